This design comes from an exercise in tuning for small area on the open sky130 flow, not from production work.
Function was checked by simulation only, so behaviour that the tests miss may differ from the original.
Order is by start time. A run may have started before the one above it ended, and the first run may already hold edits.
The series may have gaps, and a smaller design here may also do less where the tests do not look.
Power figures rest on the tool's default switching activity, not on a simulated workload.

`flow/run.sh`:
```
#!/bin/bash
# synth_recipe.tcl (not shown) runs the flow's synth.tcl, then flattens the netlist and writes it again
# the make line also repeats each setting of config.mk as NAME=value (left out here)
make -C /OpenROAD-flow-scripts/flow DESIGN_CONFIG=/design/flow/config.mk WORK_HOME=/design/flow/orfs CLKGATE_MAP_FILE= SYNTH_SCRIPT=/design/flow/synth_recipe.tcl finish
```
`flow/config.mk`:
```
export PLATFORM = sky130hd
export DESIGN_NAME = connect4_core
export DESIGN_NICKNAME = connect4_core
export VERILOG_FILES = /design/flow/design.v
export SDC_FILE = /design/flow/constraint.sdc
export NUM_CORES = 4
export LEC_CHECK = 0
export CAP_MARGIN = 20
export CORE_MARGIN = 2
export CORE_UTILIZATION = 40
export SLEW_MARGIN = 20
```
`flow/constraint.sdc`:
```
create_clock -name core_clock -period 10.0 [get_ports {Clk}]
set_input_delay 2.0000 -clock core_clock [delete_from_list [all_inputs] [get_ports {Clk}]]
set_output_delay 2.0000 -clock core_clock [all_outputs]
set_load 0.01 [all_outputs]
```
`flow/design.v`:
```
`timescale 1ns / 1ps
module connect_four (
        Clk, Reset,
        Left1, Right1, Drop1, Start1,
		  Left2, Right2, Drop2, Start2,
        board, colors, selected_col, player, game_over, winner,
		start_state, end_state
    );
    input Clk, Reset;
	 input Left1, Right1, Drop1, Start1;
	 input Left2, Right2, Drop2, Start2;
    output [41:0] board, colors;
    output [2:0] selected_col;
	output player, game_over;
	output [1:0] winner;
	output start_state, end_state;
    reg [41:0] board;  
    reg [41:0] colors;  
    reg [2:0] selected_col;  
    reg player;  
	 reg game_over;  
    reg [1:0] winner;  
    reg [20:0] col_depth;  
    reg [2:0] state;
    integer index;
    integer i, j;
    localparam
    INITIAL     = 3'b000,
	 START 	    = 3'b001,
    MOVE1       = 3'b010,
	 MOVE2       = 3'b011,
    CHECK_MOVE  = 3'b100,
    CHECK_C4    = 3'b101,
    END         = 3'b110;
	assign start_state = (state==START);
	assign end_state = (state==END);
    always @(posedge Clk, posedge Reset) begin
        if (Reset) begin
            state <= INITIAL;
        end
        else begin : STATE_MACHINE
            (* parallel_case *)
            case (state)
				INITIAL : 
				begin
				  game_over = 0;
				  player <= 0;
				  selected_col <= 3;  
				  winner <= 0;
				  board <= {42{1'b0}};
				  colors <= {42{1'b0}};
				  col_depth <= {20{1'b0}};
				  state <= START;
				end
				START :
				begin
					if(Start1 | Drop1)
						state <= MOVE1;
				end
				MOVE1 :
				begin
				  if(Drop1)
						state <= CHECK_MOVE;
				  else
				  begin
						if(Left1 & !Right1 & (selected_col > 0))
							 selected_col <= selected_col - 1'b1;
						if(Right1 & !Left1 & (selected_col < 6))
							 selected_col <= selected_col + 1'b1;
				  end
				end
				MOVE2 :
				begin
				  if(Drop2)
						state <= CHECK_MOVE;
				  else
				  begin
						if(Left2 & !Right2 & (selected_col > 0))
							 selected_col <= selected_col - 1'b1;
						if(Right2 & !Left2 & (selected_col < 6))
							 selected_col <= selected_col + 1'b1;
				  end
				end
				CHECK_MOVE :
				begin
				  if(col_depth[selected_col*3 +: 3] != 6)
				  begin
						state <= CHECK_C4;
						col_depth[selected_col*3 +: 3] <= col_depth[selected_col*3 +: 3] + 1'b1;
						board[7*col_depth[selected_col*3 +: 3]+selected_col] <= 1;
						if(player)  
							 colors[7*col_depth[selected_col*3 +: 3]+selected_col] <= 1;
				  end
				  else
				  begin
					if(player)
						state <= MOVE2;
					else
						state <= MOVE1;
					end
				end
				CHECK_C4 :
				begin
				  for(i=0; i<7; i=i+1) begin  
						for(j=0; j<3; j=j+1) begin  
							 if(board[7*(j)+i] & board[7*(j+1)+i] & board[7*(j+2)+i] & board[7*(j+3)+i]) begin
									  if(!((colors[7*(j)+i]^colors[7*(j+1)+i]) |
										(colors[7*(j+1)+i]^colors[7*(j+2)+i]) |
										(colors[7*(j+2)+i]^colors[7*(j+3)+i]))) begin
										game_over = 1;
								  end
							 end
						end
				  end
				  for(i=0; i<6; i=i+1) begin  
						for(j=0; j<4; j=j+1) begin  
							 if(board[7*i+(j)] & board[7*i+(j+1)] & board[7*i+(j+2)] & board[7*i+(j+3)]) begin
								  if(!((colors[7*i+(j)]^colors[7*i+(j+1)]) |
										(colors[7*i+(j+1)]^colors[7*i+(j+2)]) |
										(colors[7*i+(j+2)]^colors[7*i+(j+3)]))) begin
										game_over = 1;
								  end
							 end
						end
				  end
				  for(i=0; i<4; i=i+1) begin  
						for(j=0; j<3; j=j+1) begin  
							 if(board[7*(j)+(i)] & board[7*(j+1)+(i+1)] &
								  board[7*(j+2)+(i+2)] & board[7*(j+3)+(i+3)]) begin
								  if(!((colors[7*(j)+(i)]^colors[7*(j+1)+(i+1)]) |
										(colors[7*(j+1)+(i+1)]^colors[7*(j+2)+(i+2)]) |
										(colors[7*(j+2)+(i+2)]^colors[7*(j+3)+(i+3)]))) begin
										game_over = 1;
								  end
							 end
						end
				  end
				  for(i=0; i<4; i=i+1) begin  
						for(j=3; j<6; j=j+1) begin  
							 if(board[7*(j)+(i)] & board[7*(j-1)+(i+1)] &
								  board[7*(j-2)+(i+2)] & board[7*(j-3)+(i+3)]) begin
								  if(!((colors[7*(j)+(i)]^colors[7*(j-1)+(i+1)]) |
										(colors[7*(j-1)+(i+1)]^colors[7*(j-2)+(i+2)]) |
										(colors[7*(j-2)+(i+2)]^colors[7*(j-3)+(i+3)]))) begin
										game_over = 1;
								  end
							 end
						end
				  end
				  if(game_over) begin
						state <= END;
						winner <= { player, ~player };
				  end
				  else begin
						game_over=1;
						for(i=0; i<7; i=i+1) begin
							 if(col_depth[i*3 +: 3] != 6)
								game_over=0;
						end
						if(game_over) begin
							 state <= END;
							 winner <= 2'b00;
						end
						else begin
							 begin
							if(player)
								state <= MOVE1;
							else
								state <= MOVE2;
							end
							 player <= player ^ 1'b1;
							 selected_col <= 3;
						end
				  end
				 end
				 END :
				 begin
					if(Start1 | Start2)
						state <= INITIAL;
				 end
          endcase
        end
    end
endmodule
module hvsync_generator(clk, reset, vga_h_sync, vga_v_sync, inDisplayArea, CounterX, CounterY);
input clk;
input reset;
output vga_h_sync, vga_v_sync;
output inDisplayArea;
output [9:0] CounterX;
output [9:0] CounterY;
reg [9:0] CounterX;
reg [9:0] CounterY;
reg vga_HS, vga_VS;
reg inDisplayArea;
always @(posedge clk)
begin
   if(reset)
      CounterX <= 0;
   else if(CounterX==10'h320)
	   CounterX <= 0;
   else
	   CounterX <= CounterX +1;
end
always @(posedge clk)
begin
   if(reset)
      CounterY<=0; 
   else if(CounterY==10'h209)     
      CounterY<=0;
   else if(CounterX==10'h320)     
      CounterY <= CounterY + 1;
end
always @(posedge clk)
begin
	vga_HS <= (CounterX>655 && CounterX<752); 	 
	vga_VS <= (CounterY==490 ||CounterY==491); 	 
end 
always @(posedge clk)
   if(reset)
      inDisplayArea<=0;
   else
	   inDisplayArea <= (CounterX<640) && (CounterY<480);
assign vga_h_sync = ~vga_HS;
assign vga_v_sync = ~vga_VS;
endmodule
`timescale 1ns / 1ps
module vga_display (
        Clk, Reset,
        VGA_Hsync, VGA_Vsync,
		VGA_Red0, VGA_Green0, VGA_Blue0,	 
		VGA_Red1, VGA_Green1, VGA_Blue1,	 
		VGA_Red2, VGA_Green2, 				 
		board, colors, selected_col,
		player, game_over, winner,
		start_state, end_state
    );
	input Clk, Reset;
	input [41:0] board;
	input [41:0] colors;
	input [2:0] selected_col;
	input player, game_over, start_state, end_state;
	input [1:0] winner;
	output VGA_Hsync, VGA_Vsync;
	output VGA_Red0, VGA_Green0, VGA_Blue0;
	output VGA_Red1, VGA_Green1, VGA_Blue1;
	output VGA_Red2, VGA_Green2;
	wire inDisplayArea;
	wire [9:0] CounterX;
	wire [9:0] CounterY;
	reg [1:0] color;
	reg VGA_Red0, VGA_Green0, VGA_Blue0;
	reg VGA_Red1, VGA_Green1, VGA_Blue1;
	reg VGA_Red2, VGA_Green2;
	wire [9:0] x_centers [6:0];
	wire [9:0] y_centers [5:0];
	genvar gi;
	generate
		for(gi=0; gi<7; gi=gi+1) begin : XC
			assign x_centers[gi] = 10'd125 + 10'd65*gi;
		end
		for(gi=0; gi<6; gi=gi+1) begin : YC
			assign y_centers[gi] = 10'd442 - 10'd65*gi;
		end
	endgenerate
	hvsync_generator syncgen(
		.clk(Clk), .reset(Reset),
		.vga_h_sync(VGA_Hsync), .vga_v_sync(VGA_Vsync),
		.inDisplayArea(inDisplayArea),
		.CounterX(CounterX), .CounterY(CounterY)
	);
	integer row, col, offset;
	localparam
    WHITE  = 2'b00,
	 RED	  = 2'b01,
    BLACK  = 2'b10,
    YELLOW = 2'b11,
	 LTR_A  = 4'b0000,
	 LTR_B  = 4'b0001,
	 LTR_C  = 4'b0010,
	 LTR_D  = 4'b0011,
	 LTR_E  = 4'b0100,
	 LTR_I  = 4'b0101,
	 LTR_K  = 4'b0110,
	 LTR_L  = 4'b0111,
	 LTR_N  = 4'b1000,
	 LTR_P  = 4'b1001,
	 LTR_R  = 4'b1010,
	 LTR_S  = 4'b1011,
	 LTR_T  = 4'b1100,
	 LTR_W  = 4'b1101;
	function [1:0] color_letter;
	input [3:0] letter;
	input [9:0] x;
	input [9:0] y;
	input [1:0] fill;
	begin
		color_letter = WHITE;
		case(letter)
			LTR_A :
			begin
				if(((CounterX>=x && CounterX<=x+5)||(CounterX>=x+18 && CounterX<=x+23)) && CounterY>=y+24 && CounterY<=y+29)
					color_letter = fill;
				if(CounterX>=x+9 && CounterX<=x+14 && ((CounterY>=y && CounterY<=y+11)||(CounterY>=y+21 && CounterY<=y+23)))
					color_letter = fill;
				if(((CounterX>=x+3 && CounterX<=x+8)||(CounterX>=x+15 && CounterX<=x+20)) && CounterY>=y+15 && CounterY<=y+23)
					color_letter = fill;
				if(((CounterX>=x+6 && CounterX<=x+8)||(CounterX>=x+15 && CounterX<=x+17)) && CounterY>=y+6 && CounterY<=y+23)
					color_letter = fill;
			end
			LTR_B :
			begin
				if(CounterX >= x && CounterX <= x+5 && CounterY>=y && CounterY<=y+29)
					color_letter = fill;
				if(CounterX >= x && CounterX <= x+20 && ((CounterY>=y && CounterY<=y+2)||(CounterY>=y+12 && CounterY<=y+14)||(CounterY>=y+27 && CounterY<=y+29)))
					color_letter = fill;
				if(CounterX >= x+18 && CounterX <= x+23 && ((CounterY>=y+3 && CounterY<=y+11)||(CounterY>=y+15 && CounterY<=y+26)))
					color_letter = fill;				
			end
			LTR_C :
			begin
				if(CounterX >= x && CounterX <= x+5 && CounterY>=y+6 && CounterY<=y+23)
					color_letter = fill;
				if(CounterX >= x+6 && CounterX <= x+17 && ((CounterY>=y && CounterY<=y+2)||(CounterY>=y+27 && CounterY<=y+29)))
					color_letter = fill;
				if(((CounterX >= x+3 && CounterX <= x+8)||(CounterX >= x+15 && CounterX <= x+20)) && ((CounterY>=y+3 && CounterY<=y+5)||(CounterY>=y+24 && CounterY<=y+26)))
					color_letter = fill;
				if(CounterX >= x+18 && CounterX <= x+20 && ((CounterY>=y+3 && CounterY<=y+8)||(CounterY>=y+21 && CounterY<=y+26)))
					color_letter = fill;
			end
			LTR_D :
			begin
				if(CounterX >= x && CounterX <= x+5 && CounterY>=y && CounterY<=y+29)
					color_letter = fill;
				if(CounterX >= x && CounterX <= x+17 && ((CounterY>=y && CounterY<=y+2)||(CounterY>=y+27 && CounterY<=y+29)))
					color_letter = fill;
				if(CounterX >= x+15 && CounterX <= x+20 && ((CounterY>=y+3 && CounterY<=y+5)||(CounterY>=y+24 && CounterY<=y+26)))
					color_letter = fill;
				if(CounterX >= x+18 && CounterX <= x+23 && CounterY>=y+6 && CounterY<=y+23)
					color_letter = fill;
			end
			LTR_E :
			begin
				if(CounterX >= x && CounterX <= x+5 && CounterY>=y && CounterY<=y+29)
					color_letter = fill;
				if(CounterX >= x && CounterX <= x+20 && ((CounterY>=y && CounterY<=y+2)||(CounterY>=y+27 && CounterY<=y+29)))
					color_letter = fill;
				if(CounterX >= x && CounterX <= x+17 && CounterY>=y+12 && CounterY<=y+14)
					color_letter = fill;
			end
			LTR_I :
			begin
				if(CounterX >= x && CounterX <= x+5 && CounterY>=y && CounterY<=y+29)
					color_letter = fill;
			end
			LTR_K :
			begin
				if(CounterX >= x && CounterX <= x+5 && CounterY>=y && CounterY<=y+29)
					color_letter = fill;
				if(CounterX >= x+6 && CounterX <= x+8 && CounterY>=y+9 && CounterY<=y+17)
					color_letter = fill;
				if(CounterX >= x+9 && CounterX <= x+11 && ((CounterY>=y+6 && CounterY<=y+11)||(CounterY>=y+15 && CounterY<=y+20)))
					color_letter = fill;
				if(CounterX >= x+12 && CounterX <= x+14 && ((CounterY>=y+3 && CounterY<=y+8)||(CounterY>=y+18 && CounterY<=y+23)))
					color_letter = fill;
				if(CounterX >= x+15 && CounterX <= x+17 && ((CounterY>=y && CounterY<=y+5)||(CounterY>=y+21 && CounterY<=y+26)))
					color_letter = fill;
				if(CounterX >= x+18 && CounterX <= x+20 && ((CounterY>=y && CounterY<=y+2)||(CounterY>=y+24 && CounterY<=y+29)))
					color_letter = fill;
				if(CounterX >= x+21 && CounterX <= x+23 && CounterY>=y+27 && CounterY<=y+29)
					color_letter = fill;
			end
			LTR_L :
			begin
				if(CounterX>=x && CounterX<=x+5 && CounterY>=y && CounterY<=y+29)
					color_letter = fill;
				if(CounterX>=x && CounterX<=x+19 && CounterY>=y+27 && CounterY<=y+29)
					color_letter = fill;
			end
			LTR_N :
			begin
				if(((CounterX >= x && CounterX <= x+5)||(CounterX >= x+18 && CounterX <= x+23)) && CounterY>=y && CounterY<=y+29)
					color_letter = fill;
				if(CounterX >= x+6 && CounterX <= x+8 && CounterY>=y+3 && CounterY<=y+11)
					color_letter = fill;
				if(CounterX >= x+9 && CounterX <= x+11 && CounterY>=y+6 && CounterY<=y+17)
					color_letter = fill;
				if(CounterX >= x+12 && CounterX <= x+14 && CounterY>=y+12 && CounterY<=y+23)
					color_letter = fill;
				if(CounterX >= x+15 && CounterX <= x+17 && CounterY>=y+18 && CounterY<=y+26)
					color_letter = fill;
			end
			LTR_P :
			begin
				if(CounterX >= x && CounterX <= x+5 && CounterY>=y && CounterY<=y+29)
					color_letter = fill;
				if(CounterX >= x && CounterX <= x+20 && ((CounterY>=y && CounterY<=y+2)||(CounterY>=y+15 && CounterY<=y+17)))
					color_letter = fill;
				if(CounterX >= x+18 && CounterX <= x+23 && (CounterY>=y+3 && CounterY<=y+14))
					color_letter = fill;
			end
			LTR_R :
			begin
				if(CounterX >= x && CounterX <= x+5 && CounterY>=y && CounterY<=y+29)
					color_letter = fill;
				if(CounterX >= x && CounterX <= x+20 && ((CounterY>=y && CounterY<=y+2)||(CounterY>=y+15 && CounterY<=y+17)))
					color_letter = fill;
				if(CounterX >= x+18 && CounterX <= x+23 && ((CounterY>=y+3 && CounterY<=y+14) || (CounterY>=y+18 && CounterY<=y+26)))
					color_letter = fill;
				if(CounterX >= x+21 && CounterX <= x+26 && CounterY>=y+27 && CounterY<=y+29)
					color_letter = fill;
			end
			LTR_S :
			begin
				if(CounterX >= x+3 && CounterX <= x+17 && ((CounterY>=y && CounterY<=y+2)||(CounterY>=y+27 && CounterY<=y+29)))
					color_letter = fill;
				if(CounterX >= x && CounterX <= x+5 && ((CounterY>=y+3 && CounterY<=y+11) || (CounterY>=y+21 && CounterY<=y+26)))
					color_letter = fill;
				if(CounterX >= x+15 && CounterX <= x+20 && ((CounterY>=y+3 && CounterY<=y+8) || (CounterY>=y+18 && CounterY<=y+26)))
					color_letter = fill;
				if(CounterX >= x+3 && CounterX <= x+11 && CounterY>=y+12 && CounterY<=y+14)
					color_letter = fill;
				if(CounterX >= x+9 && CounterX <= x+17 && CounterY>=y+15 && CounterY<=y+17)
					color_letter = fill;
			end
			LTR_T :
			begin
				if(CounterX>=x && CounterX<=x+23 && CounterY>=y && CounterY<=y+2)
					color_letter = fill;
				if(CounterX>=x+9 && CounterX<=x+14 && CounterY>=y && CounterY<=y+29)
					color_letter = fill;
			end
			LTR_W :
			begin
				if(CounterY>=y && CounterY<=y+8 && ((CounterX>=x && CounterX<=x+5)||(CounterX>=x+36 && CounterX<=x+41)))
					color_letter = fill;
				if(CounterY>=y+9 && CounterY<=y+14 && ((CounterX>=x+3 && CounterX<=x+8)||(CounterX>=x+33 && CounterX<=x+38)))
					color_letter = fill;
				if(CounterY>=y+15 && CounterY<=y+20 && ((CounterX>=x+6 && CounterX<=x+11)||(CounterX>=x+30 && CounterX<=x+35)))
					color_letter = fill;
				if(CounterY>=y+18 && CounterY<=y+29 && ((CounterX>=x+9 && CounterX<=x+14)||(CounterX>=x+27 && CounterX<=x+32)))
					color_letter = fill;
				if(CounterX>=x+18 && CounterX<=x+23 && CounterY>=y && CounterY<=y+14)
					color_letter = fill;
				if(CounterY>=y+9 && CounterY<=y+20 && ((CounterX>=x+15 && CounterX<=x+17)||(CounterX>=x+24 && CounterX<=x+26)))
					color_letter = fill;
			end
		endcase
	end
	endfunction
	always @(posedge Clk)
	begin : GAME_DISPLAY
		if(!Reset)
		begin
			color=WHITE;
			if(CounterX >= 88 && CounterX <= 551 && CounterY >= 80 && CounterY <= 479) begin
				color=YELLOW;
			end
			for(row=0; row<6; row=row+1) begin
				for(col=0; col<7; col=col+1) begin
					if(CounterX >= (x_centers[col]-27) && CounterX <= (x_centers[col]+27) && CounterY >= (y_centers[row]-27) && CounterY <= (y_centers[row]+27)) begin
						if(board[7*(row)+col] == 1'b1)  
							color=(colors[7*(row)+col] == 1'b1)?BLACK:RED;
						else  
							color=WHITE;
					end
				end
			end
			if(CounterY >=13 && CounterY <= 67) begin
				if(start_state) begin
					if(CounterX >= 184 && CounterX <= 207)
						color=color_letter(LTR_P,184, 25, BLACK);
					if(CounterX >= 211 && CounterX <= 237)
						color=color_letter(LTR_R,211, 25, BLACK);
					if(CounterX >= 241 && CounterX <= 261)
						color=color_letter(LTR_E,241, 25, BLACK);
					if(CounterX >= 266 && CounterX <= 286)
						color=color_letter(LTR_S,266, 25, BLACK);
					if(CounterX >= 293 && CounterX <= 313)
						color=color_letter(LTR_S,293, 25, BLACK);
					if(CounterX >= 327 && CounterX <= 347)
						color=color_letter(LTR_S,327, 25, BLACK);
					if(CounterX >= 351 && CounterX <= 374)
						color=color_letter(LTR_T,351, 25, BLACK);
					if(CounterX >= 375 && CounterX <= 398)
						color=color_letter(LTR_A,375, 25, BLACK);
					if(CounterX >= 402 && CounterX <= 428)
						color=color_letter(LTR_R,402, 25, BLACK);
					if(CounterX >= 429 && CounterX <= 452)
						color=color_letter(LTR_T,429, 25, BLACK);
				end
				else if(end_state) begin
					case(winner)
					 2'b00:
					 begin
						if(CounterX >= 262 && CounterX <= 285)
							color=color_letter(LTR_D,262, 25, YELLOW);
						if(CounterX >= 290 && CounterX <= 316)
							color=color_letter(LTR_R,290, 25, YELLOW);
						if(CounterX >= 320 && CounterX <= 343)
							color=color_letter(LTR_A,320, 25, YELLOW);
						if(CounterX >= 344 && CounterX <= 385)
							color=color_letter(LTR_W,344, 25, YELLOW);
					 end
					 2'b01:  
					 begin
						if(CounterX >= 229 && CounterX <= 255)
							color=color_letter(LTR_R,229, 25, RED);
						if(CounterX >= 259 && CounterX <= 279)
							color=color_letter(LTR_E,259, 25, RED);
						if(CounterX >= 285 && CounterX <= 306)
							color=color_letter(LTR_D,285, 25, RED);
						if(CounterX >= 332 && CounterX <= 373)
							color=color_letter(LTR_W,332, 25, RED);
						if(CounterX >= 377 && CounterX <= 382)
							color=color_letter(LTR_I,377, 25, RED);
						if(CounterX >= 389 && CounterX <= 412)
							color=color_letter(LTR_N,389, 25, RED);
						if(CounterX >= 418 && CounterX <= 438)
							color=color_letter(LTR_S,418, 25, RED);
					 end
					 2'b10:  
					 begin
						if(CounterX >= 185 && CounterX <= 208)
							color=color_letter(LTR_B,185, 25, BLACK);
						if(CounterX >= 213 && CounterX <= 232)
							color=color_letter(LTR_L,213, 25, BLACK);
						if(CounterX >= 235 && CounterX <= 259)
							color=color_letter(LTR_A,235, 25, BLACK);
						if(CounterX >= 263 && CounterX <= 283)
							color=color_letter(LTR_C,263, 25, BLACK);
						if(CounterX >= 288 && CounterX <= 311)
							color=color_letter(LTR_K,288, 25, BLACK);
						if(CounterX >= 332 && CounterX <= 373)
							color=color_letter(LTR_W,332, 25, BLACK);
						if(CounterX >= 377 && CounterX <= 382)
							color=color_letter(LTR_I,377, 25, BLACK);
						if(CounterX >= 389 && CounterX <= 412)
							color=color_letter(LTR_N,389, 25, BLACK);
						if(CounterX >= 418 && CounterX <= 438)
							color=color_letter(LTR_S,418, 25, BLACK);
					 end
					 endcase
				end
				else begin
					if(CounterX >= (x_centers[selected_col]-27) && CounterX <= (x_centers[selected_col]+27)) begin
						color = (player==1'b1)?BLACK:RED;  
					end
				end
			end
			case(color)
				RED:
				begin
					VGA_Red0 <= 1'b0;
					VGA_Red1 <= inDisplayArea;
					VGA_Red2 <= inDisplayArea;
					VGA_Green0 <= 1'b0;
					VGA_Green1 <= 1'b0;
					VGA_Green2 <= 1'b0;
					VGA_Blue0 <= 1'b0;
					VGA_Blue1 <= 1'b0;
				end
				BLACK:
				begin
					VGA_Red0 <= 1'b0;
					VGA_Red1 <= 1'b0;
					VGA_Red2 <= 1'b0;
					VGA_Green0 <= 1'b0;
					VGA_Green1 <= 1'b0;
					VGA_Green2 <= 1'b0;
					VGA_Blue0 <= 1'b0;
					VGA_Blue1 <= 1'b0;
				end
				WHITE:
				begin
					VGA_Red0 <= inDisplayArea;
					VGA_Red1 <= inDisplayArea;
					VGA_Red2 <= inDisplayArea;
					VGA_Green0 <= inDisplayArea;
					VGA_Green1 <= inDisplayArea;
					VGA_Green2 <= inDisplayArea;
					VGA_Blue0 <= inDisplayArea;
					VGA_Blue1 <= inDisplayArea;
				end
				YELLOW:
				begin
					VGA_Red0 <= 1'b0;
					VGA_Red1 <= inDisplayArea;
					VGA_Red2 <= inDisplayArea;
					VGA_Green0 <= 1'b0;
					VGA_Green1 <= inDisplayArea;
					VGA_Green2 <= inDisplayArea;
					VGA_Blue0 <= 1'b0;
					VGA_Blue1 <= 1'b0;
				end
			endcase
		end
	end
endmodule
`timescale 1ns / 1ps
module connect4_core (
        Clk, Reset,
        Left1, Right1, Drop1, Start1,
        Left2, Right2, Drop2, Start2,
        VGA_Red0, VGA_Green0, VGA_Blue0,
        VGA_Red1, VGA_Green1, VGA_Blue1,
        VGA_Red2, VGA_Green2,
        VGA_Hsync, VGA_Vsync,
        Ld6, Ld5, Ld4, Ld3, Ld2, Ld1, Ld0,
        board, colors, selected_col, player, game_over, winner,
        start_state, end_state
    );
    input Clk, Reset;
    input Left1, Right1, Drop1, Start1;
    input Left2, Right2, Drop2, Start2;
    output VGA_Red0, VGA_Green0, VGA_Blue0;
    output VGA_Red1, VGA_Green1, VGA_Blue1;
    output VGA_Red2, VGA_Green2;
    output VGA_Hsync, VGA_Vsync;
    output Ld6, Ld5, Ld4, Ld3, Ld2, Ld1, Ld0;
    output [41:0] board, colors;
    output [2:0] selected_col;
    output player, game_over;
    output [1:0] winner;
    output start_state, end_state;
    connect_four connect_four_mod(
        .Clk(Clk), .Reset(Reset),
        .Left1(Left1), .Right1(Right1), .Drop1(Drop1), .Start1(Start1),
        .Left2(Left2), .Right2(Right2), .Drop2(Drop2), .Start2(Start2),
        .board(board), .colors(colors), .selected_col(selected_col),
        .player(player), .game_over(game_over), .winner(winner),
        .start_state(start_state), .end_state(end_state)
    );
    vga_display vga_display_mod(
        .Clk(Clk), .Reset(Reset),
        .VGA_Hsync(VGA_Hsync), .VGA_Vsync(VGA_Vsync),
        .VGA_Red0(VGA_Red0), .VGA_Green0(VGA_Green0), .VGA_Blue0(VGA_Blue0),
        .VGA_Red1(VGA_Red1), .VGA_Green1(VGA_Green1), .VGA_Blue1(VGA_Blue1),
        .VGA_Red2(VGA_Red2), .VGA_Green2(VGA_Green2),
        .board(board), .colors(colors), .selected_col(selected_col),
        .player(player), .game_over(game_over), .winner(winner),
        .start_state(start_state), .end_state(end_state)
    );
    assign Ld6 = (selected_col == 0);
    assign Ld5 = (selected_col == 1);
    assign Ld4 = (selected_col == 2);
    assign Ld3 = (selected_col == 3);
    assign Ld2 = (selected_col == 4);
    assign Ld1 = (selected_col == 5);
    assign Ld0 = (selected_col == 6);
endmodule
```
==> results by group, run 1 <==
Finish
  – Synth-to-layout area growth: 11.2%
  – Reg area: between 0.003 and 0.004 mm2
  – Ant. Diodes: 0
  – Multi-input gate area: around 0.011 mm2
  – Fillers: 4096
  – Most common cell after layout, fill and taps aside: nor2_1
  – Post-Layout Inst Area: 0.0181 mm2
  – Layout Cells excl Fill: 2617
  – Layout cell share with drive strength beyond 1: around 7.0%
  – Layout Nets: ~2100
  – Most frequent cells in the layout: 199 x nor2_1, 172 x nand2_1, 128 x a21oi_1

Worst setup path
  – CP max FO: 16
  – Reg2reg setup slack: 4.18 ns
  – Crit. End Element: flop
  – Max incr delay on CP: 0.75 ns
  – Worst Setup EP: connect_four_mod.colors[1]
  – Class of the most critical setup path: reg -> reg
  – CP Launch Type: flop
  – Buffers and inverters on the worst path: 1
  – Critical-path cell list: mux4_2, o21ai_0, fa_1, inv_1, ha_1, ha_1, nor2b_1, o21ai_0, or3_1, a21oi_1, a21o_1, nor2b_1, ha_1, a31oi_1, nand3_1, nor2_1, o21a_1
  – CP most frequent cell: ha_1
  – FF-to-FF Start: connect_four_mod.selected_col[0]
  – Worst path required time: 10.35 ns
  – Setup crit start: connect_four_mod.selected_col[0]
  – Critical path's top delay family: compound AO/OA/AOI/OAI gates
  – Cell depth of the worst flop-to-flop path: 17
  – CP max stage cell: edfxtp_1
  – Reg-to-Reg End: connect_four_mod.colors[1]
  – Crit. path cell count: 17
  – WP data arrival: 6.17 ns

Logic synthesis
  – Synth Area in Adders: 4.17%
  – Post-Synth Simple-Gate Area: 28.6%
  – Mux cell area share after synthesis: 0.990%
  – Top post-synthesis cells by area: edfxtp_1 21%, nor2_1 4.6%, o21a_1 4.4%
  – Cell taking the most area after synthesis: edfxtp_1
  – Sequential cell area fraction in the yosys report: roughly 24%
  – Compound-cell area share of the yosys netlist: a little under a third
  – Largest family of logic cells by synthesized area: compound AO/OA/AOI/OAI gates
  – Commonest register cell after synthesis: edfxtp_1
  – Mapped Area: 0.0163 mm2
  – Yosys warning count: 3
  – Yosys cell types: 117
  – Share of the synthesized area in the top cell type: 21.2%
  – #FFs+latches synth: between 100 and 150
  – Syn_nets: 2171
  – Synth Instances: around 2100
  – EDFF count, synth: 115
  – FFs w/ async S/R, synth: around 2.1%
  – Xor/xnor share of the synthesized area: 3.22%
  – Syn Area/Cell: slightly below 8 um2

Place
  – Placed Area: 0.0175 mm2
  – Global placement routability congestion: between 1 and 1.5
  – Placed cells: 2585
  – Pre-CTS setup slack: approximately 4.2 ns
  – HPWL Detailed: around 60000 um
  – I/O Buffers: 119

Timing
  – Final TNS setup: 0 ns
  – Final setup fails: 0
  – Crit path time final: 5.82 ns
  – Clk_skew: 0.0177 ns
  – Pins over their slew limit: 0
  – Final worst slack: 4.18 ns
  – Worst Tran Pin Value: 1.19 ns
  – Final hold slack: 0.594 ns
  – Final Hold Fails: 0
  – F_max: between 150 and 200 MHz
  – Period utilization: 58.2%
  – Unrepaired setup endpoints after global routing: no
  – Slew HR: about a fifth

Floorplanning
  – Starting Density: 40.8%
  – Site row count: 73
  – Die Footprint: between 0.04 and 0.05 mm2
  – Die H: 206 um
  – Die width: 206 um
  – Core Region: between 0.04 and 0.05 mm2
  – IO Pins: 120

Detailed routing
  – DR vias: 18792
  – DR WL/cell: 31.7 um
  – WL final: between 80000 and 90000 um
  – Post-route ant nets: 0
  – Initial DRC Count: 2482
  – Drt pass-1 iters: 6
  – Vias per std cell: 7.18
  – DRC viols: 0

Clocking
  – Clock buffer depth: 2
  – Worst skew pair latency: 0.48 ns
  – Clock sink total: 141
  – CTS tree: yes
  – CTS Buf Count: 17
  – Cts-stage hold buffer count: 0
  – Clock slew at reported path FFs: around 0.070 ns
  – Post-cts sizing count: 0
  – Post-CTS setup repair buffer count: 0
  – CTS HTree Levels: 4
  – Root Driver: clkbuf_16

Global route
  – Total grt overflow: 0
  – Initial antenna violation count: 1
  – Global-route wire length before repair: 121000 um
  – Largest net degree at the start of global routing: 83
  – Vias in the first global route: 17587
  – Total GRT Usage: 39.3%

Pwr
  – Power per cell area: approximately 230 mW/mm2
  – Max IR drop VDD: 0.000240 V
  – Leak Pwr: 5.87 nW

Worst hold path
  – Hold path cells: 1
  – Hold path startpoint: vga_display_mod.syncgen.inDisplayArea
  – Hold Crit Class: reg -> reg

Run
  – Max-cap viol count: 0

Status
  – Status: no timing/DRC/antenna violations
power breakdown:
group | switching [mW] | internal, mW
Sequential | 0.389 | 0.812
Combinational | 1.40 | 0.757
Clock | 0.277 | 0.453
Total | 2.06 | 2.02
Yosys cell counts (all sizes together) (24+ instances only):
master / instances
edfxtp: 115
ha: 48
inv: 53
a31oi: 35
and3: 28
nor2b: 37
nand4: 86
a21oi: 132
o21ai: 113
nand3: 63
nor2: 203
buf: 102
or4: 24
a22oi: 27
o21a: 95
xnor2: 51
clkbuf: 102
nor4: 31
nand2b: 53
nand2: 173
nor3: 68
stage by stage:
stage / utilization, % / power, mW
after global routing: 45.3 / 4.33
after global placement: 43.6 / 3.28
after floorplan: - / 2.49
final: 45.3 / 4.09
after CTS: 45.3 / 4.06
after detailed placement: 43.6 / 3.31
metal layers:
layer	part of all wire, %	global-route usage [%]	vias to the layer above
li1	-	-	8043
met1	38	49.6	9050
met2	44	60.1	1362
met3	11	9.30	335
met4	7.1	24.9	2
met5	0.020	0	-
final cells by class:
class	count	area share, %
clock buffers	22	2.73
well taps	525	3.62
multi-input cells	1709	61.5
clock inverters	10	0.946
repair buffers	155	8.06
inverters	55	1.14
flip-flops and latches	141	22.0
worst min-delay path by stage:
stage | end
after global placement | vga_display_mod.VGA_Green1
after floorplan | vga_display_mod.VGA_Green1
after CTS | vga_display_mod.VGA_Red1
final | vga_display_mod.VGA_Red1
after global routing | vga_display_mod.VGA_Red1
after detailed placement | vga_display_mod.VGA_Red1
kinds of logic after synthesis:
family / count (synthesis)
and+or+nand+nor: 880
AOI/OAI and AO/OA: 705
buffers and inverters: 259
DFF: 141
xor gates and xnor gates: 60
adders and majority gates: 52
muxes: 12
==> run 2, diff against run 1 <==
==> flow/design.v (replaced) <==
`timescale 1ns / 1ps
module connect_four (
        Clk, Reset,
        Left1, Right1, Drop1, Start1,
        Left2, Right2, Drop2, Start2,
        board, colors, selected_col, player, game_over, winner,
        start_state, end_state
    );
    input Clk, Reset;
    input Left1, Right1, Drop1, Start1;
    input Left2, Right2, Drop2, Start2;
    output [41:0] board, colors;
    output [2:0] selected_col;
    output player, game_over;
    output [1:0] winner;
    output start_state, end_state;
    reg [41:0] colors;
    reg [2:0] selected_col;
    reg player;
    reg win;                 
    reg [20:0] col_depth;    
    reg [2:0] state;
    localparam
        INITIAL    = 3'b000,
        START      = 3'b001,
        MOVE       = 3'b010,    
        CHECK_MOVE = 3'b011,
        CHECK_C4   = 3'b110,
        END        = 3'b100;
    wire s_init  = (state == INITIAL);
    wire s_move  = (state == MOVE);
    wire s_cm    = (state == CHECK_MOVE);
    wire s_c4    = (state == CHECK_C4);
    assign start_state = (state == START);
    assign end_state   = (state == END);
    assign game_over   = end_state | s_init;
    assign winner      = {win & player, win & ~player};
    genvar gr, gc;
    generate
        for (gc = 0; gc < 7; gc = gc + 1) begin : COLS
            wire [2:0] d = col_depth[3*gc +: 3];
            for (gr = 0; gr < 6; gr = gr + 1) begin : ROWS
                assign board[7*gr+gc] = (d > gr);
            end
        end
    endgenerate
    wire [6:0] full = board[41:35];
    wire sel_full = full[selected_col];
    wire L = player ? Left2  : Left1;
    wire R = player ? Right2 : Right1;
    wire D = player ? Drop2  : Drop1;
    wire [41:0] p = player ? colors : (board & ~colors);
    reg four;
    integer i, j;
    always @* begin
        four = 1'b0;
        for (i = 0; i < 7; i = i + 1)
            for (j = 0; j < 3; j = j + 1)
                if (p[7*j+i] & p[7*(j+1)+i] & p[7*(j+2)+i] & p[7*(j+3)+i]) four = 1'b1;
        for (i = 0; i < 6; i = i + 1)
            for (j = 0; j < 4; j = j + 1)
                if (p[7*i+j] & p[7*i+j+1] & p[7*i+j+2] & p[7*i+j+3]) four = 1'b1;
        for (i = 0; i < 4; i = i + 1)
            for (j = 0; j < 3; j = j + 1)
                if (p[7*j+i] & p[7*(j+1)+i+1] & p[7*(j+2)+i+2] & p[7*(j+3)+i+3]) four = 1'b1;
        for (i = 0; i < 4; i = i + 1)
            for (j = 3; j < 6; j = j + 1)
                if (p[7*j+i] & p[7*(j-1)+i+1] & p[7*(j-2)+i+2] & p[7*(j-3)+i+3]) four = 1'b1;
    end
    wire draw = &full;
    always @(posedge Clk, posedge Reset) begin
        if (Reset)
            state <= INITIAL;
        else case (state)
            INITIAL:    state <= START;
            START:      if (Start1 | Drop1) state <= MOVE;
            MOVE:       if (D) state <= CHECK_MOVE;
            CHECK_MOVE: state <= sel_full ? MOVE : CHECK_C4;
            CHECK_C4:   state <= (four | draw) ? END : MOVE;
            END:        if (Start1 | Start2) state <= INITIAL;
            default:    state <= state;
        endcase
    end
    always @(posedge Clk) begin
        if (s_init) begin
            player <= 1'b0;
            win <= 1'b0;
        end else if (s_c4) begin
            if (four) win <= 1'b1;
            else if (!draw) player <= ~player;
        end
    end
    always @(posedge Clk) begin
        if (s_init || (s_c4 && !four && !draw))
            selected_col <= 3'd3;
        else if (s_move && !D) begin
            if (L & !R & (selected_col != 3'd0))
                selected_col <= selected_col - 1'b1;
            if (R & !L & (selected_col != 3'd6))
                selected_col <= selected_col + 1'b1;
        end
    end
    generate
        for (gc = 0; gc < 7; gc = gc + 1) begin : UPD
            wire place = s_cm & (selected_col == gc);
            wire [2:0] d = col_depth[3*gc +: 3];
            always @(posedge Clk) begin
                if (s_init)
                    col_depth[3*gc +: 3] <= 3'd0;
                else if (place & !full[gc])
                    col_depth[3*gc +: 3] <= d + 1'b1;
            end
            for (gr = 0; gr < 6; gr = gr + 1) begin : CUPD
                always @(posedge Clk) begin
                    if (s_init)
                        colors[7*gr+gc] <= 1'b0;
                    else if (place & player & (d == gr))
                        colors[7*gr+gc] <= 1'b1;
                end
            end
        end
    endgenerate
endmodule
`timescale 1ns / 1ps
module hvsync_generator(clk, reset, vga_h_sync, vga_v_sync, inDisplayArea, CounterX, CounterY);
    input clk;
    input reset;
    output vga_h_sync, vga_v_sync;
    output inDisplayArea;
    output [9:0] CounterX;
    output [9:0] CounterY;
    reg [9:0] CounterX;
    reg [9:0] CounterY;
    reg vga_HS, vga_VS;
    reg inDisplayArea;
    wire x_end = CounterX[9] & CounterX[8] & CounterX[5];    
    wire y_end = CounterY[9] & CounterY[3] & CounterY[0];    
    always @(posedge clk) begin
        if (reset | x_end)
            CounterX <= 10'd0;
        else
            CounterX <= CounterX + 1'b1;
    end
    always @(posedge clk) begin
        if (reset | y_end)
            CounterY <= 10'd0;
        else if (x_end)
            CounterY <= CounterY + 1'b1;
    end
    always @(posedge clk) begin
        vga_HS <= (CounterX > 10'd655) && (CounterX < 10'd752);
        vga_VS <= (CounterY == 10'd490) || (CounterY == 10'd491);
    end
    always @(posedge clk)
        if (reset)
            inDisplayArea <= 1'b0;
        else
            inDisplayArea <= (CounterX < 10'd640) && (CounterY < 10'd480);
    assign vga_h_sync = ~vga_HS;
    assign vga_v_sync = ~vga_VS;
endmodule
`timescale 1ns / 1ps
module vga_display (
        Clk, Reset,
        VGA_Hsync, VGA_Vsync,
        VGA_Red0, VGA_Green0, VGA_Blue0,
        VGA_Red1, VGA_Green1, VGA_Blue1,
        VGA_Red2, VGA_Green2,
        board, colors, selected_col,
        player, game_over, winner,
        start_state, end_state
    );
    input Clk, Reset;
    input [41:0] board;
    input [41:0] colors;
    input [2:0] selected_col;
    input player, game_over, start_state, end_state;
    input [1:0] winner;
    output VGA_Hsync, VGA_Vsync;
    output VGA_Red0, VGA_Green0, VGA_Blue0;
    output VGA_Red1, VGA_Green1, VGA_Blue1;
    output VGA_Red2, VGA_Green2;
    wire inDisplayArea;
    wire [9:0] X, Y;
    hvsync_generator syncgen(
        .clk(Clk), .reset(Reset),
        .vga_h_sync(VGA_Hsync), .vga_v_sync(VGA_Vsync),
        .inDisplayArea(inDisplayArea),
        .CounterX(X), .CounterY(Y)
    );
    reg xin, yin;
    reg [2:0] xc, yr;
    always @* begin
        xin = 1'b1; xc = 3'd0;
        if      (X>=10'd98  && X<=10'd152) xc = 3'd0;
        else if (X>=10'd163 && X<=10'd217) xc = 3'd1;
        else if (X>=10'd228 && X<=10'd282) xc = 3'd2;
        else if (X>=10'd293 && X<=10'd347) xc = 3'd3;
        else if (X>=10'd358 && X<=10'd412) xc = 3'd4;
        else if (X>=10'd423 && X<=10'd477) xc = 3'd5;
        else if (X>=10'd488 && X<=10'd542) xc = 3'd6;
        else xin = 1'b0;
        yin = 1'b1; yr = 3'd0;
        if      (Y>=10'd415 && Y<=10'd469) yr = 3'd0;
        else if (Y>=10'd350 && Y<=10'd404) yr = 3'd1;
        else if (Y>=10'd285 && Y<=10'd339) yr = 3'd2;
        else if (Y>=10'd220 && Y<=10'd274) yr = 3'd3;
        else if (Y>=10'd155 && Y<=10'd209) yr = 3'd4;
        else if (Y>=10'd90  && Y<=10'd144) yr = 3'd5;
        else yin = 1'b0;
    end
    wire [5:0] cidx = 7*yr + xc;
    wire occ = board[cidx];
    wire blk = colors[cidx];
    reg [3:0] gy;
    reg gin;
    always @* begin
        gin = 1'b1; gy = 4'd0;
        case (Y)
            25, 26, 27: gy = 4'd0;
            28, 29, 30: gy = 4'd1;
            31, 32, 33: gy = 4'd2;
            34, 35, 36: gy = 4'd3;
            37, 38, 39: gy = 4'd4;
            40, 41, 42: gy = 4'd5;
            43, 44, 45: gy = 4'd6;
            46, 47, 48: gy = 4'd7;
            49, 50, 51: gy = 4'd8;
            52, 53, 54: gy = 4'd9;
            default: gin = 1'b0;
        endcase
    end
    reg g_start;
    always @* begin
        g_start = 1'b0;
        case (gy)
            4'd0: g_start = (X>=10'd184 && X<=10'd204) || (X>=10'd211 && X<=10'd231) || (X>=10'd241 && X<=10'd261) || (X>=10'd269 && X<=10'd283) || (X>=10'd296 && X<=10'd310) || (X>=10'd330 && X<=10'd344) || (X>=10'd351 && X<=10'd374) || (X>=10'd384 && X<=10'd389) || (X>=10'd402 && X<=10'd422) || (X>=10'd429 && X<=10'd452);
            4'd1: g_start = (X>=10'd184 && X<=10'd189) || (X>=10'd202 && X<=10'd207) || (X>=10'd211 && X<=10'd216) || (X>=10'd229 && X<=10'd234) || (X>=10'd241 && X<=10'd246) || (X>=10'd266 && X<=10'd271) || (X>=10'd281 && X<=10'd286) || (X>=10'd293 && X<=10'd298) || (X>=10'd308 && X<=10'd313) || (X>=10'd327 && X<=10'd332) || (X>=10'd342 && X<=10'd347) || (X>=10'd360 && X<=10'd365) || (X>=10'd384 && X<=10'd389) || (X>=10'd402 && X<=10'd407) || (X>=10'd420 && X<=10'd425) || (X>=10'd438 && X<=10'd443);
            4'd2: g_start = (X>=10'd184 && X<=10'd189) || (X>=10'd202 && X<=10'd207) || (X>=10'd211 && X<=10'd216) || (X>=10'd229 && X<=10'd234) || (X>=10'd241 && X<=10'd246) || (X>=10'd266 && X<=10'd271) || (X>=10'd281 && X<=10'd286) || (X>=10'd293 && X<=10'd298) || (X>=10'd308 && X<=10'd313) || (X>=10'd327 && X<=10'd332) || (X>=10'd342 && X<=10'd347) || (X>=10'd360 && X<=10'd365) || (X>=10'd381 && X<=10'd392) || (X>=10'd402 && X<=10'd407) || (X>=10'd420 && X<=10'd425) || (X>=10'd438 && X<=10'd443);
            4'd3: g_start = (X>=10'd184 && X<=10'd189) || (X>=10'd202 && X<=10'd207) || (X>=10'd211 && X<=10'd216) || (X>=10'd229 && X<=10'd234) || (X>=10'd241 && X<=10'd246) || (X>=10'd266 && X<=10'd271) || (X>=10'd293 && X<=10'd298) || (X>=10'd327 && X<=10'd332) || (X>=10'd360 && X<=10'd365) || (X>=10'd381 && X<=10'd392) || (X>=10'd402 && X<=10'd407) || (X>=10'd420 && X<=10'd425) || (X>=10'd438 && X<=10'd443);
            4'd4: g_start = (X>=10'd184 && X<=10'd189) || (X>=10'd202 && X<=10'd207) || (X>=10'd211 && X<=10'd216) || (X>=10'd229 && X<=10'd234) || (X>=10'd241 && X<=10'd258) || (X>=10'd269 && X<=10'd277) || (X>=10'd296 && X<=10'd304) || (X>=10'd330 && X<=10'd338) || (X>=10'd360 && X<=10'd365) || (X>=10'd381 && X<=10'd383) || (X>=10'd390 && X<=10'd392) || (X>=10'd402 && X<=10'd407) || (X>=10'd420 && X<=10'd425) || (X>=10'd438 && X<=10'd443);
            4'd5: g_start = (X>=10'd184 && X<=10'd204) || (X>=10'd211 && X<=10'd231) || (X>=10'd241 && X<=10'd246) || (X>=10'd275 && X<=10'd283) || (X>=10'd302 && X<=10'd310) || (X>=10'd336 && X<=10'd344) || (X>=10'd360 && X<=10'd365) || (X>=10'd378 && X<=10'd383) || (X>=10'd390 && X<=10'd395) || (X>=10'd402 && X<=10'd422) || (X>=10'd438 && X<=10'd443);
            4'd6: g_start = (X>=10'd184 && X<=10'd189) || (X>=10'd211 && X<=10'd216) || (X>=10'd229 && X<=10'd234) || (X>=10'd241 && X<=10'd246) || (X>=10'd281 && X<=10'd286) || (X>=10'd308 && X<=10'd313) || (X>=10'd342 && X<=10'd347) || (X>=10'd360 && X<=10'd365) || (X>=10'd378 && X<=10'd383) || (X>=10'd390 && X<=10'd395) || (X>=10'd402 && X<=10'd407) || (X>=10'd420 && X<=10'd425) || (X>=10'd438 && X<=10'd443);
            4'd7: g_start = (X>=10'd184 && X<=10'd189) || (X>=10'd211 && X<=10'd216) || (X>=10'd229 && X<=10'd234) || (X>=10'd241 && X<=10'd246) || (X>=10'd266 && X<=10'd271) || (X>=10'd281 && X<=10'd286) || (X>=10'd293 && X<=10'd298) || (X>=10'd308 && X<=10'd313) || (X>=10'd327 && X<=10'd332) || (X>=10'd342 && X<=10'd347) || (X>=10'd360 && X<=10'd365) || (X>=10'd378 && X<=10'd395) || (X>=10'd402 && X<=10'd407) || (X>=10'd420 && X<=10'd425) || (X>=10'd438 && X<=10'd443);
            4'd8: g_start = (X>=10'd184 && X<=10'd189) || (X>=10'd211 && X<=10'd216) || (X>=10'd229 && X<=10'd234) || (X>=10'd241 && X<=10'd246) || (X>=10'd266 && X<=10'd271) || (X>=10'd281 && X<=10'd286) || (X>=10'd293 && X<=10'd298) || (X>=10'd308 && X<=10'd313) || (X>=10'd327 && X<=10'd332) || (X>=10'd342 && X<=10'd347) || (X>=10'd360 && X<=10'd365) || (X>=10'd375 && X<=10'd380) || (X>=10'd393 && X<=10'd398) || (X>=10'd402 && X<=10'd407) || (X>=10'd420 && X<=10'd425) || (X>=10'd438 && X<=10'd443);
            4'd9: g_start = (X>=10'd184 && X<=10'd189) || (X>=10'd211 && X<=10'd216) || (X>=10'd232 && X<=10'd237) || (X>=10'd241 && X<=10'd261) || (X>=10'd269 && X<=10'd283) || (X>=10'd296 && X<=10'd310) || (X>=10'd330 && X<=10'd344) || (X>=10'd360 && X<=10'd365) || (X>=10'd375 && X<=10'd380) || (X>=10'd393 && X<=10'd398) || (X>=10'd402 && X<=10'd407) || (X>=10'd423 && X<=10'd428) || (X>=10'd438 && X<=10'd443);
            default: g_start = 1'b0;
        endcase
    end
    reg g_draw;
    always @* begin
        g_draw = 1'b0;
        case (gy)
            4'd0: g_draw = (X>=10'd262 && X<=10'd279) || (X>=10'd290 && X<=10'd310) || (X>=10'd329 && X<=10'd334) || (X>=10'd344 && X<=10'd349) || (X>=10'd362 && X<=10'd367) || (X>=10'd380 && X<=10'd385);
            4'd1: g_draw = (X>=10'd262 && X<=10'd267) || (X>=10'd277 && X<=10'd282) || (X>=10'd290 && X<=10'd295) || (X>=10'd308 && X<=10'd313) || (X>=10'd329 && X<=10'd334) || (X>=10'd344 && X<=10'd349) || (X>=10'd362 && X<=10'd367) || (X>=10'd380 && X<=10'd385);
            4'd2: g_draw = (X>=10'd262 && X<=10'd267) || (X>=10'd280 && X<=10'd285) || (X>=10'd290 && X<=10'd295) || (X>=10'd308 && X<=10'd313) || (X>=10'd326 && X<=10'd337) || (X>=10'd344 && X<=10'd349) || (X>=10'd362 && X<=10'd367) || (X>=10'd380 && X<=10'd385);
            4'd3: g_draw = (X>=10'd262 && X<=10'd267) || (X>=10'd280 && X<=10'd285) || (X>=10'd290 && X<=10'd295) || (X>=10'd308 && X<=10'd313) || (X>=10'd326 && X<=10'd337) || (X>=10'd347 && X<=10'd352) || (X>=10'd359 && X<=10'd370) || (X>=10'd377 && X<=10'd382);
            4'd4: g_draw = (X>=10'd262 && X<=10'd267) || (X>=10'd280 && X<=10'd285) || (X>=10'd290 && X<=10'd295) || (X>=10'd308 && X<=10'd313) || (X>=10'd326 && X<=10'd328) || (X>=10'd335 && X<=10'd337) || (X>=10'd347 && X<=10'd352) || (X>=10'd359 && X<=10'd370) || (X>=10'd377 && X<=10'd382);
            4'd5: g_draw = (X>=10'd262 && X<=10'd267) || (X>=10'd280 && X<=10'd285) || (X>=10'd290 && X<=10'd310) || (X>=10'd323 && X<=10'd328) || (X>=10'd335 && X<=10'd340) || (X>=10'd350 && X<=10'd355) || (X>=10'd359 && X<=10'd361) || (X>=10'd368 && X<=10'd370) || (X>=10'd374 && X<=10'd379);
            4'd6: g_draw = (X>=10'd262 && X<=10'd267) || (X>=10'd280 && X<=10'd285) || (X>=10'd290 && X<=10'd295) || (X>=10'd308 && X<=10'd313) || (X>=10'd323 && X<=10'd328) || (X>=10'd335 && X<=10'd340) || (X>=10'd350 && X<=10'd361) || (X>=10'd368 && X<=10'd379);
            4'd7: g_draw = (X>=10'd262 && X<=10'd267) || (X>=10'd280 && X<=10'd285) || (X>=10'd290 && X<=10'd295) || (X>=10'd308 && X<=10'd313) || (X>=10'd323 && X<=10'd340) || (X>=10'd353 && X<=10'd358) || (X>=10'd371 && X<=10'd376);
            4'd8: g_draw = (X>=10'd262 && X<=10'd267) || (X>=10'd277 && X<=10'd282) || (X>=10'd290 && X<=10'd295) || (X>=10'd308 && X<=10'd313) || (X>=10'd320 && X<=10'd325) || (X>=10'd338 && X<=10'd343) || (X>=10'd353 && X<=10'd358) || (X>=10'd371 && X<=10'd376);
            4'd9: g_draw = (X>=10'd262 && X<=10'd279) || (X>=10'd290 && X<=10'd295) || (X>=10'd311 && X<=10'd316) || (X>=10'd320 && X<=10'd325) || (X>=10'd338 && X<=10'd343) || (X>=10'd353 && X<=10'd358) || (X>=10'd371 && X<=10'd376);
            default: g_draw = 1'b0;
        endcase
    end
    reg g_red;
    always @* begin
        g_red = 1'b0;
        case (gy)
            4'd0: g_red = (X>=10'd229 && X<=10'd249) || (X>=10'd259 && X<=10'd279) || (X>=10'd285 && X<=10'd302) || (X>=10'd332 && X<=10'd337) || (X>=10'd350 && X<=10'd355) || (X>=10'd368 && X<=10'd373) || (X>=10'd377 && X<=10'd382) || (X>=10'd389 && X<=10'd394) || (X>=10'd407 && X<=10'd412) || (X>=10'd421 && X<=10'd435);
            4'd1: g_red = (X>=10'd229 && X<=10'd234) || (X>=10'd247 && X<=10'd252) || (X>=10'd259 && X<=10'd264) || (X>=10'd285 && X<=10'd290) || (X>=10'd300 && X<=10'd305) || (X>=10'd332 && X<=10'd337) || (X>=10'd350 && X<=10'd355) || (X>=10'd368 && X<=10'd373) || (X>=10'd377 && X<=10'd382) || (X>=10'd389 && X<=10'd397) || (X>=10'd407 && X<=10'd412) || (X>=10'd418 && X<=10'd423) || (X>=10'd433 && X<=10'd438);
            4'd2: g_red = (X>=10'd229 && X<=10'd234) || (X>=10'd247 && X<=10'd252) || (X>=10'd259 && X<=10'd264) || (X>=10'd285 && X<=10'd290) || (X>=10'd303 && X<=10'd306) || (X>=10'd332 && X<=10'd337) || (X>=10'd350 && X<=10'd355) || (X>=10'd368 && X<=10'd373) || (X>=10'd377 && X<=10'd382) || (X>=10'd389 && X<=10'd400) || (X>=10'd407 && X<=10'd412) || (X>=10'd418 && X<=10'd423) || (X>=10'd433 && X<=10'd438);
            4'd3: g_red = (X>=10'd229 && X<=10'd234) || (X>=10'd247 && X<=10'd252) || (X>=10'd259 && X<=10'd264) || (X>=10'd285 && X<=10'd290) || (X>=10'd303 && X<=10'd306) || (X>=10'd335 && X<=10'd340) || (X>=10'd347 && X<=10'd358) || (X>=10'd365 && X<=10'd370) || (X>=10'd377 && X<=10'd382) || (X>=10'd389 && X<=10'd400) || (X>=10'd407 && X<=10'd412) || (X>=10'd418 && X<=10'd423);
            4'd4: g_red = (X>=10'd229 && X<=10'd234) || (X>=10'd247 && X<=10'd252) || (X>=10'd259 && X<=10'd276) || (X>=10'd285 && X<=10'd290) || (X>=10'd303 && X<=10'd306) || (X>=10'd335 && X<=10'd340) || (X>=10'd347 && X<=10'd358) || (X>=10'd365 && X<=10'd370) || (X>=10'd377 && X<=10'd382) || (X>=10'd389 && X<=10'd394) || (X>=10'd398 && X<=10'd403) || (X>=10'd407 && X<=10'd412) || (X>=10'd421 && X<=10'd429);
            4'd5: g_red = (X>=10'd229 && X<=10'd249) || (X>=10'd259 && X<=10'd264) || (X>=10'd285 && X<=10'd290) || (X>=10'd303 && X<=10'd306) || (X>=10'd338 && X<=10'd343) || (X>=10'd347 && X<=10'd349) || (X>=10'd356 && X<=10'd358) || (X>=10'd362 && X<=10'd367) || (X>=10'd377 && X<=10'd382) || (X>=10'd389 && X<=10'd394) || (X>=10'd398 && X<=10'd403) || (X>=10'd407 && X<=10'd412) || (X>=10'd427 && X<=10'd435);
            4'd6: g_red = (X>=10'd229 && X<=10'd234) || (X>=10'd247 && X<=10'd252) || (X>=10'd259 && X<=10'd264) || (X>=10'd285 && X<=10'd290) || (X>=10'd303 && X<=10'd306) || (X>=10'd338 && X<=10'd349) || (X>=10'd356 && X<=10'd367) || (X>=10'd377 && X<=10'd382) || (X>=10'd389 && X<=10'd394) || (X>=10'd401 && X<=10'd412) || (X>=10'd433 && X<=10'd438);
            4'd7: g_red = (X>=10'd229 && X<=10'd234) || (X>=10'd247 && X<=10'd252) || (X>=10'd259 && X<=10'd264) || (X>=10'd285 && X<=10'd290) || (X>=10'd303 && X<=10'd306) || (X>=10'd341 && X<=10'd346) || (X>=10'd359 && X<=10'd364) || (X>=10'd377 && X<=10'd382) || (X>=10'd389 && X<=10'd394) || (X>=10'd401 && X<=10'd412) || (X>=10'd418 && X<=10'd423) || (X>=10'd433 && X<=10'd438);
            4'd8: g_red = (X>=10'd229 && X<=10'd234) || (X>=10'd247 && X<=10'd252) || (X>=10'd259 && X<=10'd264) || (X>=10'd285 && X<=10'd290) || (X>=10'd300 && X<=10'd305) || (X>=10'd341 && X<=10'd346) || (X>=10'd359 && X<=10'd364) || (X>=10'd377 && X<=10'd382) || (X>=10'd389 && X<=10'd394) || (X>=10'd404 && X<=10'd412) || (X>=10'd418 && X<=10'd423) || (X>=10'd433 && X<=10'd438);
            4'd9: g_red = (X>=10'd229 && X<=10'd234) || (X>=10'd250 && X<=10'd255) || (X>=10'd259 && X<=10'd279) || (X>=10'd285 && X<=10'd302) || (X>=10'd341 && X<=10'd346) || (X>=10'd359 && X<=10'd364) || (X>=10'd377 && X<=10'd382) || (X>=10'd389 && X<=10'd394) || (X>=10'd407 && X<=10'd412) || (X>=10'd421 && X<=10'd435);
            default: g_red = 1'b0;
        endcase
    end
    reg g_black;
    always @* begin
        g_black = 1'b0;
        case (gy)
            4'd0: g_black = (X>=10'd185 && X<=10'd205) || (X>=10'd213 && X<=10'd218) || (X>=10'd244 && X<=10'd249) || (X>=10'd269 && X<=10'd280) || (X>=10'd288 && X<=10'd293) || (X>=10'd303 && X<=10'd308) || (X>=10'd332 && X<=10'd337) || (X>=10'd350 && X<=10'd355) || (X>=10'd368 && X<=10'd373) || (X>=10'd377 && X<=10'd382) || (X>=10'd389 && X<=10'd394) || (X>=10'd407 && X<=10'd412) || (X>=10'd421 && X<=10'd435);
            4'd1: g_black = (X>=10'd185 && X<=10'd190) || (X>=10'd203 && X<=10'd208) || (X>=10'd213 && X<=10'd218) || (X>=10'd244 && X<=10'd249) || (X>=10'd266 && X<=10'd271) || (X>=10'd278 && X<=10'd283) || (X>=10'd288 && X<=10'd293) || (X>=10'd300 && X<=10'd305) || (X>=10'd332 && X<=10'd337) || (X>=10'd350 && X<=10'd355) || (X>=10'd368 && X<=10'd373) || (X>=10'd377 && X<=10'd382) || (X>=10'd389 && X<=10'd397) || (X>=10'd407 && X<=10'd412) || (X>=10'd418 && X<=10'd423) || (X>=10'd433 && X<=10'd438);
            4'd2: g_black = (X>=10'd185 && X<=10'd190) || (X>=10'd203 && X<=10'd208) || (X>=10'd213 && X<=10'd218) || (X>=10'd241 && X<=10'd252) || (X>=10'd263 && X<=10'd268) || (X>=10'd281 && X<=10'd283) || (X>=10'd288 && X<=10'd293) || (X>=10'd297 && X<=10'd302) || (X>=10'd332 && X<=10'd337) || (X>=10'd350 && X<=10'd355) || (X>=10'd368 && X<=10'd373) || (X>=10'd377 && X<=10'd382) || (X>=10'd389 && X<=10'd400) || (X>=10'd407 && X<=10'd412) || (X>=10'd418 && X<=10'd423) || (X>=10'd433 && X<=10'd438);
            4'd3: g_black = (X>=10'd185 && X<=10'd190) || (X>=10'd203 && X<=10'd208) || (X>=10'd213 && X<=10'd218) || (X>=10'd241 && X<=10'd252) || (X>=10'd263 && X<=10'd268) || (X>=10'd288 && X<=10'd299) || (X>=10'd335 && X<=10'd340) || (X>=10'd347 && X<=10'd358) || (X>=10'd365 && X<=10'd370) || (X>=10'd377 && X<=10'd382) || (X>=10'd389 && X<=10'd400) || (X>=10'd407 && X<=10'd412) || (X>=10'd418 && X<=10'd423);
            4'd4: g_black = (X>=10'd185 && X<=10'd205) || (X>=10'd213 && X<=10'd218) || (X>=10'd241 && X<=10'd243) || (X>=10'd250 && X<=10'd252) || (X>=10'd263 && X<=10'd268) || (X>=10'd288 && X<=10'd296) || (X>=10'd335 && X<=10'd340) || (X>=10'd347 && X<=10'd358) || (X>=10'd365 && X<=10'd370) || (X>=10'd377 && X<=10'd382) || (X>=10'd389 && X<=10'd394) || (X>=10'd398 && X<=10'd403) || (X>=10'd407 && X<=10'd412) || (X>=10'd421 && X<=10'd429);
            4'd5: g_black = (X>=10'd185 && X<=10'd190) || (X>=10'd203 && X<=10'd208) || (X>=10'd213 && X<=10'd218) || (X>=10'd238 && X<=10'd243) || (X>=10'd250 && X<=10'd255) || (X>=10'd263 && X<=10'd268) || (X>=10'd288 && X<=10'd299) || (X>=10'd338 && X<=10'd343) || (X>=10'd347 && X<=10'd349) || (X>=10'd356 && X<=10'd358) || (X>=10'd362 && X<=10'd367) || (X>=10'd377 && X<=10'd382) || (X>=10'd389 && X<=10'd394) || (X>=10'd398 && X<=10'd403) || (X>=10'd407 && X<=10'd412) || (X>=10'd427 && X<=10'd435);
            4'd6: g_black = (X>=10'd185 && X<=10'd190) || (X>=10'd203 && X<=10'd208) || (X>=10'd213 && X<=10'd218) || (X>=10'd238 && X<=10'd243) || (X>=10'd250 && X<=10'd255) || (X>=10'd263 && X<=10'd268) || (X>=10'd288 && X<=10'd293) || (X>=10'd297 && X<=10'd302) || (X>=10'd338 && X<=10'd349) || (X>=10'd356 && X<=10'd367) || (X>=10'd377 && X<=10'd382) || (X>=10'd389 && X<=10'd394) || (X>=10'd401 && X<=10'd412) || (X>=10'd433 && X<=10'd438);
            4'd7: g_black = (X>=10'd185 && X<=10'd190) || (X>=10'd203 && X<=10'd208) || (X>=10'd213 && X<=10'd218) || (X>=10'd238 && X<=10'd255) || (X>=10'd263 && X<=10'd268) || (X>=10'd281 && X<=10'd283) || (X>=10'd288 && X<=10'd293) || (X>=10'd300 && X<=10'd305) || (X>=10'd341 && X<=10'd346) || (X>=10'd359 && X<=10'd364) || (X>=10'd377 && X<=10'd382) || (X>=10'd389 && X<=10'd394) || (X>=10'd401 && X<=10'd412) || (X>=10'd418 && X<=10'd423) || (X>=10'd433 && X<=10'd438);
            4'd8: g_black = (X>=10'd185 && X<=10'd190) || (X>=10'd203 && X<=10'd208) || (X>=10'd213 && X<=10'd218) || (X>=10'd235 && X<=10'd240) || (X>=10'd253 && X<=10'd258) || (X>=10'd266 && X<=10'd271) || (X>=10'd278 && X<=10'd283) || (X>=10'd288 && X<=10'd293) || (X>=10'd303 && X<=10'd308) || (X>=10'd341 && X<=10'd346) || (X>=10'd359 && X<=10'd364) || (X>=10'd377 && X<=10'd382) || (X>=10'd389 && X<=10'd394) || (X>=10'd404 && X<=10'd412) || (X>=10'd418 && X<=10'd423) || (X>=10'd433 && X<=10'd438);
            4'd9: g_black = (X>=10'd185 && X<=10'd205) || (X>=10'd213 && X<=10'd232) || (X>=10'd235 && X<=10'd240) || (X>=10'd253 && X<=10'd258) || (X>=10'd269 && X<=10'd280) || (X>=10'd288 && X<=10'd293) || (X>=10'd306 && X<=10'd311) || (X>=10'd341 && X<=10'd346) || (X>=10'd359 && X<=10'd364) || (X>=10'd377 && X<=10'd382) || (X>=10'd389 && X<=10'd394) || (X>=10'd407 && X<=10'd412) || (X>=10'd421 && X<=10'd435);
            default: g_black = 1'b0;
        endcase
    end
    localparam WHITE = 2'b00, RED = 2'b01, BLACK = 2'b10, YELLOW = 2'b11;
    reg [1:0] color;
    always @* begin
        color = WHITE;
        if (X >= 10'd88 && X <= 10'd551 && Y >= 10'd80)
            color = YELLOW;
        if (xin && yin)
            color = occ ? (blk ? BLACK : RED) : WHITE;
        if (Y >= 10'd13 && Y <= 10'd67) begin
            color = WHITE;
            if (start_state) begin
                if (gin && g_start) color = BLACK;
            end else if (end_state) begin
                case (winner)
                    2'b00: if (gin && g_draw)  color = YELLOW;
                    2'b01: if (gin && g_red)   color = RED;
                    2'b10: if (gin && g_black) color = BLACK;
                    default: ;
                endcase
            end else if (xin && xc == selected_col)
                color = player ? BLACK : RED;
        end
    end
    reg w_r, nb_r, wy_r;
    always @(posedge Clk) begin
        w_r  <= inDisplayArea & (color == WHITE);
        nb_r <= inDisplayArea & (color != BLACK);
        wy_r <= inDisplayArea & (color == WHITE || color == YELLOW);
    end
    assign VGA_Red0 = w_r;
    assign VGA_Green0 = w_r;
    assign VGA_Blue0 = w_r;
    assign VGA_Blue1 = w_r;
    assign VGA_Red1 = nb_r;
    assign VGA_Red2 = nb_r;
    assign VGA_Green1 = wy_r;
    assign VGA_Green2 = wy_r;
endmodule
`timescale 1ns / 1ps
module connect4_core (
        Clk, Reset,
        Left1, Right1, Drop1, Start1,
        Left2, Right2, Drop2, Start2,
        VGA_Red0, VGA_Green0, VGA_Blue0,
        VGA_Red1, VGA_Green1, VGA_Blue1,
        VGA_Red2, VGA_Green2,
        VGA_Hsync, VGA_Vsync,
        Ld6, Ld5, Ld4, Ld3, Ld2, Ld1, Ld0,
        board, colors, selected_col, player, game_over, winner,
        start_state, end_state
    );
    input Clk, Reset;
    input Left1, Right1, Drop1, Start1;
    input Left2, Right2, Drop2, Start2;
    output VGA_Red0, VGA_Green0, VGA_Blue0;
    output VGA_Red1, VGA_Green1, VGA_Blue1;
    output VGA_Red2, VGA_Green2;
    output VGA_Hsync, VGA_Vsync;
    output Ld6, Ld5, Ld4, Ld3, Ld2, Ld1, Ld0;
    output [41:0] board, colors;
    output [2:0] selected_col;
    output player, game_over;
    output [1:0] winner;
    output start_state, end_state;
    connect_four connect_four_mod(
        .Clk(Clk), .Reset(Reset),
        .Left1(Left1), .Right1(Right1), .Drop1(Drop1), .Start1(Start1),
        .Left2(Left2), .Right2(Right2), .Drop2(Drop2), .Start2(Start2),
        .board(board), .colors(colors), .selected_col(selected_col),
        .player(player), .game_over(game_over), .winner(winner),
        .start_state(start_state), .end_state(end_state)
    );
    vga_display vga_display_mod(
        .Clk(Clk), .Reset(Reset),
        .VGA_Hsync(VGA_Hsync), .VGA_Vsync(VGA_Vsync),
        .VGA_Red0(VGA_Red0), .VGA_Green0(VGA_Green0), .VGA_Blue0(VGA_Blue0),
        .VGA_Red1(VGA_Red1), .VGA_Green1(VGA_Green1), .VGA_Blue1(VGA_Blue1),
        .VGA_Red2(VGA_Red2), .VGA_Green2(VGA_Green2),
        .board(board), .colors(colors), .selected_col(selected_col),
        .player(player), .game_over(game_over), .winner(winner),
        .start_state(start_state), .end_state(end_state)
    );
    assign Ld6 = (selected_col == 0);
    assign Ld5 = (selected_col == 1);
    assign Ld4 = (selected_col == 2);
    assign Ld3 = (selected_col == 3);
    assign Ld2 = (selected_col == 4);
    assign Ld1 = (selected_col == 5);
    assign Ld0 = (selected_col == 6);
endmodule
--- a/flow/config.mk
+++ b/flow/config.mk
@@ -5,6 +5,7 @@
 export SDC_FILE = /design/flow/constraint.sdc
 export NUM_CORES = 4
 export LEC_CHECK = 0
+export ABC_AREA = 1
 export CAP_MARGIN = 20
 export CORE_MARGIN = 2
 export CORE_UTILIZATION = 40
==> run 2 against run 1 <==
Compared with the run above:
- final cell count is 2.8% higher
- largest power group unchanged
- clock skew is 0.011 ns lower
- highest routed layer is now met4
- setup slack worse by 1.4 ns
- wire length decreased by 19%
- still clean on timing, DRC and antenna
- critical path type unchanged
- global-route usage grew 0.98 points
- via count down 11%
==> results by group, run 2 <==
Timing
  – Crit path time final: 7.23 ns (+1.41 ns)
  – Final Hold Fails: 0 (unchanged)
  – Slew HR: 21.0% (+0.87 points)
  – Final setup fails: 0 (unchanged)
  – Unrepaired setup endpoints after global routing: no
  – Clk_skew: 0.00686 ns (-0.0109 ns)
  – F_max: 138 MHz (-19%)
  – Final TNS setup: 0 ns (unchanged)
  – Worst Tran Pin Value: 1.17 ns (-0.0145 ns)
  – Pins over their slew limit: 0 (unchanged)
  – Period utilization: 72.3% (+14 points)

Finish
  – Layout cell share with drive strength beyond 1: 3.92% (-3.1 points)
  – Reg area: 0.00206 mm2 (-48%)
  – Post-Layout Inst Area: 0.0141 mm2 (-22%)
  – Most frequent cells in the layout: 542 x nand2_1, 287 x inv_1, 261 x nor2_1
  – Multi-input gate area: 0.00873 mm2 (-22%)
  – Fin util: 46.3% (+0.95 points)
  – Synth-to-layout area growth: 14.3%
  – Layout Nets: 2359 (+10%)
  – Most common cell after layout, fill and taps aside: nand2_1
  – Fillers: 3344 (-18%)
  – Max reg flops: 42

Logic synthesis
  – #FFs+latches synth: 102 (-28%)
  – Sequential cell area fraction in the yosys report: 16.7% (-7.8 points)
  – EDFF count, synth: 0 (-100%)
  – Yosys cell types: 60 (-49%)
  – FFs w/ async S/R, synth: 2.94% (+0.81 points)
  – Syn_nets: 2289 (+5.4%)
  – Mapped Area: 0.0123 mm2 (-24%)
  – Share of the synthesized area in the top cell type: 16.5% (-4.7 points)
  – Cell taking the most area after synthesis: nand2_1
  – Syn Area/Cell: 5.55 um2 (-28%)
  – Top cells by count, synth: 542 x nand2_1, 287 x inv_1, 262 x nor2_1
  – Yosys warning count: 3 (unchanged)
  – Synth Instances: 2219 (+5.2%)
  – Top-count cell post-synth: nand2_1
  – Top post-synthesis cells by area: nand2_1 17%, dfxtp_1 16%, nand3_1 9.2%
  – Commonest register cell after synthesis: dfxtp_1

Floorplanning
  – Starting Density: 40.5% (-0.27 points)
  – Die H: 179 um (-13%)
  – Core Region: 0.0304 mm2 (-24%)
  – Die width: 179 um (-13%)
  – IO Pins: 120 (unchanged)
  – Die Footprint: 0.0322 mm2 (-24%)
  – Site row count: 64 (-12%)

Detailed routing
  – DR WL/cell: 25.1 um (-21%)
  – Initial DRC Count: 2594 (+4.5%)
  – WL final: 67400 um (-19%)
  – DR vias: 16696 (-11%)
  – Drt pass-1 iters: 6 (unchanged)
  – DRC viols: 0 (unchanged)
  – Post-route ant nets: 0 (unchanged)
  – Vias per std cell: 6.20 (-14%)

Clocking
  – CTS HTree Levels: 3 (-1)
  – CTS Buf Count: 9 (-8)
  – Clock buffer depth: 2 (unchanged)
  – Post-cts sizing count: 0 (unchanged)
  – Clock sink total: 102 (-28%)
  – CTS tree: yes
  – Clock slew at reported path FFs: 0.08 ns (about the same)
  – Cts-stage hold buffer count: 0 (unchanged)
  – Worst skew pair latency: 0.39 ns (-0.09 ns)
  – Root Driver: clkbuf_16
  – Post-CTS setup repair buffer count: 0 (unchanged)

Global route
  – Global-route wire length before repair: 97700 um (-19%)
  – Largest net degree at the start of global routing: 85 (+2.4%)
  – GR Util met1: 54.2% (+4.5 points)
  – Vias in the first global route: 15027 (-15%)
  – Routing usage on met3: 18.1% (+8.8 points)
  – Total grt overflow: 0 (unchanged)
  – Initial antenna violation count: 1 (unchanged)
  – Total GRT Usage: 40.2% (+0.98 points)
  – GR peak layer: met1
  – Met2 usage: 53.8% (-6.3 points)

Worst setup path
  – Max incr delay on CP: 0.80 ns (+0.05 ns)
  – CP max FO: 22 (+6)
  – Crit. End Element: flop
  – CP most frequent cell: nand2_1
  – Class of the most critical setup path: reg -> reg
  – CP Launch Type: flop
  – CP max stage cell: ha_1
  – WP data arrival: 7.53 ns (+1.36 ns)
  – Worst path required time: 10.30 ns (-0.05 ns)
  – Reg2reg setup slack: 2.77 ns (-1.41 ns)

Pwr
  – Combinational share of power: 47.9% (-4.8 points)
  – Power per cell area: 125 mW/mm2 (-44%)
  – Max IR drop VDD: 0.000146 V (-39%)
  – P_sw: 0.824 mW (-60%)
  – Sequential fraction of design power: 29.5% (about the same)
  – Internal: 0.939 mW (-54%)
  – Clk pwr share: 22.6% (+4.7 points)
  – Switch share: 46.7% (-3.8 points)
  – Leak Pwr: 6.24 nW (+6.5%)

Status
  – Status: no timing/DRC/antenna violations

Place
  – I/O Buffers: 119 (unchanged)
  – Placed Area: 0.0137 mm2 (-21%)
  – HPWL Detailed: 54200 um (-9.3%)
  – Global placement routability congestion: 1.14 (+9.9%)

Worst hold path
  – Hold Crit Class: reg -> reg

Run
  – Max-cap viol count: 0 (unchanged)
==> run 2: layout make-up <==
cell class	instances	share of cell area, %
clock buffers	9	1.60
well taps	396	3.52
multi-input cells	1734	62.0
inverters	312	8.34
flip-flops and latches	102	14.6
clock inverters	7	0.702
diodes	1	0.0178
repair buffers	130	9.19
==> run 2: power by group through the flow <==
stage,combinational [mW],clock (mW),sequential (mW)
after floorplan,0.454,0,0.509
after global placement,0.796,0,0.525
after detailed placement,0.801,0,0.526
after CTS,0.806,0.410,0.516
after global routing,0.901,0.421,0.526
final,0.844,0.399,0.520
==> run 2: worst max-delay path: cells and delay by family (launching register included) <==
family / cells / cell delay, ns
AO/OA/AOI/OAI: 5 / 1.06
adder cells (fa/ha/maj): 4 / 2.09
AND/OR/NAND/NOR: 12 / 1.31
flip-flops: 1 / 0.32
buffers and inverters: 8 / 2.34
==> run 2: final timing paths <==
| kind | to | from | depth (start not counted) |
|---|---|---|---|
| min in group asynchronous | connect_four_mod.state[0] | Reset | 2 |
| worst max register to register | vga_display_mod.wy_r | vga_display_mod.syncgen.CounterX[1] | 29 |
| max in group asynchronous | connect_four_mod.state[1] | Reset | 2 |
| worst min-delay path | vga_display_mod.nb_r | vga_display_mod.syncgen.inDisplayArea | 2 |
| worst min register to register | vga_display_mod.nb_r | vga_display_mod.syncgen.inDisplayArea | 2 |
| worst max-delay path | vga_display_mod.wy_r | vga_display_mod.syncgen.CounterX[1] | 29 |
==> run 2: stage by stage <==
step / power [mW] / hold slack (ns) / worst slack (ns) / std cells
2_1_floorplan: 0.963 / 0.416 / 5.04 / 2219
3_3_place_gp: 1.32 / 0.439 / 3.49 / 2673
3_5_place_dp: 1.33 / 0.446 / 3.27 / 2673
4_1_cts: 1.73 / 0.457 / 3.23 / 2689
5_1_grt: 1.85 / 0.481 / 2.43 / 2690
6_report: 1.76 / 0.465 / 2.77 / 2691
==> run 2: kinds of logic (layout without fill, tap and decap cells) <==
kind of cell	count (synthesis)	in the layout	synth area share [%]
AO/OA/AOI/OAI	514	514	23.7
XOR/XNOR	8	8	0.569
adder cells (fa/ha/maj)	60	60	6.34
buffers and inverters	383	458	12.5
flip-flops	102	102	16.7
multiplexers	3	3	0.244
other	0	1	0
AND/OR/NAND/NOR	1149	1149	40.0
==> run 2: per-layer routing <==
layer,wire length (um),vias to the layer above
met3,10900,282
met2,25500,1307
met4,3890,0
met1,27100,7606
met5,0,-
li1,-,7501
## Run 3: large edit since run 2, in outline
flow/design.v: 390 -> 3752 lines; modules unchanged: 0
  connect4_core: edited, 51 -> 3748 lines, shown in part
  removed: connect_four, hvsync_generator, vga_display
==> module connect4_core as of run 3, first 78 of 3748 lines <==
module connect4_core(Clk, Reset, Left1, Right1, Drop1, Start1, Left2, Right2, Drop2, Start2, VGA_Red0, VGA_Green0, VGA_Blue0, VGA_Red1, VGA_Green1, VGA_Blue1, VGA_Red2, VGA_Green2, VGA_Hsync, VGA_Vsync, Ld6
, Ld5, Ld4, Ld3, Ld2, Ld1, Ld0, board, colors, selected_col, player, game_over, winner, start_state, end_state);
  input Clk;
  wire Clk;
  input Reset;
  wire Reset;
  input Left1;
  wire Left1;
  input Right1;
  wire Right1;
  input Drop1;
  wire Drop1;
  input Start1;
  wire Start1;
  input Left2;
  wire Left2;
  input Right2;
  wire Right2;
  input Drop2;
  wire Drop2;
  input Start2;
  wire Start2;
  output VGA_Red0;
  wire VGA_Red0;
  output VGA_Green0;
  wire VGA_Green0;
  output VGA_Blue0;
  reg VGA_Blue0;
  output VGA_Red1;
  reg VGA_Red1;
  output VGA_Green1;
  reg VGA_Green1;
  output VGA_Blue1;
  wire VGA_Blue1;
  output VGA_Red2;
  wire VGA_Red2;
  output VGA_Green2;
  wire VGA_Green2;
  output VGA_Hsync;
  wire VGA_Hsync;
  output VGA_Vsync;
  wire VGA_Vsync;
  output Ld6;
  wire Ld6;
  output Ld5;
  wire Ld5;
  output Ld4;
  wire Ld4;
  output Ld3;
  wire Ld3;
  output Ld2;
  wire Ld2;
  output Ld1;
  wire Ld1;
  output Ld0;
  wire Ld0;
  output [41:0] board;
  wire [41:0] board;
  output [41:0] colors;
  wire [41:0] colors;
  output [2:0] selected_col;
  reg [2:0] selected_col;
  output player;
  reg player;
  output game_over;
  wire game_over;
  output [1:0] winner;
  wire [1:0] winner;
  output start_state;
  wire start_state;
  output end_state;
  wire end_state;
  wire [6:0] \connect_four_mod.COLS[0].w ;
  wire [6:0] \connect_four_mod.COLS[1].w ;
  wire [6:0] \connect_four_mod.COLS[2].w ;
  wire [6:0] \connect_four_mod.COLS[3].w ;
  wire [6:0] \connect_four_mod.COLS[4].w ;
  wire [6:0] \connect_four_mod.COLS[5].w ;
==> run 3 against run 2 <==
Compared with the run above:
- wire length fell by 30%
- die area fell by 21%
- flip-flop and latch count fell by 16
- critical endpoint is now winner[0]
- highest routed layer is now met5
==> results by group, run 3 <==
Logic synthesis
  – Yosys cell types: 54 (-10%)
  – #FFs+latches synth: 86 (-16%)
  – Sequential cell area fraction in the yosys report: 18.0% (+1.3 points)
  – Commonest register cell after synthesis: dfxtp_1
  – Top post-synthesis cells by area: nand2_1 19%, dfxtp_1 17%, inv_1 11%
  – Yosys warning count: 1 (-2)
  – Top-count cell post-synth: nand2_1
  – Syn Area/Cell: 5.64 um2 (+1.5%)
  – Top cells by count, synth: 476 x nand2_1, 270 x inv_1, 214 x nor2_1
  – Share of the synthesized area in the top cell type: 18.5% (+2.0 points)
  – Synth Instances: 1711 (-23%)
  – Syn_nets: 1788 (-22%)
  – Mapped Area: 0.00964 mm2 (-22%)
  – Cell taking the most area after synthesis: nand2_1
  – FFs w/ async S/R, synth: 3.49% (+0.55 points)
  – EDFF count, synth: 0 (unchanged)

Place
  – I/O Buffers: 119 (unchanged)
  – Global placement routability congestion: 1.04 (-9.3%)
  – Placed Area: 0.0111 mm2 (-19%)
  – HPWL Detailed: 37700 um (-30%)

Timing
  – Worst Tran Pin Value: 0.998 ns (-0.175 ns)
  – Final setup fails: 0 (unchanged)
  – Slew HR: 33.4% (+12 points)
  – Period utilization: 55.5% (-17 points)
  – Final TNS setup: 0 ns (unchanged)
  – Final hold slack: 0.498 ns (+0.0323 ns)
  – Clk_skew: 0.0239 ns (+0.0170 ns)
  – Unrepaired setup endpoints after global routing: no
  – Crit path time final: 5.55 ns (-1.68 ns)
  – F_max: 180 MHz (+30%)
  – Pins over their slew limit: 0 (unchanged)
  – Final Hold Fails: 0 (unchanged)

Clocking
  – Worst skew pair latency: 0.37 ns (-0.02 ns)
  – CTS HTree Levels: 3 (unchanged)
  – Root Driver: clkbuf_16
  – Cts-stage hold buffer count: 0 (unchanged)
  – Clock slew at reported path FFs: 0.09 ns (about the same)
  – Post-CTS setup repair buffer count: 0 (unchanged)
  – Clock sink total: 86 (-16%)
  – CTS tree: yes
  – CTS Buf Count: 9 (unchanged)
  – Clock buffer depth: 2 (unchanged)
  – Post-cts sizing count: 0 (unchanged)

Finish
  – Fillers: 2557 (-24%)
  – Synth-to-layout area growth: 18.1%
  – Post-Layout Inst Area: 0.0114 mm2 (-19%)
  – Ant. Diodes: 0 (-1)
  – Most frequent cells in the layout: 476 x nand2_1, 270 x inv_1, 213 x nor2_1
  – Layout cell share with drive strength beyond 1: 4.62% (+0.70 points)
  – Most common cell after layout, fill and taps aside: nand2_1
  – Layout Nets: 1890 (-20%)
  – Fin util: 48.4% (+2.1 points)

Floorplanning
  – Die Footprint: 0.0254 mm2 (-21%)
  – Site row count: 56 (-13%)
  – IO Pins: 120 (unchanged)
  – Core Region: 0.0235 mm2 (-23%)
  – Die H: 159 um (-11%)
  – Die width: 159 um (-11%)
  – Starting Density: 41.0% (+0.48 points)

Detailed routing
  – Drt pass-1 iters: 5 (-1)
  – Post-route ant nets: 0 (unchanged)
  – WL final: 47100 um (-30%)
  – Initial DRC Count: 1593 (-39%)
  – Vias per std cell: 5.85 (-5.8%)
  – DR vias: 12492 (-25%)
  – DRC viols: 0 (unchanged)
  – DR WL/cell: 22.0 um (-12%)

Worst setup path
  – Class of the most critical setup path: reg -> out
  – CP max FO: 50 (+130%)
  – WP data arrival: 3.55 ns (-3.98 ns)
  – Critical-path cell list: buf_4, ha_1, or2_2, o21ai_0, o21ai_0, nand2_1, nand2_1, o21ai_0, nand2_1, nand2_1, nor2_1, nand2_1, nor2_1, nand2_1, nand2_1, nor2_1, clkdlybuf4s50_1
  – Crit. End Element: primary output
  – Worst Setup EP: winner[0]
  – Worst path required time: 8.00 ns (-2.30 ns)
  – Reg-to-Reg End: VGA_Green1
  – CP Launch Type: flop
  – Setup crit start: player
  – Reg2reg setup slack: 6.05 ns (+3.28 ns)
  – Max incr delay on CP: 0.56 ns (-0.24 ns)
  – CP most frequent cell: nand2_1
  – CP max stage cell: clkdlybuf4s50_1
  – FF-to-FF Start: vga_display_mod.Y[1]
  – Cell depth of the worst flop-to-flop path: 21 (-28%)

Status
  – Status: no timing/DRC/antenna violations

Pwr
  – Power per cell area: 152 mW/mm2 (+21%)
  – Max IR drop VDD: 0.0000945 V (-35%)
  – Leak Pwr: 5.85 nW (-6.4%)

Global route
  – Total GRT Usage: 36.0% (-4.2 points)
  – Global-route wire length before repair: 70300 um (-28%)
  – Total grt overflow: 0 (unchanged)
  – Largest net degree at the start of global routing: 51 (-40%)
  – Initial antenna violation count: 1 (unchanged)
  – Vias in the first global route: 11291 (-25%)

Run
  – Max-cap viol count: 0 (unchanged)

Worst hold path
  – Hold Crit Class: reg -> reg
run 3: changes by cell type in the layout (fill, tap and decap cells not counted), sizes merged, moves of 10 or more:
cell / delta
o31ai: -10
nor2: -55
o211ai: -16
dfxtp: -16
nand3: -98
nand2: -62
a21oi: -89
o21ai: -83
inv: -23
ha: +11
run 3: area by class of cell:
type / count / area [um2] / area share (%)
sequential: 86 / 1740 / 15.3
clock buffer: 9 / 225 / 1.98
timing repair buffer: 125 / 1240 / 10.9
multi-input combinational: 1311 / 6660 / 58.5
tap: 319 / 399 / 3.51
clock inverter: 7 / 75.1 / 0.659
inverter: 280 / 1050 / 9.23
run 3: cell families after synthesis:
logic type                 after synthesis  synth area share (%)
AOI/OAI and AO/OA                      314                  18.8
xor gates and xnor gates                 4                 0.363
adders and majority gates               67                  8.69
buffers and inverters                  314                  12.9
DFF                                     86                  18.0
and+or+nand+nor                        926                  41.2
run 3: layer usage:
metal	up-vias	share of wire (%)	track usage, %
li1	5791	-	-
met4	2	2.3	8.31
met1	5786	46	54.8
met3	76	12	8.34
met2	837	39	50.7
met5	-	0.015	0
run 3: per-stage QoR:
step	std cells	power, mW	setup WS (ns)
final	2137	1.73	4.45
after global routing	2137	1.82	4.30
after CTS	2137	1.71	4.49
after detailed placement	2121	1.33	4.88
after global placement	2121	1.33	4.94
after floorplan	1711	0.934	4.92
run 3: worst min path at each step:
stage / start / to / slack, ns / cells after the start
2_1_floorplan: vga_display_mod.inDisplayArea / VGA_Blue0 / 0.43 / 2
3_3_place_gp: vga_display_mod.X[0] / vga_display_mod.X[0] / 0.46 / 1
3_5_place_dp: vga_display_mod.X[0] / vga_display_mod.X[0] / 0.47 / 1
4_1_cts: vga_display_mod.X[0] / vga_display_mod.X[0] / 0.49 / 1
5_1_grt: vga_display_mod.X[0] / vga_display_mod.X[0] / 0.54 / 1
6_report: vga_display_mod.X[0] / vga_display_mod.X[0] / 0.50 / 1
run 3: worst max-delay path, delay by kind of cell (launching register included):
| family | cells | cell delay (ns) |
|---|---|---|
| buffers and inverters | 2 | 1.10 |
| and+or+nand+nor | 11 | 1.08 |
| adders and majority gates | 1 | 0.34 |
| DFF | 1 | 0.33 |
| AOI/OAI and AO/OA | 3 | 0.28 |
run 3: power by group:
group          total (mW)  internal (mW)  switching (mW)  leakage (nW)
registers           0.449          0.386          0.0628         0.710
logic               0.908          0.322           0.586          4.99
clock network       0.372          0.178           0.194         0.144
total                1.73          0.885           0.843          5.85
==> run 4, diff against run 3 <==
==> flow/flow/run.sh (new file) <==
#!/bin/bash
# Layout flow: the standard flow (standard.sh, unchanged synthesis script
# and register set) with these changes:
#  - ABC maps the logic for area (amap, flow/abc_area.script) instead of the
#    delay-aware map of ORFS's abc_area.script (the clock period is generous);
#  - yosys leaves half/full adders to ABC (ADDER_MAP_FILE empty);
#  - ports are buffered with buf_1 cells;
#  - the clock tree is built from clkbuf_8 cells, without dummy loads.
# Each tool's output is in orfs/logs/; make's own output is in standard.log.
set -uo pipefail
W=$(pwd)
mkdir -p scripts
for f in "$FLOW_HOME"/scripts/*; do ln -sf "$f" scripts/; done
rm -f scripts/abc_area.script
cp flow/abc_area.script scripts/abc_area.script
export SCRIPTS_DIR="$W/scripts"
export ADDER_MAP_FILE=
export BUFFER_PORTS_ARGS="-buffer_cell sky130_fd_sc_hd__buf_1"
export CTS_ARGS="-sink_clustering_enable -repair_clock_nets -buf_list sky130_fd_sc_hd__clkbuf_8 -dont_use_dummy_load"
bash standard.sh > standard.log 2>&1
==> flow/flow/abc_area.script (new file) <==
strash
dch -f
amap -m
topo
==> flow/standard.sh (new file) <==
#!/bin/bash
# synth_recipe.tcl (not shown) runs the flow's synth.tcl, then flattens the netlist and writes it again
# the make line also repeats each setting of config.mk as NAME=value (left out here)
make -C /OpenROAD-flow-scripts/flow DESIGN_CONFIG=/design/flow/config.mk WORK_HOME=/design/flow/orfs CLKGATE_MAP_FILE= SYNTH_SCRIPT=/design/flow/synth_recipe.tcl "${@:-finish}"
--- a/flow/config.mk
+++ b/flow/config.mk
@@ -8,5 +8,5 @@
 export ABC_AREA = 1
 export CAP_MARGIN = 20
 export CORE_MARGIN = 2
-export CORE_UTILIZATION = 40
+export CORE_UTILIZATION = 55
 export SLEW_MARGIN = 20
removed: flow/run.sh
==> run 4 against run 3 <==
Compared with the run above:
- highest routed layer is now met4
- setup slack got worse by 1.0 ns
- first-iteration DRC count increased by 40%
- clock-buffer cell count unchanged
- sequential share of layout area increased by 4.4 points
- wire length decreased by 20%
- critical endpoint unchanged
- synthesized area decreased by 17%
- flip-flop and latch count unchanged
- utilization increased by 13 points
- synthesized cell count decreased by 22%
- register-to-register slack got worse by 1.8 ns
- still clean on timing, DRC and antenna
==> results by group, run 4 <==
Finish
  – Multi-input gate area: 0.00543 mm2 (-19%)
  – Post-Layout Inst Area: 0.00883 mm2 (-22%)
  – Fillers: 1425 (-44%)
  – Layout Nets: 1477 (-22%)
  – Layout cell share with drive strength beyond 1: 1.57% (-3.1 points)
  – Most frequent cells in the layout: 388 x nor2_1, 207 x clkinv_1, 119 x buf_1
  – Reg area: 0.00174 mm2 (unchanged)
  – Synth-to-layout area growth: 10.1%
  – Most common cell after layout, fill and taps aside: nor2_1

Detailed routing
  – DRT met1 WL: 14200 um (-34%)
  – WL met3: 6800 um (+17%)
  – Met2 WL: 14600 um (-21%)
  – DR top layer: met4
  – DRC viols: 0 (unchanged)
  – WL final: 37600 um (-20%)
  – Vias per std cell: 7.13 (+22%)
  – Drt pass-1 iters: 11 (+6)
  – DR WL/cell: 22.8 um (+3.3%)
  – Initial DRC Count: 2230 (+40%)
  – DR vias: 11764 (-5.8%)
  – Post-route ant nets: 0 (unchanged)

Clocking
  – CTS HTree Levels: 3 (unchanged)
  – Cts-stage hold buffer count: 0 (unchanged)
  – Clock slew at reported path FFs: 0.10 ns (about the same)
  – CTS tree: yes
  – Post-CTS setup repair buffer count: 0 (unchanged)
  – Clock sink total: 86 (unchanged)
  – Clock buffer depth: 2 (unchanged)
  – Root Driver: clkbuf_8
  – Worst skew pair latency: 0.39 ns (+0.02 ns)
  – CTS Buf Count: 9 (unchanged)
  – Post-cts sizing count: 0 (unchanged)

Logic synthesis
  – Top-count cell post-synth: nor2_1
  – Syn_nets: 1348 (-25%)
  – Commonest register cell after synthesis: dfxtp_1
  – Share of the synthesized area in the top cell type: 20.7% (+2.2 points)
  – Sequential cell area fraction in the yosys report: 21.7% (+3.7 points)
  – Top cells by count, synth: 389 x nor2_1, 207 x clkinv_1, 87 x nand2_1
  – EDFF count, synth: 0 (unchanged)
  – Syn Area/Cell: 5.99 um2 (+6.3%)
  – Cell taking the most area after synthesis: dfxtp_1
  – Yosys warning count: 1 (unchanged)
  – Yosys cell types: 54 (unchanged)
  – #FFs+latches synth: 86 (unchanged)
  – Mapped Area: 0.00802 mm2 (-17%)
  – Synth Instances: 1338 (-22%)
  – FFs w/ async S/R, synth: 3.49% (unchanged)
  – Top post-synthesis cells by area: dfxtp_1 21%, nor2_1 18%, clkinv_1 9.7%

Timing
  – Final TNS setup: 0 ns (unchanged)
  – Final setup fails: 0 (unchanged)
  – Final Hold Fails: 0 (unchanged)
  – Period utilization: 65.6% (+10 points)
  – Pins over their slew limit: 0 (unchanged)
  – Unrepaired setup endpoints after global routing: no
  – Crit path time final: 6.56 ns (+1.00 ns)
  – F_max: 153 MHz (-15%)
  – Clk_skew: 0.0222 ns (-0.00164 ns)
  – Worst Tran Pin Value: 1.20 ns (+0.202 ns)
  – Slew HR: 19.1% (-14 points)

Place
  – I/O Buffers: 119 (unchanged)
  – Placed Area: 0.00870 mm2 (-22%)
  – Global placement routability congestion: 1.17 (+12%)
  – HPWL Detailed: 29400 um (-22%)

Worst hold path
  – Hold path startpoint: n3368
  – Worst Hold End: n3368
  – Hold path cells: 2 (+1)
  – Hold Crit Class: reg -> reg

Global route
  – Largest net degree at the start of global routing: 63 (+24%)
  – Total GRT Usage: 46.4% (+10 points)
  – Total grt overflow: 0 (unchanged)
  – Initial antenna violation count: 1 (unchanged)
  – Global-route wire length before repair: 57400 um (-18%)
  – Vias in the first global route: 10294 (-8.8%)

Floorplanning
  – Die width: 125 um (-22%)
  – IO Pins: 120 (unchanged)
  – Die Footprint: 0.0156 mm2 (-39%)
  – Site row count: 44 (-21%)
  – Core Region: 0.0144 mm2 (-39%)
  – Starting Density: 55.8% (+15 points)
  – Die H: 125 um (-22%)

Worst setup path
  – Reg-to-Reg End: VGA_Blue0
  – Cell depth of the worst flop-to-flop path: 23 (+9.5%)
  – FF-to-FF Start: vga_display_mod.X[9]
  – Reg2reg setup slack: 4.27 ns (-1.78 ns)
  – Class of the most critical setup path: reg -> out
  – Worst path required time: 8.00 ns (about the same)
  – CP max FO: 7 (-86%)
  – WP data arrival: 4.56 ns (+1.01 ns)
  – Crit. End Element: primary output
  – CP Launch Type: flop

Run
  – Max-cap viol count: 0 (unchanged)

Status
  – Status: no timing/DRC/antenna violations
-- run 4: cell types whose count changed in the layout (fill, tap and decap cells not counted), moves of 104 or more --
| cell | change |
|---|---|
| clkdlybuf4s50_1 | -119 |
| nand2_1 | -389 |
| nor2_1 | +175 |
| inv_1 | -270 |
| nand3_1 | -104 |
| clkinv_1 | +206 |
| buf_1 | +119 |
-- run 4: cell type report --
| cell class | instances | area share [%] |
|---|---|---|
| Multi-Input combinational cell | 1033 | 61.5 |
| Sequential cell | 86 | 19.7 |
| Antenna cell | 1 | 0.0283 |
| Inverter | 207 | 8.80 |
| Clock buffer | 9 | 1.40 |
| Tap cell | 184 | 2.61 |
| Timing Repair Buffer | 130 | 5.99 |
-- run 4: worst max-delay path by stage --
stage	startpoint	endpoint	depth (start not counted)
floorplan	player	winner[0]	14
global placement	n3308	winner[0]	19
detailed placement	n3370	winner[0]	20
CTS	n3370	winner[0]	20
global route	n3370	winner[0]	20
finish	n3370	winner[0]	20
-- run 4: through the flow --
step                      hold WS, ns  worst slack (ns)  cells  utilization [%]
after floorplan                 0.442              3.48   1338                -
after detailed placement        0.508              4.08   1640             60.6
after global placement          0.501              4.33   1640             60.6
final                           0.523              3.44   1650             61.4
after global routing            0.560              3.06   1649             61.4
after CTS                       0.525              3.64   1649             61.4
-- run 4: kinds of logic (layout without fill, tap and decap cells) --
| family | Yosys count | in the layout | share of synthesized area [%] |
|---|---|---|---|
| DFF | 86 | 86 | 21.7 |
| AOI/OAI and AO/OA | 401 | 401 | 34.4 |
| buffers and inverters | 219 | 346 | 10.8 |
| other | 0 | 1 | 0 |
| and+or+nand+nor | 632 | 632 | 33.1 |
-- run 4: metal layers --
metal | vias to the layer above | track usage (%)
met1 | 5216 | 63.8
met4 | 0 | 21.2
met2 | 1235 | 64.0
li1 | 5067 | -
met3 | 246 | 17.4
met5 | - | 0
-- run 4: worst max-delay path, stage by stage, from the launching register on --
cell      delay (ns)
dfxtp_1         0.38
nor2_1          0.37
clkinv_1        0.21
nor2_1          0.47
clkinv_1        0.23
nor2_1          0.24
clkinv_1        0.14
nor2_1          0.27
clkinv_1        0.13
nor2_1          0.21
nor2_1          0.14
a22oi_1         0.19
nor4_1          0.07
nor2_1          0.11
o21ai_0         0.09
nor3_1          0.21
nand2_1         0.08
a21oi_1         0.18
or3_1           0.25
nor2_1          0.06
buf_1           0.15
Power of run 4 is not shown: the default activity estimate is doubtful for this run.
## Run 5: large edit since run 4, in outline
flow/design.v: 3752 -> 3396 lines; modules unchanged: 0
  connect4_core: edited, 3748 -> 3392 lines, shown in part
==> module connect4_core, changes in run 5, first 106 of 4229 lines <==
@@ -77,8 +77,9 @@
   wire [6:0] \connect_four_mod.COLS[4].w ;
   wire [6:0] \connect_four_mod.COLS[5].w ;
   wire [6:0] \connect_four_mod.COLS[6].w ;
+  wire \connect_four_mod.four ;
   reg [2:0] \connect_four_mod.state ;
-  wire [9:0] n0;
+  wire n0;
   wire n1;
   wire n10;
   wire n100;
@@ -275,7 +276,7 @@
   wire n1172;
   wire n1173;
   wire n1174;
-  wire n1175;
+  wire [9:0] n1175;
   wire n1176;
   wire n1177;
   wire n1178;
@@ -316,14 +317,14 @@
   wire n1209;
   wire n121;
   wire n1210;
-  wire n1211;
+  wire [9:0] n1211;
   wire n1212;
   wire n1213;
   wire n1214;
   wire n1215;
   wire n1216;
   wire n1217;
-  wire n1218;
+  wire [9:0] n1218;
   wire n1219;
   wire n122;
   wire n1220;
@@ -333,17 +334,17 @@
   wire n1224;
   wire n1225;
   wire n1226;
-  wire n1227;
+  wire [9:0] n1227;
   wire n1228;
-  wire [9:0] n1229;
+  wire n1229;
   wire n123;
-  wire [9:0] n1230;
-  wire [2:0] n1231;
-  wire [9:0] n1232;
+  wire n1230;
+  wire n1231;
+  wire n1232;
   wire n1233;
   wire n1234;
   wire n1235;
-  wire [9:0] n1236;
+  wire n1236;
   wire n1237;
   wire n1238;
   wire n1239;
@@ -548,200 +549,24 @@
   wire n1418;
   wire n1419;
   wire n142;
-  wire n1420;
-  wire n1421;
-  wire n1422;
-  wire n1423;
-  wire n1424;
-  wire n1425;
-  wire n1426;
-  wire n1427;
-  wire n1428;
-  wire n1429;
   wire n143;
-  wire n1430;
-  wire n1431;
-  wire n1432;
-  wire n1433;
-  wire n1434;
-  wire n1435;
-  wire n1436;
-  wire n1437;
-  wire n1438;
-  wire n1439;
   wire n144;
-  wire n1440;
-  wire n1441;
-  wire n1442;
-  wire n1443;
-  wire n1444;
-  wire n1445;
-  wire n1446;
-  wire n1447;
-  wire n1448;
-  wire n1449;
   wire n145;
-  wire n1450;
-  wire n1451;
-  wire n1452;
-  wire n1453;
-  wire n1454;
-  wire n1455;
-  wire n1456;
-  wire n1457;
==> run 5 against run 4 <==
Compared with the run above:
- critical path type unchanged
- utilization up 1.6 points
- still clean
- global-route usage is 1.0 points lower
- worst hold slack about the same
==> results by group, run 5 <==
Status
  – Status: no timing/DRC/antenna violations

Detailed routing
  – DR vias: 10309 (-12%)
  – Post-route ant nets: 0 (unchanged)
  – Initial DRC Count: 1706 (-23%)
  – DRC viols: 0 (unchanged)
  – Drt pass-1 iters: 9 (-2)
  – Vias per std cell: 6.93 (-2.8%)
  – WL final: 32700 um (-13%)
  – DR WL/cell: 22.0 um (-3.6%)

Floorplanning
  – Die H: 119 um (-4.9%)
  – Site row count: 41 (-6.8%)
  – Die width: 119 um (-4.9%)
  – Die Footprint: 0.0141 mm2 (-9.5%)
  – Starting Density: 56.8% (+1.0 points)
  – Core Region: 0.0127 mm2 (-11%)
  – IO Pins: 120 (unchanged)

Run
  – Max-cap viol count: 0 (unchanged)

Logic synthesis
  – Syn_nets: 1200 (-11%)
  – Top-count cell post-synth: nor2_1
  – Share of the synthesized area in the top cell type: 21.6% (+0.87 points)
  – EDFF count, synth: 0 (unchanged)
  – Syn Area/Cell: 6.08 um2 (+1.4%)
  – FFs w/ async S/R, synth: 3.70% (+0.22 points)
  – Cell taking the most area after synthesis: dfxtp_1
  – Yosys warning count: 1 (unchanged)
  – Top cells by count, synth: 336 x nor2_1, 206 x clkinv_1, 78 x dfxtp_1
  – Commonest register cell after synthesis: dfxtp_1
  – Mapped Area: 0.00723 mm2 (-9.8%)
  – Sequential cell area fraction in the yosys report: 22.6% (+0.97 points)
  – Yosys cell types: 47 (-13%)
  – Synth Instances: 1190 (-11%)
  – #FFs+latches synth: 81 (-5.8%)
  – Top post-synthesis cells by area: dfxtp_1 22%, nor2_1 17%, clkinv_1 11%

Global route
  – Total grt overflow: 0 (unchanged)
  – Global-route wire length before repair: 50700 um (-12%)
  – Initial antenna violation count: 0 (-1)
  – Largest net degree at the start of global routing: 65 (+3.2%)
  – Total GRT Usage: 45.4% (-1.0 points)
  – Vias in the first global route: 9260 (-10%)

Worst setup path
  – WP data arrival: 4.84 ns (+0.28 ns)
  – Crit. End Element: primary output
  – FF-to-FF Start: vga_display_mod.X[4]
  – Reg-to-Reg End: VGA_Blue0
  – Worst path required time: 8.00 ns (about the same)
  – Class of the most critical setup path: reg -> out
  – Reg2reg setup slack: 3.97 ns (-0.30 ns)
  – Cell depth of the worst flop-to-flop path: 21 (-8.7%)
  – CP Launch Type: flop
  – CP max FO: 6 (-1)

Worst hold path
  – Hold Crit Class: reg -> reg
  – Worst Hold End: VGA_Green1
  – Hold path cells: 2 (unchanged)
  – Hold path startpoint: vga_display_mod.inDisplayArea

Finish
  – Layout Cells excl Fill: 1487 (-9.9%)
  – Fillers: 1255 (-12%)
  – Synth-to-layout area growth: 11.0%
  – Layout Nets: 1327 (-10%)
  – Most common cell after layout, fill and taps aside: nor2_1
  – Layout cell share with drive strength beyond 1: 1.52% (-0.049 points)
  – Ant. Diodes: 0 (-1)
  – Most frequent cells in the layout: 335 x nor2_1, 206 x clkinv_1, 119 x buf_1
  – Fin util: 63.1% (+1.6 points)

Timing
  – Unrepaired setup endpoints after global routing: no
  – Clk_skew: 0.0370 ns (+0.0148 ns)
  – Slew HR: 25.4% (+6.3 points)
  – Final setup fails: 0 (unchanged)
  – F_max: 146 MHz (-4.2%)
  – Pins over their slew limit: 0 (unchanged)
  – Final TNS setup: 0 ns (unchanged)
  – Final Hold Fails: 0 (unchanged)
  – Worst Tran Pin Value: 1.09 ns (-0.109 ns)
  – Crit path time final: 6.84 ns (+0.288 ns)
  – Period utilization: 68.4% (+2.9 points)
  – Final hold slack: 0.522 ns (-0.000416 ns)

Clocking
  – CTS Buf Count: 9 (unchanged)
  – Clock sink total: 81 (-5.8%)
  – Clock slew at reported path FFs: 0.09 ns (about the same)
  – Worst skew pair latency: 0.38 ns (about the same)
  – CTS HTree Levels: 3 (unchanged)
  – Post-CTS setup repair buffer count: 0 (unchanged)
  – Root Driver: clkbuf_8
  – CTS tree: yes
  – Clock buffer depth: 2 (unchanged)
  – Cts-stage hold buffer count: 0 (unchanged)
  – Post-cts sizing count: 0 (unchanged)

Pwr
  – Combinational share of power: 46.2%
  – Sequential fraction of design power: 36.2%
  – Power per cell area: 142 mW/mm2
  – Switch share: 48.8%
  – Internal: about 0.58 mW
  – Clk pwr share: 17.6%
  – P_sw: 0.555 mW
  – Max IR drop VDD: 0.000166 V
  – Leak Pwr: about 2.4 nW

Place
  – HPWL Detailed: 25400 um (-14%)
  – Global placement routability congestion: 1.12 (-3.6%)
  – I/O Buffers: 119 (unchanged)
  – Placed cells: 1478 (-9.9%)
## run 5: power groups by stage
stage               registers, mW  logic (mW)  clock network, mW
global placement            0.413       0.489                  0
detailed placement          0.415       0.508                  0
floorplan                   0.419       0.320                  0
finish                      0.411       0.525              0.200
CTS                         0.408       0.510              0.198
global route                0.415       0.574              0.207
## run 5: per-stage QoR
step	setup WS, ns	cell area (um2)	power (mW)
2_1_floorplan	3.41	7230	0.739
3_3_place_gp	4.03	7870	0.902
3_5_place_dp	3.88	7900	0.924
4_1_cts	3.41	8020	1.12
5_1_grt	2.94	8020	1.20
6_report	3.16	8020	1.14
## run 5: area by class of cell
type / instances / area (um2) / share of cell area (%)
multi-input cells: 891 / 4740 / 59.1
flip-flops and latches: 81 / 1640 / 20.4
inverters: 206 / 773 / 9.64
repair buffers: 128 / 534 / 6.66
well taps: 172 / 215 / 2.68
clock buffers: 9 / 124 / 1.54
## run 5: routing by layer
metal | share of wire, % | track usage (%) | wire (um)
met3 | 14 | 14.4 | 4710
met4 | 8.5 | 30.6 | 2780
met2 | 42 | 70.1 | 13900
met5 | 0 | 0 | 0
met1 | 35 | 53.6 | 11300
## run 5: kinds of logic (layout without fill, tap and decap cells)
group | after synthesis | in the layout | synth area share [%]
DFF | 81 | 81 | 22.6
AOI/OAI and AO/OA | 366 | 366 | 35.1
and+or+nand+nor | 525 | 525 | 30.3
buffers and inverters | 218 | 343 | 11.9
## run 5: worst max-delay path, cell delays in order, from the launching register on
cell      delay, ns
dfxtp_1        0.39
nor2_1         0.24
clkinv_1       0.17
nor2_1         0.19
clkinv_1       0.13
nor2_1         0.21
clkinv_1       0.16
nor2_1         0.23
clkinv_1       0.17
o221ai_1       0.22
clkinv_1       0.23
o21ai_0        0.22
o21ai_0        0.12
a221oi_1       0.32
nor2_1         0.07
nor3_1         0.25
o21ai_0        0.14
nor3_1         0.50
or3_1          0.24
nor2_1         0.09
buf_1          0.18
## run 5: how the worst max path moves through the flow
stage	cells after the start	start	end
global placement	19	n2399	winner[0]
CTS	20	n2380	winner[0]
finish	20	n2380	winner[0]
global route	20	n2380	winner[0]
floorplan	12	player	winner[1]
detailed placement	19	n2399	winner[0]
## Run 6: large edit since run 5, in outline
flow/design.v: 3396 -> 4716 lines; modules unchanged: 0
  connect4_core: edited, 3392 -> 4712 lines, shown in part
==> module connect4_core, changes in run 6, first 52 of 6311 lines <==
@@ -70,484 +70,594 @@
   wire start_state;
   output end_state;
   wire end_state;
-  wire [6:0] \connect_four_mod.COLS[0].w ;
-  wire [6:0] \connect_four_mod.COLS[1].w ;
-  wire [6:0] \connect_four_mod.COLS[2].w ;
-  wire [6:0] \connect_four_mod.COLS[3].w ;
-  wire [6:0] \connect_four_mod.COLS[4].w ;
-  wire [6:0] \connect_four_mod.COLS[5].w ;
-  wire [6:0] \connect_four_mod.COLS[6].w ;
+  wire \connect_four_mod._000_ ;
+  wire \connect_four_mod._001_ ;
+  wire \connect_four_mod._002_ ;
+  wire \connect_four_mod._003_ ;
+  wire \connect_four_mod._004_ ;
+  wire \connect_four_mod._005_ ;
+  wire \connect_four_mod._006_ ;
+  wire \connect_four_mod._007_ ;
+  wire \connect_four_mod._008_ ;
+  wire \connect_four_mod._009_ ;
+  wire \connect_four_mod._010_ ;
+  wire \connect_four_mod._011_ ;
+  wire \connect_four_mod._012_ ;
+  wire \connect_four_mod._013_ ;
+  wire \connect_four_mod._014_ ;
+  wire \connect_four_mod._015_ ;
+  wire \connect_four_mod._016_ ;
+  wire \connect_four_mod._017_ ;
+  wire \connect_four_mod._018_ ;
+  wire \connect_four_mod._019_ ;
+  wire \connect_four_mod._020_ ;
+  wire \connect_four_mod._021_ ;
+  wire \connect_four_mod._022_ ;
+  wire \connect_four_mod._023_ ;
+  wire \connect_four_mod._024_ ;
+  wire \connect_four_mod._025_ ;
+  wire \connect_four_mod._026_ ;
+  wire \connect_four_mod._027_ ;
+  wire \connect_four_mod._028_ ;
+  wire \connect_four_mod._029_ ;
+  wire \connect_four_mod._030_ ;
+  wire \connect_four_mod._031_ ;
+  wire \connect_four_mod._032_ ;
+  wire \connect_four_mod._033_ ;
+  wire \connect_four_mod._034_ ;
+  wire \connect_four_mod._035_ ;
+  wire \connect_four_mod._036_ ;
+  wire \connect_four_mod._037_ ;
+  wire \connect_four_mod._038_ ;
+  wire \connect_four_mod._039_ ;
+  wire \connect_four_mod._040_ ;
==> run 6 against run 5 <==
Compared with the run above:
- register-to-register slack got worse by 0.25 ns
- fmax decreased by 1.2%
- synthesized cell count decreased by 4.4%
- critical path depth decreased by 1
- flip-flop and latch count unchanged
- worst hold slack got worse by 0.071 ns
- total power increased by 61%
- final area decreased by 3.4%
- global-route usage decreased by 2.4 points
- final cell count decreased by 3.4%
- first-iteration DRC count increased by 0.88%
- setup slack got worse by 0.085 ns
- largest cell class unchanged
==> results by group, run 6 <==
Global route
  – Global-route wire length before repair: 45000 um (-11%)
  – Largest net degree at the start of global routing: 62 (-4.6%)
  – Total grt overflow: 0 (unchanged)
  – Total GRT Usage: 43.0% (-2.4 points)
  – Initial antenna violation count: 1 (+1)
  – Vias in the first global route: 8472 (-8.5%)

Worst setup path
  – Critical path's top delay family: simple AND/OR/NAND/NOR gates
  – WP data arrival: 4.93 ns (+0.09 ns)
  – CP max stage cell: nor4b_1
  – CP Launch Type: flop
  – Crit. path cell count: 19 (-5.0%)
  – Class of the most critical setup path: reg -> out
  – CP max FO: 7 (+1)
  – Crit. End Element: primary output
  – Max incr delay on CP: 0.69 ns (+0.19 ns)
  – Critical-path cell list: nor2_1, clkinv_1, nor2_1, clkinv_1, nor2_1, clkinv_1, nor2_1, clkinv_1, nor2_1, clkinv_1, o221ai_1, clkinv_1, o221a_1, o21a_1, nor3_1, nor4b_1, or3_1, nor2_1, buf_1
  – Reg2reg setup slack: 3.72 ns (-0.25 ns)
  – Buffers and inverters on the worst path: 7 (+1)
  – Worst path required time: 8.00 ns (about the same)
  – Cell depth of the worst flop-to-flop path: 28 (+33%)

Timing
  – Crit path time final: 6.93 ns (+0.0848 ns)
  – Final Hold Fails: 0 (unchanged)
  – Period utilization: 69.3% (+0.85 points)
  – F_max: 144 MHz (-1.2%)
  – Clk_skew: 0.0361 ns (-0.000882 ns)
  – Pins over their slew limit: 0 (unchanged)
  – Final setup fails: 0 (unchanged)
  – Slew HR: 20.7% (-4.7 points)
  – Final TNS setup: 0 ns (unchanged)
  – Final worst slack: 3.07 ns (-0.0848 ns)
  – Unrepaired setup endpoints after global routing: no
  – Worst Tran Pin Value: 1.16 ns (+0.0683 ns)

Floorplanning
  – Die H: 117 um (-1.8%)
  – Die width: 117 um (-1.8%)
  – IO Pins: 120 (unchanged)
  – Site row count: 41 (unchanged)
  – Core Region: 0.0125 mm2 (-1.6%)
  – Die Footprint: 0.0136 mm2 (-3.5%)
  – Starting Density: 55.7% (-1.2 points)

Logic synthesis
  – Top-count cell post-synth: nor2_1
  – Yosys cell types: 49 (+4.3%)
  – #FFs+latches synth: 81 (unchanged)
  – Syn Area/Cell: 6.12 um2 (+0.75%)
  – Top cells by count, synth: 319 x nor2_1, 201 x clkinv_1, 84 x o21ai_0
  – Share of the synthesized area in the top cell type: 22.4% (+0.82 points)
  – Compound-cell area share of the yosys netlist: 35.6% (+0.54 points)
  – Cell taking the most area after synthesis: dfxtp_1
  – Sequential cell area fraction in the yosys report: 23.5% (+0.86 points)
  – Mapped Area: 0.00697 mm2 (-3.7%)
  – FFs w/ async S/R, synth: 3.70% (unchanged)
  – Synth Instances: 1138 (-4.4%)
  – Synth Area in Adders: 0% (unchanged)
  – Yosys warning count: 1 (unchanged)
  – Post-Synth Simple-Gate Area: 28.8% (-1.6 points)
  – EDFF count, synth: 0 (unchanged)
  – Largest family of logic cells by synthesized area: compound AO/OA/AOI/OAI gates
  – Syn_nets: 1148 (-4.3%)
  – Commonest register cell after synthesis: dfxtp_1
  – Top post-synthesis cells by area: dfxtp_1 22%, nor2_1 17%, clkinv_1 11%
  – Mux cell area share after synthesis: 0% (unchanged)
  – Xor/xnor share of the synthesized area: 0% (unchanged)

Detailed routing
  – DRC viols: 0 (unchanged)
  – WL final: 29800 um (-8.8%)
  – DR WL/cell: 20.7 um (-5.5%)
  – Post-route ant nets: 0 (unchanged)
  – DR vias: 9625 (-6.6%)
  – Initial DRC Count: 1721 (+0.88%)
  – Vias per std cell: 6.70 (-3.3%)
  – Drt pass-1 iters: 8 (-1)

Clocking
  – Cts-stage hold buffer count: 0 (unchanged)
  – Clock buffer depth: 2 (unchanged)
  – Clock sink total: 81 (unchanged)
  – CTS Buf Count: 9 (unchanged)
  – Worst skew pair latency: 0.38 ns (about the same)
  – Post-cts sizing count: 0 (unchanged)
  – Post-CTS setup repair buffer count: 0 (unchanged)
  – CTS HTree Levels: 3 (unchanged)
  – CTS tree: yes
  – Root Driver: clkbuf_8
  – Clock slew at reported path FFs: 0.07 ns (-0.02 ns)

Place
  – Placed cells: 1427 (-3.5%)
  – HPWL Detailed: 23200 um (-8.7%)
  – Placed Area: 0.00763 mm2 (-3.5%)
  – Pre-CTS setup slack: 3.73 ns (-0.157 ns)
  – Global placement routability congestion: 1.10 (-2.5%)
  – I/O Buffers: 119 (unchanged)

Pwr
  – Internal: 0.789 mW (+36%)
  – Combinational share of power: 61.2% (+15 points)
  – Max IR drop VDD: 0.000204 V (+23%)
  – Sequential fraction of design power: 28.1% (-8.1 points)
  – Leak Pwr: 2.46 nW (+2.2%)
  – P_sw: 1.05 mW (+88%)
  – Switch share: 57.0% (+8.2 points)
  – Power per cell area: 237 mW/mm2 (+67%)
  – Clk pwr share: 10.7% (-6.9 points)

Finish
  – Synth-to-layout area growth: 11.3%
  – Fin util: 62.0% (-1.1 points)
  – Layout Nets: 1276 (-3.8%)
  – Post-Layout Inst Area: 0.00775 mm2 (-3.4%)
  – Ant. Diodes: 0 (unchanged)
  – Layout Cells excl Fill: 1436 (-3.4%)
  – Layout cell share with drive strength beyond 1: 1.82% (+0.30 points)
  – Max reg flops: 42
  – Most frequent cells in the layout: 319 x nor2_1, 201 x clkinv_1, 119 x buf_1
  – Most common cell after layout, fill and taps aside: nor2_1

Worst hold path
  – Hold Crit Class: reg -> reg
  – Hold path cells: 1 (-1)

Status
  – Status: no timing/DRC/antenna violations

Run
  – Max-cap viol count: 0 (unchanged)
-- run 6: through the flow --
| step | total power [mW] | hold WS, ns |
|---|---|---|
| finish | 1.83 | 0.452 |
| floorplan | 1.23 | 0.417 |
| global route | 1.95 | 0.473 |
| CTS | 1.79 | 0.452 |
| detailed placement | 1.60 | 0.442 |
| global placement | 1.58 | 0.432 |
-- run 6: path summary, 6_finish.rpt --
kind	startpoint	to
setup / recovery	connect_four_mod.board_reg[37]	winner[1]
hold / removal	vga_display_mod.X[0]	vga_display_mod.X[0]
setup reg to reg	connect_four_mod.board_reg[37]	VGA_Red1
hold reg to reg	vga_display_mod.X[0]	vga_display_mod.X[0]
max in group asynchronous	Reset	connect_four_mod.state[0]
min in group asynchronous	Reset	connect_four_mod.state[2]
-- run 6: layout make-up --
class                           count  area, um2
Tap cell                          172        215
Timing Repair Buffer              129        522
Fill cell                        1190       4760
Sequential cell                    81       1640
Clock buffer                        9        124
Multi-Input combinational cell    844       4500
Inverter                          201        754
-- run 6: worst reg2reg max path, delay by kind of cell (launching register included) --
kind / cells / cell delay, ns
flops: 1 / 0.38
compound gates: 6 / 1.31
simple gates: 15 / 3.47
buf+inv: 7 / 1.02
-- run 6: power groups by stage --
stage	registers, mW	logic (mW)	clock network [mW]
6_report	0.515	1.12	0.197
3_5_place_dp	0.514	1.08	0
5_1_grt	0.522	1.22	0.207
4_1_cts	0.507	1.09	0.197
3_3_place_gp	0.512	1.07	0
2_1_floorplan	0.499	0.726	0
-- run 6: per-layer routing --
metal	routed length, um	part of all wire [%]	global-route usage (%)
met1	10600	36	51.5
met2	13100	44	69.2
met3	3620	12	9.29
met4	2420	8.1	29.2
met5	9	0.030	0
-- run 6: cells by family after synthesis --
kind of cell           count (synthesis)
AND/OR/NAND/NOR                      484
AO/OA/AOI/OAI                        360
flip-flops                            81
buffers and inverters                213
==> run 7, diff against run 6 <==
--- a/flow/flow/run.sh
+++ b/flow/flow/run.sh
@@ -1,7 +1,7 @@
 #!/bin/bash
 # Layout flow: the standard flow (standard.sh, unchanged synthesis script
 # and register set) with these changes:
-#  - ABC maps the logic for area (amap, flow/abc_area.script) instead of the
+#  - ABC maps the logic for area (&nf -a, flow/abc_area.script) instead of the
 #    delay-aware map of ORFS's abc_area.script (the clock period is generous);
 #  - yosys leaves half/full adders to ABC (ADDER_MAP_FILE empty);
 #  - ports are buffered with buf_1 cells;
==> flow/flow/abc_area.script (replaced) <==
strash
&get -n
&dch -f
&nf -a -R 1000 -F 10 -A 10
&put
topo
==> run 7 against run 6 <==
Compared with the run above:
- critical path type unchanged
- total power shrank 41%
- clock power is 2% higher
- combinational power is 59% lower
- flip-flop and latch count did not move
- clock skew is 0.0068 ns lower
- synthesized cell count shrank 8.7%
- fmax is 5.7% higher
- utilization is 1.3 points higher
- sequential power is 19% lower
==> results by group, run 7 <==
Status
  – Status: no timing/DRC/antenna violations

Timing
  – Final Hold Fails: 0 (unchanged)
  – Period utilization: 65.6% (-3.7 points)
  – Pins over their slew limit: 0 (unchanged)
  – Final TNS setup: 0 ns (unchanged)
  – F_max: 153 MHz (+5.7%)
  – Unrepaired setup endpoints after global routing: no
  – Crit path time final: 6.56 ns (-0.373 ns)
  – Slew HR: 26.7% (+6.0 points)
  – Final hold slack: 0.528 ns (+0.0765 ns)
  – Final setup fails: 0 (unchanged)
  – Clk_skew: 0.0293 ns (-0.00682 ns)
  – Worst Tran Pin Value: 1.10 ns (-0.0602 ns)

Floorplanning
  – Die H: 116 um (-0.50%)
  – Starting Density: 56.9% (+1.3 points)
  – IO Pins: 120 (unchanged)
  – Site row count: 40 (-2.4%)
  – Die width: 116 um (-0.50%)
  – Die Footprint: 0.0134 mm2 (-1.0%)
  – Core Region: 0.0121 mm2 (-3.2%)

Place
  – Global placement routability congestion: 1.13 (+3.1%)
  – Placed cells: 1324 (-7.2%)
  – I/O Buffers: 119 (unchanged)
  – HPWL Detailed: 21300 um (-8.2%)
  – Placed Area: 0.00754 mm2 (-1.1%)

Worst setup path
  – WP data arrival: 4.56 ns (-0.37 ns)
  – Class of the most critical setup path: reg -> out
  – Worst path required time: 8.00 ns (about the same)
  – CP max FO: 9 (+2)
  – Cell depth of the worst flop-to-flop path: 25 (-11%)
  – Crit. End Element: primary output
  – CP Launch Type: flop

Detailed routing
  – DR vias: 9257 (-3.8%)
  – DRC viols: 0 (unchanged)
  – Initial DRC Count: 1756 (+2.0%)
  – Drt pass-1 iters: 9 (+1)
  – WL final: 29200 um (-2.0%)
  – DR WL/cell: 21.9 um (+5.6%)
  – Post-route ant nets: 0 (unchanged)
  – Vias per std cell: 6.94 (+3.6%)

Pwr
  – Power per cell area: 141 mW/mm2 (-40%)
  – Leak Pwr: 2.45 nW (-0.28%)
  – Switch share: 46.7% (-10 points)
  – Max IR drop VDD: 0.000168 V (-18%)
  – Combinational share of power: 42.6% (-19 points)
  – Sequential fraction of design power: 38.8% (+11 points)
  – P_sw: 0.504 mW (-52%)
  – Internal: 0.576 mW (-27%)
  – Clk pwr share: 18.6% (+7.9 points)

Clocking
  – Clock slew at reported path FFs: 0.06 ns (about the same)
  – Clock buffer depth: 2 (unchanged)
  – Clock sink total: 81 (unchanged)
  – CTS HTree Levels: 3 (unchanged)
  – CTS tree: yes
  – CTS Buf Count: 9 (unchanged)
  – Worst skew pair latency: 0.38 ns (about the same)
  – Root Driver: clkbuf_8
  – Cts-stage hold buffer count: 0 (unchanged)
  – Post-cts sizing count: 0 (unchanged)
  – Post-CTS setup repair buffer count: 0 (unchanged)

Finish
  – Post-Layout Inst Area: 0.00767 mm2 (-1.1%)
  – Most frequent cells in the layout: 133 x a21oi_1, 133 x nand2_1, 130 x nor2_1
  – Layout Nets: 1177 (-7.8%)
  – Ant. Diodes: 0 (unchanged)
  – Layout Cells excl Fill: 1333 (-7.2%)
  – Synth-to-layout area growth: 11.2%
  – Layout cell share with drive strength beyond 1: 1.80% (-0.017 points)
  – Max reg flops: 42 (unchanged)

Run
  – Max-cap viol count: 0 (unchanged)

Logic synthesis
  – Yosys warning count: 1 (unchanged)
  – Top post-synthesis cells by area: dfxtp_1 23%, a21oi_1 9.7%, nand2_1 7.2%
  – Syn Area/Cell: 6.64 um2 (+8.4%)
  – EDFF count, synth: 0 (unchanged)
  – Top cells by count, synth: 133 x a21oi_1, 133 x nand2_1, 130 x nor2_1
  – Mapped Area: 0.00689 mm2 (-1.0%)
  – Cell taking the most area after synthesis: dfxtp_1
  – FFs w/ async S/R, synth: 3.70% (unchanged)
  – Syn_nets: 1049 (-8.6%)
  – Yosys cell types: 53 (+8.2%)
  – Commonest register cell after synthesis: dfxtp_1
  – Share of the synthesized area in the top cell type: 22.6% (+0.24 points)
  – Synth Instances: 1039 (-8.7%)
  – Sequential cell area fraction in the yosys report: 23.7% (+0.25 points)
  – #FFs+latches synth: 81 (unchanged)

Global route
  – Global-route wire length before repair: 44300 um (-1.5%)
  – Total grt overflow: 0 (unchanged)
  – Total GRT Usage: 42.6% (-0.44 points)
  – Initial antenna violation count: 0 (-1)
  – Largest net degree at the start of global routing: 56 (-9.7%)
  – Vias in the first global route: 8082 (-4.6%)

Worst hold path
  – Hold Crit Class: reg -> reg
  – Hold path cells: 2 (+1)
## run 7: layer usage
layer  track usage, %  part of all wire (%)  vias to the layer above
met2             65.8                    44                      768
met3             12.7                    12                      181
met1             50.9                    36                     4183
li1                 -                     -                     4125
met5                0                     0                        -
met4             29.0                   7.8                        0
## run 7: kinds of logic after synthesis
kind of cell	count (synthesis)	synth area share [%]
AOI/OAI and AO/OA	369	32.6
muxes	6	0.926
DFF	81	23.7
buffers and inverters	52	3.48
xor gates and xnor gates	42	5.34
and+or+nand+nor	489	33.9
## run 7: final cells by class
class / count / area, um2
clock buffers: 9 / 124
inverters: 40 / 150
multi-input cells: 906 / 5020
well taps: 168 / 210
flip-flops and latches: 81 / 1640
fillers: 1150 / 4450
repair buffers: 129 / 522
## run 7: metrics by stage
| stage | setup slack [ns] | power [mW] | util [%] |
|---|---|---|---|
| 2_1_floorplan | 3.90 | 0.705 | - |
| 3_3_place_gp | 4.11 | 0.864 | 62.3 |
| 3_5_place_dp | 3.95 | 0.869 | 62.3 |
| 4_1_cts | 3.55 | 1.06 | 63.3 |
| 5_1_grt | 3.07 | 1.13 | 63.3 |
| 6_report | 3.44 | 1.08 | 63.3 |
## run 7: final timing paths
check	start	endpoint	slack [ns]
setup / recovery	connect_four_mod.board_reg[37]	winner[0]	3.44
hold / removal	connect_four_mod.stack_reg[0]	connect_four_mod.stack_reg[1]	0.53
setup reg to reg	connect_four_mod.board_reg[37]	VGA_Green1	3.75
hold reg to reg	connect_four_mod.stack_reg[0]	connect_four_mod.stack_reg[1]	0.53
max in group asynchronous	Reset	connect_four_mod.state[2]	8.38
min in group asynchronous	Reset	connect_four_mod.state[1]	1.49
## run 7: power groups by stage
stage / Clock (mW) / Combinational [mW] / Sequential, mW
global route: 0.209 / 0.497 / 0.423
finish: 0.201 / 0.460 / 0.419
floorplan: 0 / 0.279 / 0.426
global placement: 0 / 0.443 / 0.420
CTS: 0.199 / 0.449 / 0.415
detailed placement: 0 / 0.447 / 0.422
## run 7: critical path, stage by stage (launching register included)
cell and delay (ns):
dfxtp_1 0.40, or2_0 0.33, nor2_1 0.22, clkinv_1 0.17
nor2_1 0.29, clkinv_1 0.19, nor2_1 0.16, clkinv_1 0.14
nor2_1 0.25, nor2b_1 0.13, a21oi_1 0.41, a21oi_1 0.11
a21oi_1 0.18, a21oi_1 0.08, a21oi_1 0.12, nand3_1 0.09
or4_1 0.50, and3_1 0.28, buf_1 0.14

==> static timing again, ports no longer ideal <==
Ports are ideal in the flow. The routed layouts listed here were re-timed in OpenROAD.
Step 1 assumes that a clkbuf_16 drives the clock port and a buf_2 every other input.
Step 2 times the ports against the registers' clock, not the clock port: input delays grow and output delays shrink by t, the midpoint of the rising clock arrivals with the driver on.
Slacks: ideal ports / drivers / drivers and shift; pairs: ideal ports / drivers.
run | t, ns | setup slack, ns | slew at the worst register clock pin (ns)
run 1 | 0.534 | 4.176 / 4.176 / 4.176 | 0.07 / 0.07
run 2 | 0.441 | 2.771 / 2.771 / 2.771 | 0.08 / 0.08
run 3 | 0.410 | 4.447 / 4.398 / 4.808 | 0.09 / 0.09
run 4 | 0.414 | 3.444 / 3.405 / 3.819 | 0.10 / 0.10
run 5 | 0.402 | 3.156 / 3.117 / 3.520 | 0.10 / 0.10
run 6 | 0.404 | 3.071 / 3.030 / 3.434 | 0.10 / 0.10
run 7 | 0.403 | 3.444 / 3.405 / 3.752 | 0.10 / 0.10
After both steps setup and hold are still met in every run listed.
